This is an optimization exercise on Yosys and OpenROAD, whose aim is small area, a short achievable clock period and few clock cycles, not a production implementation.
In this exercise RTL edits were held to simulation tests only and were not proved equivalent to the original.
Runs are listed by start time; runs that overlapped did not see each other's results, and the first one shown may already differ from the original design.
Some runs may be left out. An edit can pass the tests and still lose a function that they never use.
No activity file was given, so power comes from the tool's default toggle rates.

--- flow/run.sh ---
#!/bin/bash
# synth_recipe.tcl (not shown) runs the flow's synth.tcl, then flattens the netlist and writes it again
# the make line also repeats each setting of config.mk as NAME=value (left out here)
make -C /OpenROAD-flow-scripts/flow DESIGN_CONFIG=/design/flow/config.mk WORK_HOME=/design/flow/orfs CLKGATE_MAP_FILE= SYNTH_SCRIPT=/design/flow/synth_recipe.tcl finish
--- flow/config.mk ---
export PLATFORM = sky130hd
export DESIGN_NAME = mycpu_top
export DESIGN_NICKNAME = mycpu_top
export VERILOG_FILES = /design/flow/design.v
export SDC_FILE = /design/flow/constraint.sdc
export NUM_CORES = 4
export LEC_CHECK = 0
export CAP_MARGIN = 20
export CORE_MARGIN = 2
export CORE_UTILIZATION = 40
export PLACE_DENSITY = 0.6
export SETUP_SLACK_MARGIN = 0.2
export SLEW_MARGIN = 20
--- flow/constraint.sdc ---
create_clock -name core_clock -period 12.0 [get_ports {clk}]
set_input_delay 2.4000 -clock core_clock [delete_from_list [all_inputs] [get_ports {clk}]]
set_output_delay 2.4000 -clock core_clock [all_outputs]
set_load 0.01 [all_outputs]
--- flow/design.v ---
module reg_file(
    input         clk,
    input  [ 4:0] waddr,
    input  [31:0] wdata,
    input  [ 4:0] raddr1,
    input  [ 4:0] raddr2,
    output [31:0] rdata1,
    output [31:0] rdata2
);
    reg [31:0] r [1:31];
    always @(posedge clk) begin
        if (waddr != 5'd0) r[waddr] <= wdata;
    end
    assign rdata1 = (raddr1 == 5'd0) ? 32'd0 : r[raddr1];
    assign rdata2 = (raddr2 == 5'd0) ? 32'd0 : r[raddr2];
endmodule
module muldiv(
    input         clk,
    input         resetn,
    input         start,         
    input         start_div,
    input         start_sgn,
    input  [31:0] x,             
    input  [31:0] y,             
    input         mthi,          
    input         mtlo,
    input  [31:0] mtval,
    output [31:0] hi,
    output [31:0] lo,
    output        busy_nl        
);
    reg [31:0] H, L, M;
    reg [ 5:0] cnt;
    reg        busy, isdiv, sgn, negq, negr;
    wire mul_last = ~isdiv & (cnt == 6'd31);
    wire div_last =  isdiv & (cnt == 6'd35);
    wire last     = mul_last | div_last;
    assign busy_nl = busy & ~last;
    assign hi = H;
    assign lo = L;
    wire neg_l  = isdiv & ((cnt == 6'd0) | (cnt == 6'd34));
    wire neg_m  = isdiv & (cnt == 6'd1);
    wire neg_h  = isdiv & (cnt == 6'd35);
    wire negph  = neg_l | neg_m | neg_h;
    wire dstep  = isdiv & ~negph;
    wire        msub = sgn & (cnt == 6'd31);
    wire [32:0] mext = {sgn & M[31], M};
    wire [32:0] a_in = negph ? 33'd0 :
                       isdiv ? {H, L[31]} : {sgn & H[31], H};
    wire [32:0] b_in = neg_l ? ~{1'b0, L} :
                       neg_m ? ~{1'b0, M} :
                       neg_h ? ~{1'b0, H} :
                       isdiv ? ~{1'b0, M} :
                       (L[0] ? (msub ? ~mext : mext) : 33'd0);
    wire        c_in = negph | isdiv | (L[0] & msub);
    wire [33:0] sum  = {1'b0, a_in} + {1'b0, b_in} + {33'd0, c_in};
    wire        q    = sum[33];
    always @(posedge clk) begin
        if (~resetn) begin
            busy <= 1'b0;
        end else if (start) begin
            busy <= 1'b1;
        end else if (last) begin
            busy <= 1'b0;
        end
    end
    always @(posedge clk) begin
        if (start) begin
            H     <= 32'd0;
            L     <= start_div ? x : y;
            M     <= start_div ? y : x;
            cnt   <= 6'd0;
            isdiv <= start_div;
            sgn   <= start_sgn;
            negq  <= start_sgn & (x[31] ^ y[31]);
            negr  <= start_sgn & x[31];
        end else if (mthi) begin
            H <= mtval;
        end else if (mtlo) begin
            L <= mtval;
        end else if (busy) begin
            cnt <= cnt + 6'd1;
            if (~isdiv) begin
                H <= sum[32:1];
                L <= {sum[0], L[31:1]};
            end else if (dstep) begin
                H <= q ? sum[31:0] : {H[30:0], L[31]};
                L <= {L[30:0], q};
            end else begin
                if (cnt == 6'd0  && sgn  && L[31]) L <= sum[31:0];
                if (cnt == 6'd1  && sgn  && M[31]) M <= sum[31:0];
                if (cnt == 6'd34 && negq)          L <= sum[31:0];
                if (cnt == 6'd35 && negr)          H <= sum[31:0];
            end
        end
    end
endmodule
module mycpu_top(
    input  resetn,
    input  clk,
    output        inst_sram_en,
    output [ 3:0] inst_sram_wen,
    output [31:0] inst_sram_addr,
    output [31:0] inst_sram_wdata,
    input  [31:0] inst_sram_rdata,
    output        data_sram_en,
    output [ 3:0] data_sram_wen,
    output [31:0] data_sram_addr,
    output [31:0] data_sram_wdata,
    input  [31:0] data_sram_rdata,
    output [31:0] debug_wb_pc,
    output [ 3:0] debug_wb_rf_wen,
    output [ 4:0] debug_wb_rf_wnum,
    output [31:0] debug_wb_rf_wdata
);
    assign inst_sram_en    = 1'b1;
    assign inst_sram_wen   = 4'b0;
    assign inst_sram_wdata = 32'b0;
    assign data_sram_en    = 1'b1;
    reg  [31:0] pc_f1, pc_f2;
    reg         f2v;
    reg         id_v;
    reg  [31:0] id_ir, id_pc;
    reg  [ 4:0] ex_dest;
    reg  [31:0] ex_a, ex_b, ex_st, ex_pc;
    reg  [ 4:0] ex_sa;
    reg         ex_add, ex_sub, ex_slt, ex_sltu, ex_and, ex_or, ex_xor, ex_nor;
    reg         ex_sll, ex_srl, ex_sra, ex_mfhi, ex_mflo;
    reg         ex_ld, ex_st_en, ex_md, ex_div, ex_sgn, ex_mthi, ex_mtlo;
    reg  [ 2:0] ex_w;        
    reg  [ 4:0] m1_dest;
    reg  [31:0] m1_res, m1_pc, m1_wdata;
    reg  [ 3:0] m1_wen;
    reg         m1_ld;
    reg  [ 2:0] m1_w;
    reg  [ 4:0] m2_dest;
    reg  [31:0] m2_res, m2_pc, m2_old;
    reg         m2_ld;
    reg  [ 2:0] m2_w;
    reg  [ 4:0] wb_dest;
    reg  [31:0] wb_val, wb_pc;
    reg  [ 3:0] wb_wen;
    wire [ 5:0] op = id_ir[31:26];
    wire [ 4:0] rs = id_ir[25:21];
    wire [ 4:0] rt = id_ir[20:16];
    wire [ 4:0] rd = id_ir[15:11];
    wire [ 5:0] fn = id_ir[5:0];
    wire [15:0] imm = id_ir[15:0];
    wire is_r      = (op == 6'd0);
    wire is_regimm = (op == 6'd1);
    wire is_j      = (op == 6'd2);
    wire is_jal    = (op == 6'd3);
    wire is_beq    = (op == 6'd4);
    wire is_bne    = (op == 6'd5);
    wire is_blez   = (op == 6'd6);
    wire is_bgtz   = (op == 6'd7);
    wire is_immalu = (op[5:3] == 3'b001);
    wire is_lui    = (op == 6'd15);
    wire is_load   = (op[5:3] == 3'b100);
    wire is_store  = (op[5:3] == 3'b101);
    wire is_lwlr   = is_load & (op[1:0] == 2'b10);
    wire r_jr   = is_r & (fn[5:1] == 5'b00100);
    wire r_jalr = is_r & (fn == 6'b001001);
    wire r_mfhi = is_r & (fn == 6'b010000);
    wire r_mflo = is_r & (fn == 6'b010010);
    wire r_mthi = is_r & (fn == 6'b010001);
    wire r_mtlo = is_r & (fn == 6'b010011);
    wire r_md   = is_r & (fn[5:2] == 4'b0110);
    wire r_shift = is_r & (fn[5:3] == 3'b000);
    wire link    = is_jal | r_jalr | (is_regimm & rt[4]);
    wire is_bj   = is_regimm | is_j | is_jal | is_beq | is_bne | is_blez | is_bgtz | r_jr;
    wire uses_rs = ~(is_j | is_jal | is_lui);
    wire uses_rt = is_r | is_beq | is_bne | is_store | is_lwlr;
    wire [4:0] dest = is_r ? rd :
                      (is_immalu | is_load) ? rt :
                      link ? 5'd31 : 5'd0;
    wire [31:0] rf_a, rf_b;
    wire [31:0] ex_res;
    wire [31:0] m2_val;
    wire rs_nz = (rs != 5'd0);
    wire rt_nz = (rt != 5'd0);
    wire a_ex = rs_nz & (rs == ex_dest);
    wire a_m1 = rs_nz & (rs == m1_dest);
    wire a_m2 = rs_nz & (rs == m2_dest);
    wire a_wb = rs_nz & (rs == wb_dest);
    wire b_ex = rt_nz & (rt == ex_dest);
    wire b_m1 = rt_nz & (rt == m1_dest);
    wire b_m2 = rt_nz & (rt == m2_dest);
    wire b_wb = rt_nz & (rt == wb_dest);
    wire [31:0] va = a_ex ? ex_res : a_m1 ? m1_res : a_m2 ? m2_val : a_wb ? wb_val : rf_a;
    wire [31:0] vb = b_ex ? ex_res : b_m1 ? m1_res : b_m2 ? m2_val : b_wb ? wb_val : rf_b;
    wire ld_haz = (uses_rs & ((a_ex & ex_ld) | (a_m1 & m1_ld))) |
                  (uses_rt & ((b_ex & ex_ld) | (b_m1 & m1_ld)));
    wire md_busy_nl;
    wire md_haz = (r_mfhi | r_mflo | r_mthi | r_mtlo) & (md_busy_nl | ex_md);
    wire br_haz = is_bj & ~f2v;
    wire id_stall = id_v & (ld_haz | md_haz | br_haz);
    wire id_go    = id_v & ~id_stall;
    wire a_zero = (va == 32'd0);
    wire eq     = (va == vb);
    wire taken  = is_j | is_jal | r_jr |
                  (is_beq & eq) | (is_bne & ~eq) |
                  (is_blez & (va[31] | a_zero)) | (is_bgtz & ~(va[31] | a_zero)) |
                  (is_regimm & (va[31] ^ rt[0]));
    wire [31:0] br_tgt = id_pc + 32'd4 + {{14{imm[15]}}, imm, 2'b00};
    wire [31:0] target = r_jr ? va :
                         (is_j | is_jal) ? {4'hb, id_ir[25:0], 2'b00} : br_tgt;
    wire zext = (op == 6'd12) | (op == 6'd13) | (op == 6'd14);
    wire [31:0] immv = is_lui ? {imm, 16'd0} :
                       zext   ? {16'd0, imm} : {{16{imm[15]}}, imm};
    wire [31:0] opa = link ? id_pc : is_lui ? 32'd0 : va;
    wire [31:0] opb = link ? 32'd8 : is_r ? vb : immv;
    wire f_add  = is_load | is_store | link | (op == 6'd8) | (op == 6'd9) |
                  (is_r & (fn[5:1] == 5'b10000));
    wire f_sub  = is_r & (fn[5:1] == 5'b10001);
    wire f_slt  = (op == 6'd10) | (is_r & (fn == 6'b101010));
    wire f_sltu = (op == 6'd11) | (is_r & (fn == 6'b101011));
    wire f_and  = (op == 6'd12) | (is_r & (fn == 6'b100100));
    wire f_or   = (op == 6'd13) | is_lui | (is_r & (fn == 6'b100101));
    wire f_xor  = (op == 6'd14) | (is_r & (fn == 6'b100110));
    wire f_nor  = is_r & (fn == 6'b100111);
    wire f_sll  = r_shift & (fn[1:0] == 2'b00);
    wire f_srl  = r_shift & (fn[1:0] == 2'b10);
    wire f_sra  = r_shift & (fn[1:0] == 2'b11);
    assign inst_sram_addr = pc_f1;
    always @(posedge clk) begin
        pc_f2 <= pc_f1;
        if (~resetn) begin
            pc_f1 <= 32'hbfc00000;
            f2v   <= 1'b0;
            id_v  <= 1'b0;
        end else if (id_stall) begin
            if (f2v) begin
                pc_f1 <= pc_f2;
                f2v   <= 1'b0;
            end else begin
                pc_f1 <= pc_f1 + 32'd4;
                f2v   <= 1'b1;
            end
        end else begin
            id_v <= f2v;
            if (id_v & taken) begin
                pc_f1 <= target;
                f2v   <= 1'b0;
            end else begin
                pc_f1 <= pc_f1 + 32'd4;
                f2v   <= 1'b1;
            end
        end
    end
    always @(posedge clk) begin
        if (~id_stall) begin
            id_ir <= inst_sram_rdata;
            id_pc <= pc_f2;
        end
    end
    always @(posedge clk) begin
        if (~resetn | ~id_go) begin
            ex_dest  <= 5'd0;
            ex_ld    <= 1'b0;
            ex_st_en <= 1'b0;
            ex_md    <= 1'b0;
            ex_mthi  <= 1'b0;
            ex_mtlo  <= 1'b0;
        end else begin
            ex_dest  <= dest;
            ex_ld    <= is_load;
            ex_st_en <= is_store;
            ex_md    <= r_md;
            ex_mthi  <= r_mthi;
            ex_mtlo  <= r_mtlo;
        end
    end
    always @(posedge clk) begin
        if (id_go) begin
            ex_a    <= opa;
            ex_b    <= opb;
            ex_st   <= vb;
            ex_pc   <= id_pc;
            ex_sa   <= fn[2] ? va[4:0] : id_ir[10:6];
            ex_add  <= f_add;
            ex_sub  <= f_sub;
            ex_slt  <= f_slt;
            ex_sltu <= f_sltu;
            ex_and  <= f_and;
            ex_or   <= f_or;
            ex_xor  <= f_xor;
            ex_nor  <= f_nor;
            ex_sll  <= f_sll;
            ex_srl  <= f_srl;
            ex_sra  <= f_sra;
            ex_mfhi <= r_mfhi;
            ex_mflo <= r_mflo;
            ex_div  <= fn[1];
            ex_sgn  <= ~fn[0];
            ex_w    <= op[2:0];
        end
    end
    wire [31:0] hi, lo;
    wire        cmp   = ex_sub | ex_slt | ex_sltu;
    wire [32:0] sum   = {1'b0, ex_a} + {1'b0, ex_b ^ {32{cmp}}} + {32'd0, cmp};
    wire        slt_r = (ex_a[31] & ~ex_b[31]) | (~(ex_a[31] ^ ex_b[31]) & sum[31]);
    wire        sltu_r = ~sum[32];
    wire [31:0] sll_r = ex_b << ex_sa;
    wire [31:0] sr_r  = $signed({ex_sra & ex_b[31], ex_b}) >>> ex_sa;
    assign ex_res = ({32{ex_add | ex_sub}} & sum[31:0]) |
                    ({32{ex_slt}}  & {31'd0, slt_r}) |
                    ({32{ex_sltu}} & {31'd0, sltu_r}) |
                    ({32{ex_and}}  & (ex_a & ex_b)) |
                    ({32{ex_or}}   & (ex_a | ex_b)) |
                    ({32{ex_xor}}  & (ex_a ^ ex_b)) |
                    ({32{ex_nor}}  & ~(ex_a | ex_b)) |
                    ({32{ex_sll}}  & sll_r) |
                    ({32{ex_srl | ex_sra}} & sr_r) |
                    ({32{ex_mfhi}} & hi) |
                    ({32{ex_mflo}} & lo);
    wire [1:0] ea = sum[1:0];
    reg  [3:0] st_wen;
    reg [31:0] st_data;
    always @(*) begin
        case (ex_w)
            3'd0:    st_wen = 4'b0001 << ea;                  
            3'd1:    st_wen = 4'b0011 << ea;                  
            3'd2:    st_wen = 4'b1111 >> (2'd3 - ea);         
            3'd6:    st_wen = 4'b1111 << ea;                  
            default: st_wen = 4'b1111;                        
        endcase
        if (ex_w == 3'd2) st_data = ex_st >> {(2'd3 - ea), 3'b000};
        else              st_data = ex_st << {ea, 3'b000};
    end
    muldiv md(
        .clk      (clk),
        .resetn   (resetn),
        .start    (ex_md),
        .start_div(ex_div),
        .start_sgn(ex_sgn),
        .x        (ex_a),
        .y        (ex_b),
        .mthi     (ex_mthi),
        .mtlo     (ex_mtlo),
        .mtval    (ex_a),
        .hi       (hi),
        .lo       (lo),
        .busy_nl  (md_busy_nl)
    );
    always @(posedge clk) begin
        if (~resetn) begin
            m1_dest <= 5'd0;
            m1_wen  <= 4'd0;
            m1_ld   <= 1'b0;
        end else begin
            m1_dest <= ex_dest;
            m1_wen  <= ex_st_en ? st_wen : 4'd0;
            m1_ld   <= ex_ld;
        end
        m1_res   <= ex_res;
        m1_pc    <= ex_pc;
        m1_wdata <= ex_st_en ? st_data : ex_st;
        m1_w     <= ex_w;
    end
    assign data_sram_addr  = m1_res;
    assign data_sram_wen   = m1_wen;
    assign data_sram_wdata = m1_wdata;
    always @(posedge clk) begin
        if (~resetn) begin
            m2_dest <= 5'd0;
            m2_ld   <= 1'b0;
        end else begin
            m2_dest <= m1_dest;
            m2_ld   <= m1_ld;
        end
        m2_res <= m1_res;
        m2_pc  <= m1_pc;
        m2_old <= m1_wdata;
        m2_w   <= m1_w;
    end
    wire [ 1:0] la = m2_res[1:0];
    wire [31:0] md_ = data_sram_rdata;
    wire [ 7:0] lbyte = la[1] ? (la[0] ? md_[31:24] : md_[23:16]) : (la[0] ? md_[15:8] : md_[7:0]);
    wire [15:0] lhalf = la[1] ? md_[31:16] : md_[15:0];
    reg  [31:0] ld_val;
    reg  [ 3:0] ld_wen;
    always @(*) begin
        ld_wen = 4'b1111;
        case (m2_w)
            3'd0: ld_val = {{24{lbyte[7]}}, lbyte};      
            3'd4: ld_val = {24'd0, lbyte};               
            3'd1: ld_val = {{16{lhalf[15]}}, lhalf};     
            3'd5: ld_val = {16'd0, lhalf};               
            3'd2: begin                                  
                case (la)
                    2'd0: begin ld_val = {md_[7:0],  m2_old[23:0]}; ld_wen = 4'b1000; end
                    2'd1: begin ld_val = {md_[15:0], m2_old[15:0]}; ld_wen = 4'b1100; end
                    2'd2: begin ld_val = {md_[23:0], m2_old[7:0]};  ld_wen = 4'b1110; end
                    default: ld_val = md_;
                endcase
            end
            3'd6: begin                                  
                case (la)
                    2'd1: begin ld_val = {m2_old[31:24], md_[31:8]};  ld_wen = 4'b0111; end
                    2'd2: begin ld_val = {m2_old[31:16], md_[31:16]}; ld_wen = 4'b0011; end
                    2'd3: begin ld_val = {m2_old[31:8],  md_[31:24]}; ld_wen = 4'b0001; end
                    default: ld_val = md_;
                endcase
            end
            default: ld_val = md_;                       
        endcase
    end
    assign m2_val = m2_ld ? ld_val : m2_res;
    always @(posedge clk) begin
        if (~resetn) wb_dest <= 5'd0;
        else         wb_dest <= m2_dest;
        wb_val <= m2_val;
        wb_pc  <= m2_pc;
        wb_wen <= m2_ld ? ld_wen : 4'b1111;
    end
    reg_file rf(
        .clk   (clk),
        .waddr (wb_dest),
        .wdata (wb_val),
        .raddr1(rs),
        .raddr2(rt),
        .rdata1(rf_a),
        .rdata2(rf_b)
    );
    assign debug_wb_pc       = wb_pc;
    assign debug_wb_rf_wen   = wb_wen;
    assign debug_wb_rf_wnum  = wb_dest;
    assign debug_wb_rf_wdata = wb_val;
endmodule
==> results of run 1 <==
[Yosys cell counts (all sizes together) (74+ instances only)]
cell / count / share of area (%)
a21oi: 417 / 2.3
a22oi: 175 / 1.4
dfxtp: 412 / 9.1
edfxtp: 1275 / 42
nand3: 197 / 1.1
o221ai: 74 / 0.71
nand2: 481 / 2.0
mux2i: 387 / 4.3
nor3: 106 / 0.60
nor2: 492 / 2.0
o211ai: 81 / 0.70
clkbuf: 353 / 1.5
buf: 263 / 1.7
mux2: 99 / 1.2
xnor2: 130 / 1.3
ha: 192 / 2.6
mux4: 486 / 12
o21ai: 363 / 2.0
inv: 200 / 0.83
a211oi: 145 / 1.2
[kinds of logic after synthesis]
family,after synthesis,share of synthesized area [%]
AOI/OAI and AO/OA,1848,13.8
and+or+nand+nor,1696,8.78
DFF,1687,51.3
muxes,972,17.6
buffers and inverters,817,3.97
adders and majority gates,196,2.74
xor gates and xnor gates,193,1.86
other,2,0.00828
[through the flow]
step	util, %	cell area [um^2]	worst slack, ns
CTS	45.7	103000	4.07
floorplan	-	90900	3.91
detailed placement	42.9	96600	3.33
global route	45.7	103000	3.65
finish	45.7	103000	3.88
global placement	42.9	96600	3.42
[per-layer routing]
layer	global-route usage, %	vias to the layer above	share of wire (%)
met5	0	-	0.033
met4	20.0	20	7.1
met3	6.93	1040	9.8
met2	51.4	4506	46
met1	40.5	35777	37
li1	-	29162	-
[area by class of cell]
type                    instances  area (um^2)
diodes                         10         25.0
well taps                    2992         3740
clock inverters               122         1450
fillers                     20409       122000
repair buffers                497         4430
multi-input cells            4943        41100
clock buffers                 217         4810
inverters                     201          754
flip-flops and latches       1687        46600
[worst max-delay path, delay by kind of cell (launching register included)]
kind / cells / cell delay, ns
AO/OA/AOI/OAI: 8 / 3.62
AND/OR/NAND/NOR: 7 / 2.37
adder cells (fa/ha/maj): 1 / 0.40
XOR/XNOR: 2 / 0.52
buffers and inverters: 2 / 0.58
flip-flops: 1 / 0.45
[final timing paths]
check / from / to / slack, ns / cells after the start
setup / recovery: ex_sub$_DFFE_PP_ / pc_f1[28]$_SDFF_PN1_ / 3.88 / 20
hold / removal: m1_pc[12]$_DFF_P_ / m2_pc[12]$_DFF_P_ / 0.33 / 0
setup reg to reg: ex_sub$_DFFE_PP_ / pc_f1[28]$_SDFF_PN1_ / 3.88 / 20
hold reg to reg: m1_pc[12]$_DFF_P_ / m2_pc[12]$_DFF_P_ / 0.33 / 0
[power by group through the flow]
stage / combinational [mW] / sequential (mW) / clock (mW)
after floorplan: 1.24 / 6.73 / 0
after global placement: 2.14 / 6.81 / 0
after detailed placement: 2.15 / 6.81 / 0
after CTS: 2.16 / 6.68 / 5.94
after global routing: 2.31 / 6.69 / 6.16
final: 2.23 / 6.69 / 5.88
==> run_results.csv, run 1 <==
group,metric,value,unit
outcome,outcome,"finished clean",
cells_and_area,area_delta_synth_final,13.4,%
floorplanning,core,225000,um^2
cells_and_area,nets,7775,
clock_network,cts_setup_buffers,0,
power_and_ir_drop,leakagePower,35.2,nW
floorplanning,start_util,40.3,%
clock_network,cts_tree,"built",
routing,via_per_inst,6.61,
grt,gr-total-overflow,0,
sta,finalHoldViolations,0,
sta,fmax,123,MHz
power_and_ir_drop,ir_drop,147,uV
cells_and_area,mostFrequentLayoutCell,"edfxtp_1",
power_and_ir_drop,p_sw,4.21,mW
power_and_ir_drop,total_power,14.8,mW
worst_setup_path,cp-start-kind,"flip-flop",
worst_setup_path,cpMostUsedCell,"a211oi_1",
worst_setup_path,critical-path-max-stage-delay,0.87,ns
sta,rsz0062_at_grt,"false",
clock_network,clk_latency,0.90,ns
synthesis,async_flop_share,0,%
sta,period_needed,8.12,ns
sta,setup_viol_count_final,0,
synthesis,yosys_warnings,3,
synthesis,synth_area,90700,um^2
clock_network,hold_buffers,0,
routing,post_drt_wl_per_cell,36.0,um
sta,skew,0.121,ns
floorplanning,fp.dieW,480,um
clock_network,clkSinkCount,1687,
synthesis,synthFlopType,"edfxtp_1",
worst_setup_path,crit_path_end_kind,"flip-flop",
synthesis,synth-seq-area-share,51.3,%
worst_setup_path,critPathArrivalTime,8.82,ns
worst_hold_path,hold_path.class,"reg2reg",
placed_design,port_buffers,238,
clock_network,cts_resized,0,
clock_network,ctsHtreeMaxLevel,4,
sta,drv_slew,0,
clock_network,cts_made_buffers,183,
routing,via_count,70505,
grt,grt_util_all_layers,32.4,%
routing,wirelength,384,mm
sta,worstMarginPinSlew,1.23,ns
routing,drt_pass1_iterations,8,
synthesis,synth.distinct_cells,99,
worst_setup_path,critPathSlowestCell,"nor3b_1",
routing,drc,0,
power_and_ir_drop,p_seq_share,45.2,%
floorplanning,die_y,480,um
cells_and_area,stdcell_count,10669,
sta,slew-limit-headroom,17.7,%
worst_setup_path,path_cells,"nor3_2 > buf_4 > xnor2_1 > inv_1 > fa_1 > nand2b_1 > a211oi_1 > o21ai_1 > a211o_1 > a211oi_1 > nor3_1 > nor3b_1 > o21ai_0 > xor2_1 > a2111oi_0 > and4_1 > nand2_2 > a31oi_1 > and2_1 > o211ai_1",
synthesis,syn-instance-count,7411,
worst_setup_path,crit_type,"reg2reg",
placed_design,post-place-cells,10319,
placed_design,hpwl,259,mm
cells_and_area,regMostFlops,"rf.r",
power_and_ir_drop,pwr-share-clk,39.7,%
floorplanning,ios,277,
placed_design,gp_congestion,1.00,
sta,post-route-period-util,67.7,%
synthesis,postSynthAreaPerCell,12.2,um^2
synthesis,synth_seq_cells,1687,
clock_network,cts-root-buf,"clkbuf_16",
grt,antenna_found_initial,26,
power_and_ir_drop,p_int,10.6,mW
cells_and_area,largest_reg_flops,992,
power_and_ir_drop,cellPowerDensity,144,nW/um^2
flow_run,drv_cap,0,
power_and_ir_drop,swShare,28.4,%
synthesis,synth_edf_count,1275,
grt,grt_pass1_vias,67485,
clock_network,cts.clk_slew.worst_paths,0.06,ns
routing,ant_nets,0,
power_and_ir_drop,pwr-share-comb,15.1,%
cells_and_area,drive_above_1_share,16.5,%
worst_setup_path,critPathRequiredTime,12.70,ns
cells_and_area,layout_common_cells,"1275 x edfxtp_1, 486 x mux4_2, 479 x nand2_1, 452 x nor2_1, 417 x a21oi_1",
floorplanning,dieArea,231000,um^2
floorplanning,rows,174,
routing,drt_iter0_markers,10126,
clock_network,cts_buffer_depth,3,
grt,grt_max_degree,112,
grt,grt_pass1_wl,531,mm
worst_setup_path,path_max_fanout,31,
sta,hold-worst-slack,0.325,ns
sta,setup_tns,0,ns
Testbench counts, summed over its fixed seeds: cycles 32,560.
==> run 2: changes to the inputs <==
--- a/flow/design.v
+++ b/flow/design.v
@@ -31,29 +31,47 @@
 );
     reg [31:0] H, L, M;
-    reg [ 5:0] cnt;
+    reg [33:0] T3;
+    reg [ 4:0] cnt;
     reg        busy, isdiv, sgn, negq, negr;
-    wire mul_last = ~isdiv & (cnt == 6'd31);
-    wire div_last =  isdiv & (cnt == 6'd35);
-    wire last     = mul_last | div_last;
-    assign busy_nl = busy & ~last;
+    wire prep  = (cnt == 5'd0);
+    wire trip  = (cnt == 5'd1);
+    wire fix   = (cnt == 5'd18);
+    wire step  = ~prep & ~trip & ~fix;
+    assign busy_nl = busy & ~fix;
     assign hi = H;
     assign lo = L;
-    wire neg_l  = isdiv & ((cnt == 6'd0) | (cnt == 6'd34));
-    wire neg_m  = isdiv & (cnt == 6'd1);
-    wire neg_h  = isdiv & (cnt == 6'd35);
-    wire negph  = neg_l | neg_m | neg_h;
-    wire dstep  = isdiv & ~negph;
-    wire        msub = sgn & (cnt == 6'd31);
-    wire [32:0] mext = {sgn & M[31], M};
-    wire [32:0] a_in = negph ? 33'd0 :
-                       isdiv ? {H, L[31]} : {sgn & H[31], H};
-    wire [32:0] b_in = neg_l ? ~{1'b0, L} :
-                       neg_m ? ~{1'b0, M} :
-                       neg_h ? ~{1'b0, H} :
-                       isdiv ? ~{1'b0, M} :
-                       (L[0] ? (msub ? ~mext : mext) : 33'd0);
-    wire        c_in = negph | isdiv | (L[0] & msub);
-    wire [33:0] sum  = {1'b0, a_in} + {1'b0, b_in} + {33'd0, c_in};
-    wire        q    = sum[33];
+    wire [33:0] P   = isdiv ? {H, L[31:30]} : {2'b00, H};
+    wire [33:0] M1  = {2'b00, M};
+    wire [33:0] M2  = {1'b0, M, 1'b0};
+    wire        sub = step & isdiv;
+    wire [33:0] p1  = step ? P : 34'd0;
+    wire [33:0] q1  = step ? M1 : {2'b00, L};
+    wire        i1  = sub | ~step;
+    wire [34:0] s1  = {1'b0, p1} + {1'b0, q1 ^ {34{i1}}} + {34'd0, i1};
+    wire        l_zero = (L == 32'd0);
+    wire [33:0] p2  = step ? P : trip ? M1 : 34'd0;
+    wire [33:0] q2  = (step | trip) ? M2 : prep ? M1 : {2'b00, H};
+    wire        i2  = sub | prep | fix;
+    wire        c2  = sub | prep | (fix & (isdiv | l_zero));
+    wire [34:0] s2  = {1'b0, p2} + {1'b0, q2 ^ {34{i2}}} + {34'd0, c2};
+    wire [34:0] s3  = {1'b0, P} + {1'b0, T3 ^ {34{sub}}} + {34'd0, sub};
+    reg  [33:0] sel;
+    reg  [ 1:0] qd;
+    always @(*) begin
+        if (isdiv) begin
+            if (s3[34])      begin sel = s3[33:0]; qd = 2'd3; end
+            else if (s2[34]) begin sel = s2[33:0]; qd = 2'd2; end
+            else if (s1[34]) begin sel = s1[33:0]; qd = 2'd1; end
+            else             begin sel = P;        qd = 2'd0; end
+        end else begin
+            qd = 2'd0;
+            case (L[1:0])
+                2'd0: sel = P;
+                2'd1: sel = s1[33:0];
+                2'd2: sel = s2[33:0];
+                default: sel = s3[33:0];
+            endcase
+        end
+    end
     always @(posedge clk) begin
         if (~resetn) begin
@@ -61,5 +79,5 @@
         end else if (start) begin
             busy <= 1'b1;
-        end else if (last) begin
+        end else if (fix) begin
             busy <= 1'b0;
         end
@@ -70,5 +88,5 @@
             L     <= start_div ? x : y;
             M     <= start_div ? y : x;
-            cnt   <= 6'd0;
+            cnt   <= 5'd0;
             isdiv <= start_div;
             sgn   <= start_sgn;
@@ -80,16 +98,19 @@
             L <= mtval;
         end else if (busy) begin
-            cnt <= cnt + 6'd1;
-            if (~isdiv) begin
-                H <= sum[32:1];
-                L <= {sum[0], L[31:1]};
-            end else if (dstep) begin
-                H <= q ? sum[31:0] : {H[30:0], L[31]};
-                L <= {L[30:0], q};
+            cnt <= cnt + 5'd1;
+            if (prep) begin
+                if (sgn & L[31]) L <= s1[31:0];
+                if (sgn & M[31]) M <= s2[31:0];
+            end else if (trip) begin
+                T3 <= s2[33:0];
+            end else if (fix) begin
+                if (negq)                 L <= s1[31:0];
+                if (isdiv ? negr : negq)  H <= s2[31:0];
+            end else if (isdiv) begin
+                H <= sel[31:0];
+                L <= {L[29:0], qd};
             end else begin
-                if (cnt == 6'd0  && sgn  && L[31]) L <= sum[31:0];
-                if (cnt == 6'd1  && sgn  && M[31]) M <= sum[31:0];
-                if (cnt == 6'd34 && negq)          L <= sum[31:0];
-                if (cnt == 6'd35 && negr)          H <= sum[31:0];
+                H <= sel[33:2];
+                L <= {sel[1:0], L[31:2]};
             end
         end
@@ -121,4 +142,5 @@
     reg         f2v;
     reg         id_v;
+    reg         id_pred;     
     reg  [31:0] id_ir, id_pc;
     reg  [ 4:0] ex_dest;
@@ -224,4 +246,12 @@
     wire f_sra  = r_shift & (fn[1:0] == 2'b11);
     assign inst_sram_addr = pc_f1;
+    wire [31:0] fi     = inst_sram_rdata;
+    wire        f_isj  = (fi[31:27] == 5'b00001);
+    wire        f_isb  = ((fi[31:26] == 6'd1) | (fi[31:28] == 4'b0001)) & fi[15];
+    wire        f_pred = f2v & (f_isj | f_isb);
+    wire [31:0] f_tgt  = f_isj ? {4'hb, fi[25:0], 2'b00} :
+                                 pc_f1 + {{14{fi[15]}}, fi[15:0], 2'b00};
+    wire        redirect = id_v & (id_pred ? ~taken : taken);
+    wire [31:0] red_tgt  = id_pred ? pc_f2 + 32'd4 : target;
     always @(posedge clk) begin
         pc_f2 <= pc_f1;
@@ -230,8 +260,10 @@
             f2v   <= 1'b0;
             id_v  <= 1'b0;
+            id_pred <= 1'b0;
         end else if (id_stall) begin
             if (f2v) begin
                 pc_f1 <= pc_f2;
                 f2v   <= 1'b0;
+                id_pred <= 1'b0;
             end else begin
                 pc_f1 <= pc_f1 + 32'd4;
@@ -240,7 +272,11 @@
         end else begin
             id_v <= f2v;
-            if (id_v & taken) begin
-                pc_f1 <= target;
+            id_pred <= f_pred;
+            if (redirect) begin
+                pc_f1 <= red_tgt;
                 f2v   <= 1'b0;
+            end else if (f_pred) begin
+                pc_f1 <= f_tgt;
+                f2v   <= 1'b1;
             end else begin
                 pc_f1 <= pc_f1 + 32'd4;
@@ -273,5 +309,5 @@
     end
     always @(posedge clk) begin
-        if (id_go) begin
+        begin
             ex_a    <= opa;
             ex_b    <= opb;
==> flow/flow/run.sh (new file) <==
#!/bin/bash
set -euo pipefail
bash standard.sh SETUP_SLACK_MARGIN=7.5 finish > standard_make.log 2>&1
==> flow/standard.sh (new file) <==
#!/bin/bash
# synth_recipe.tcl (not shown) runs the flow's synth.tcl, then flattens the netlist and writes it again
# the make line also repeats each setting of config.mk as NAME=value (left out here)
make -C /OpenROAD-flow-scripts/flow DESIGN_CONFIG=/design/flow/config.mk WORK_HOME=/design/flow/orfs CLKGATE_MAP_FILE= SYNTH_SCRIPT=/design/flow/synth_recipe.tcl "${@:-finish}"
removed: flow/run.sh
==> run_results.csv, run 2 <==
group,metric,value,unit
cells_and_area,multi_input_area,55300,um^2
floorplanning,ios,277,
clock_network,clkSinkCount,1721,
synthesis,synth-seq-area-share,45.6,%
power_and_ir_drop,cellPowerDensity,149,nW/um^2
synthesis,synthFlopType,"edfxtp_1",
clock_network,ctsHtreeMaxLevel,4,
power_and_ir_drop,ir_drop,142,uV
power_and_ir_drop,total_power,18.2,mW
power_and_ir_drop,pwr-share-clk,34.3,%
clock_network,cts.clk_slew.worst_paths,0.07,ns
synthesis,syn-instance-count,8919,
floorplanning,rows,184,
cells_and_area,drive_above_1_share,25.3,%
floorplanning,die_y,506,um
worst_hold_path,hold_path.class,"reg2reg",
grt,gr-total-overflow,0,
clock_network,cts_buffer_depth,3,
power_and_ir_drop,p_int,12.2,mW
grt,grt_pass1_wl,649,mm
sta,period_needed,6.43,ns
cells_and_area,seqCellArea,46200,um^2
power_and_ir_drop,p_sw,6.09,mW
sta,slew-limit-headroom,15.2,%
grt,antenna_found_initial,39,
routing,wirelength,477,mm
worst_setup_path,critPathSlowestCell,"and2_1",
clock_network,cts_tree,"built",
cells_and_area,reg_top3,"rf.r x992, md.T3 x34",
clock_network,clk_latency,0.94,ns
synthesis,synth_most_common_cell,"edfxtp_1",
worst_setup_path,critPathArrivalTime,7.22,ns
sta,finalHoldViolations,0,
sta,worstMarginPinSlew,1.26,ns
sta,setup_tns,0,ns
cells_and_area,fill_cells,22176,
synthesis,synth-simple-area-share,9.94,%
synthesis,synth_area_leaders,"edfxtp_1 34%, mux4_2 12%, dfxtp_1 11%",
clock_network,cts_made_buffers,192,
synthesis,async_flop_share,0,%
synthesis,synthMuxAreaShare,17.1,%
clock_network,cts-root-buf,"clkbuf_16",
cells_and_area,layout_common_cells,"1158 x edfxtp_1, 626 x nand2_1, 530 x nor2_1, 520 x mux4_2, 507 x a21oi_1",
worst_setup_path,crit_type,"reg2reg",
synthesis,synth_edf_count,1158,
synthesis,synth_top_area_share,34.5,%
routing,ant_nets,0,
grt,grt_util_all_layers,35.6,%
routing,drc,0,
cells_and_area,mostFrequentLayoutCell,"edfxtp_1",
flow_run,drv_cap,0,
placed_design,gp_congestion,1.01,
synthesis,yosys.area.top_type,"edfxtp_1",
sta,fmax,156,MHz
cells_and_area,regMostFlops,"rf.r",
grt,grt_pass1_vias,81087,
cells_and_area,largest_reg_flops,992,
routing,via_per_inst,6.69,
synthesis,postSynthAreaPerCell,11.3,um^2
worst_setup_path,critPathRequiredTime,12.80,ns
floorplanning,dieArea,256000,um^2
power_and_ir_drop,swShare,33.4,%
sta,drv_slew,0,
power_and_ir_drop,pwr-share-comb,25.4,%
synthesis,synth_area,101000,um^2
sta,skew,0.131,ns
sta,setup_viol_count_final,0,
worst_setup_path,critical-path-max-stage-delay,0.58,ns
floorplanning,start_util,40.2,%
synthesis,yosys_warnings,3,
synthesis,synth_seq_cells,1721,
power_and_ir_drop,p_seq_share,40.3,%
routing,post_drt_wl_per_cell,37.0,um
synthesis,synth_top_family_by_area,"multiplexers",
grt,grt_max_degree,85,
routing,drt_pass1_iterations,10,
sta,post-route-period-util,53.6,%
synthesis,synthAdderAreaFrac,3.72,%
sta,rsz0062_at_grt,"true",
worst_setup_path,path_cells,"buf_4 > buf_8 > and2_1 > buf_4 > a2111oi_0 > o21ai_1 > nand4_1 > a32oi_1 > a21oi_4 > xor2_1 > o211ai_1 > or4_4 > nor4_4 > nand4_1 > mux2_4 > a31oi_4 > nor2_4 > buf_12 > buf_16 > or3_1 > o311ai_1",
routing,via_count,86270,
routing,drt_iter0_markers,13054,
synthesis,synth-xor-area-share,3.49,%
floorplanning,fp.dieW,506,um
floorplanning,core,251000,um^2
worst_setup_path,crit_path_end_kind,"flip-flop",
synthesis,synth.distinct_cells,122,
worst_setup_path,cp-start-kind,"flip-flop",
cells_and_area,area_delta_synth_final,21.6,%
outcome,outcome,"finished clean",
power_and_ir_drop,leakagePower,45.0,nW
cells_and_area,final_cell_area,123000,um^2
synthesis,ys_top_cells_by_count,"1158 x edfxtp_1, 660 x nand2_1, 596 x nor2_1",
synthesis,synth_compound_gate_area_share,15.9,%
cells_and_area,nets,9743,
placed_design,dpl-instance-area,107000,um^2
worst_setup_path,path_max_fanout,40,
placed_design,hpwl,313,mm
placed_design,port_buffers,238,
[run 2: worst paths after layout]
check,start,end,slack [ns],cells past startpoint
max reg2reg,flip-flop,pc_f1[4]$_SDFF_PN0_,5.57,21
min,ex_pc[10]$_DFF_P_,m1_pc[10]$_DFF_P_,0.31,0
min reg2reg,ex_pc[10]$_DFF_P_,m1_pc[10]$_DFF_P_,0.31,0
max,flip-flop,pc_f1[4]$_SDFF_PN0_,5.57,21
[run 2: worst max-delay path: cells and delay by family, from the launching register on]
family,cells,cell delay (ns)
flops,1,0.31
xor+xnor,1,0.17
simple gates,7,2.47
compound gates,7,1.45
buf+inv,5,1.42
mux,1,0.45
[run 2: metrics by stage]
stage | hold WS, ns | std cells | worst slack (ns) | util, %
after global routing | 0.308 | 12893 | 5.65 | 48.9
after detailed placement | 0.312 | 12121 | 3.18 | 42.8
after CTS | 0.292 | 12707 | 5.63 | 47.5
after global placement | 0.312 | 12118 | 3.27 | 42.8
after floorplan | 0.310 | 8955 | 5.78 | -
final | 0.309 | 12903 | 5.57 | 48.9
[run 2: area by class of cell]
class                           count  share of cell area [%]
Antenna cell                       13                  0.0265
Clock buffer                      237                    4.18
Clock inverter                    118                    1.23
Inverter                          211                   0.665
Multi-Input combinational cell   6325                    45.1
Sequential cell                  1721                    37.6
Tap cell                         3348                    3.41
Timing Repair Buffer              930                    7.78
[run 2: power groups by stage]
| stage | combinational [mW] | sequential [mW] | clock (mW) |
|---|---|---|---|
| 3_5_place_dp | 3.82 | 7.44 | 0 |
| 2_1_floorplan | 2.14 | 7.29 | 0 |
| 4_1_cts | 4.22 | 7.33 | 6.30 |
| 3_3_place_gp | 3.79 | 7.45 | 0 |
| 6_report | 4.64 | 7.35 | 6.25 |
| 5_1_grt | 4.81 | 7.34 | 6.50 |
[run 2: routing by layer]
layer / vias up / GRT usage, % / share of wire [%]
met5: - / 0 / 0.065
met2: 5999 / 54.9 / 44
met1: 43376 / 45.2 / 37
li1: 35361 / - / -
met4: 28 / 20.9 / 7.4
met3: 1506 / 9.04 / 11
[run 2: logic make-up after synthesis]
| group | Yosys count |
|---|---|
| AOI/OAI and AO/OA | 2390 |
| xor gates and xnor gates | 402 |
| adders and majority gates | 296 |
| buffers and inverters | 916 |
| DFF | 1721 |
| muxes | 1055 |
| other | 2 |
| and+or+nand+nor | 2137 |
[run 2: what timing repair did]
action / CTS / global route
gates cloned: 28 / 10
setup endpoints to repair: 369 / 215
hold endpoints to repair: 0 / 0
hold buffers: 0 / 0
resized for setup: 731 / 412
pin swaps: 205 / 222
buffers inserted: 203 / 172
Testbench counts for the RTL of run 2, summed over its fixed seeds: cycles 29,532.
==> run 3: changes to the inputs <==
--- a/flow/design.v
+++ b/flow/design.v
@@ -31,47 +31,29 @@
 );
     reg [31:0] H, L, M;
-    reg [33:0] T3;
-    reg [ 4:0] cnt;
+    reg [ 5:0] cnt;
     reg        busy, isdiv, sgn, negq, negr;
-    wire prep  = (cnt == 5'd0);
-    wire trip  = (cnt == 5'd1);
-    wire fix   = (cnt == 5'd18);
-    wire step  = ~prep & ~trip & ~fix;
-    assign busy_nl = busy & ~fix;
+    wire mul_last = ~isdiv & (cnt == 6'd31);
+    wire div_last =  isdiv & (cnt == 6'd35);
+    wire last     = mul_last | div_last;
+    assign busy_nl = busy & ~last;
     assign hi = H;
     assign lo = L;
-    wire [33:0] P   = isdiv ? {H, L[31:30]} : {2'b00, H};
-    wire [33:0] M1  = {2'b00, M};
-    wire [33:0] M2  = {1'b0, M, 1'b0};
-    wire        sub = step & isdiv;
-    wire [33:0] p1  = step ? P : 34'd0;
-    wire [33:0] q1  = step ? M1 : {2'b00, L};
-    wire        i1  = sub | ~step;
-    wire [34:0] s1  = {1'b0, p1} + {1'b0, q1 ^ {34{i1}}} + {34'd0, i1};
-    wire        l_zero = (L == 32'd0);
-    wire [33:0] p2  = step ? P : trip ? M1 : 34'd0;
-    wire [33:0] q2  = (step | trip) ? M2 : prep ? M1 : {2'b00, H};
-    wire        i2  = sub | prep | fix;
-    wire        c2  = sub | prep | (fix & (isdiv | l_zero));
-    wire [34:0] s2  = {1'b0, p2} + {1'b0, q2 ^ {34{i2}}} + {34'd0, c2};
-    wire [34:0] s3  = {1'b0, P} + {1'b0, T3 ^ {34{sub}}} + {34'd0, sub};
-    reg  [33:0] sel;
-    reg  [ 1:0] qd;
-    always @(*) begin
-        if (isdiv) begin
-            if (s3[34])      begin sel = s3[33:0]; qd = 2'd3; end
-            else if (s2[34]) begin sel = s2[33:0]; qd = 2'd2; end
-            else if (s1[34]) begin sel = s1[33:0]; qd = 2'd1; end
-            else             begin sel = P;        qd = 2'd0; end
-        end else begin
-            qd = 2'd0;
-            case (L[1:0])
-                2'd0: sel = P;
-                2'd1: sel = s1[33:0];
-                2'd2: sel = s2[33:0];
-                default: sel = s3[33:0];
-            endcase
-        end
-    end
+    wire neg_l  = isdiv & ((cnt == 6'd0) | (cnt == 6'd34));
+    wire neg_m  = isdiv & (cnt == 6'd1);
+    wire neg_h  = isdiv & (cnt == 6'd35);
+    wire negph  = neg_l | neg_m | neg_h;
+    wire dstep  = isdiv & ~negph;
+    wire        msub = sgn & (cnt == 6'd31);
+    wire [32:0] mext = {sgn & M[31], M};
+    wire [32:0] a_in = negph ? 33'd0 :
+                       isdiv ? {H, L[31]} : {sgn & H[31], H};
+    wire [32:0] b_in = neg_l ? ~{1'b0, L} :
+                       neg_m ? ~{1'b0, M} :
+                       neg_h ? ~{1'b0, H} :
+                       isdiv ? ~{1'b0, M} :
+                       (L[0] ? (msub ? ~mext : mext) : 33'd0);
+    wire        c_in = negph | isdiv | (L[0] & msub);
+    wire [33:0] sum  = {1'b0, a_in} + {1'b0, b_in} + {33'd0, c_in};
+    wire        q    = sum[33];
     always @(posedge clk) begin
         if (~resetn) begin
@@ -79,5 +61,5 @@
         end else if (start) begin
             busy <= 1'b1;
-        end else if (fix) begin
+        end else if (last) begin
             busy <= 1'b0;
         end
@@ -88,5 +70,5 @@
             L     <= start_div ? x : y;
             M     <= start_div ? y : x;
-            cnt   <= 5'd0;
+            cnt   <= 6'd0;
             isdiv <= start_div;
             sgn   <= start_sgn;
@@ -98,19 +80,16 @@
             L <= mtval;
         end else if (busy) begin
-            cnt <= cnt + 5'd1;
-            if (prep) begin
-                if (sgn & L[31]) L <= s1[31:0];
-                if (sgn & M[31]) M <= s2[31:0];
-            end else if (trip) begin
-                T3 <= s2[33:0];
-            end else if (fix) begin
-                if (negq)                 L <= s1[31:0];
-                if (isdiv ? negr : negq)  H <= s2[31:0];
-            end else if (isdiv) begin
-                H <= sel[31:0];
-                L <= {L[29:0], qd};
+            cnt <= cnt + 6'd1;
+            if (~isdiv) begin
+                H <= sum[32:1];
+                L <= {sum[0], L[31:1]};
+            end else if (dstep) begin
+                H <= q ? sum[31:0] : {H[30:0], L[31]};
+                L <= {L[30:0], q};
             end else begin
-                H <= sel[33:2];
-                L <= {sel[1:0], L[31:2]};
+                if (cnt == 6'd0  && sgn  && L[31]) L <= sum[31:0];
+                if (cnt == 6'd1  && sgn  && M[31]) M <= sum[31:0];
+                if (cnt == 6'd34 && negq)          L <= sum[31:0];
+                if (cnt == 6'd35 && negr)          H <= sum[31:0];
             end
         end
==> run_results.csv, run 3 <==
group,metric,value,unit
outcome,outcome,"finished clean",
routing,drt_iter0_markers,10512,
worst_setup_path,critical-path-max-stage-delay,0.73,ns
worst_setup_path,crit_cells,20,
power_and_ir_drop,ir_drop,140,uV
synthesis,synth_area,93900,um^2
worst_setup_path,critPathArrivalTime,7.11,ns
synthesis,yosys_warnings,3,
cells_and_area,layout_common_cells,"1124 x edfxtp_1, 515 x nand2_1, 507 x dfxtp_1, 500 x mux4_2, 444 x nor2_1",
routing,via_per_inst,6.65,
clock_network,cts.clk_slew.worst_paths,0.07,ns
cells_and_area,largest_reg_flops,992,
sta,post-route-period-util,52.9,%
grt,grt_max_degree,89,
worst_setup_path,path_cells,"buf_4 > nand2b_1 > nor2_1 > a211oi_1 > a31oi_1 > a211oi_1 > a211o_1 > a32o_1 > a221oi_1 > nor3_1 > nand4_1 > buf_4 > buf_4 > o21bai_2 > a41o_4 > mux2i_4 > buf_6 > buf_16 > o311a_1 > a311oi_2",
placed_design,dpl-instance-area,99700,um^2
synthesis,ys_top_cells_by_count,"1124 x edfxtp_1, 564 x dfxtp_1, 543 x nand2_1",
power_and_ir_drop,swShare,32.5,%
placed_design,hpwl,291,mm
cells_and_area,stdcell_count,11616,
clock_network,ctsHtreeMaxLevel,4,
placed_design,gp_congestion,1.05,
worst_setup_path,critPathSlowestCell,"a31oi_1",
synthesis,synthFlopType,"edfxtp_1",
sta,hold-worst-slack,0.320,ns
grt,gr-total-overflow,0,
floorplanning,rows,177,
clock_network,cts_made_buffers,183,
power_and_ir_drop,p_seq_share,41.5,%
routing,drt_pass1_iterations,8,
worst_setup_path,crit_path_end_kind,"flip-flop",
power_and_ir_drop,total_power,17.2,mW
floorplanning,dieArea,239000,um^2
cells_and_area,regMostFlops,"rf.r",
clock_network,cts-root-buf,"clkbuf_16",
synthesis,async_flop_share,0,%
floorplanning,core,233000,um^2
sta,rsz0062_at_grt,"true",
floorplanning,ios,277,
synthesis,synth-seq-area-share,47.9,%
grt,grt_pass1_wl,596,mm
worst_setup_path,cpMostUsedCell,"buf_4",
worst_setup_path,path_max_fanout,22,
power_and_ir_drop,pwr-share-clk,34.7,%
grt,grt_pass1_vias,74360,
power_and_ir_drop,pwr-share-comb,23.8,%
cells_and_area,final_cell_area,113000,um^2
clock_network,cts_tree,"built",
worst_setup_path,cp-start-kind,"flip-flop",
sta,skew,0.114,ns
routing,wirelength,437,mm
routing,ant_nets,0,
power_and_ir_drop,p_int,11.6,mW
grt,grt_util_all_layers,35.5,%
routing,drc,0,
cells_and_area,multi_input_area,48000,um^2
synthesis,synth_area_leaders,"edfxtp_1 36%, dfxtp_1 12%, mux4_2 12%",
synthesis,synth_most_common_cell,"edfxtp_1",
placed_design,post-place-cells,10979,
cells_and_area,seqCellArea,45200,um^2
synthesis,synth.distinct_cells,129,
floorplanning,die_y,489,um
synthesis,postSynthAreaPerCell,11.8,um^2
worst_setup_path,r2r_slack,5.65,ns
clock_network,clkSinkCount,1688,
worst_setup_path,worstReg2RegEnd,"pc_f1[18]$_SDFF_PN0_",
worst_setup_path,r2r_cells,20,
power_and_ir_drop,leakagePower,40.5,nW
routing,via_count,77203,
worst_setup_path,critPathRequiredTime,12.76,ns
synthesis,synth_top_area_share,35.9,%
synthesis,synth_seq_cells,1688,
cells_and_area,mostFrequentLayoutCell,"edfxtp_1",
sta,finalHoldViolations,0,
sta,fmax,157,MHz
power_and_ir_drop,cellPowerDensity,153,nW/um^2
worst_setup_path,cp-endpoint,"pc_f1[18]$_SDFF_PN0_",
sta,slew-limit-headroom,23.8,%
flow_run,drv_cap,0,
placed_design,port_buffers,238,
sta,setup_viol_count_final,0,
cells_and_area,fill_cells,20501,
sta,setup_tns,0,ns
synthesis,syn-instance-count,7938,
grt,antenna_found_initial,19,
synthesis,yosys.area.top_type,"edfxtp_1",
worst_setup_path,cp.buffers_inverters,5,
clock_network,clk_latency,0.90,ns
sta,worstMarginPinSlew,1.14,ns
cells_and_area,drive_above_1_share,24.2,%
synthesis,synth_edf_count,1124,
cells_and_area,nets,8612,
floorplanning,fp.dieW,489,um
worst_setup_path,crit_family,"compound AO/OA/AOI/OAI gates",
worst_setup_path,crit_type,"reg2reg",
cells_and_area,area_delta_synth_final,20.0,%
power_and_ir_drop,p_sw,5.60,mW
sta,period_needed,6.35,ns
clock_network,cts_buffer_depth,3,
sta,drv_slew,0,
worst_hold_path,hold_path.class,"reg2reg",
floorplanning,start_util,40.3,%
routing,post_drt_wl_per_cell,37.6,um
==> run 3: cell types whose count changed in the layout (fill, tap and decap cells not counted), moves of 45 or more <==
cell,change
mux2_2,-50
ha_1,-67
xnor2_1,-95
nand2_1,-111
mux2i_1,-45
nand3_1,+49
nor2_1,-86
buf_4,-125
a21oi_1,-140
a21o_1,-58
==> run 3: worst register-to-register path, cell delays in order (launching register included) <==
cell	delay, ns
dfxtp_4	0.63
buf_4	0.54
nand2b_1	0.57
nor2_1	0.47
a211oi_1	0.15
a31oi_1	0.73
a211oi_1	0.12
a211o_1	0.32
a32o_1	0.26
a221oi_1	0.50
nor3_1	0.13
nand4_1	0.12
buf_4	0.16
buf_4	0.13
o21bai_2	0.07
a41o_4	0.30
mux2i_4	0.22
buf_6	0.14
buf_16	0.13
o311a_1	0.30
a311oi_2	0.26
==> run 3: power groups by stage <==
stage | Sequential [mW] | Clock (mW) | Combinational (mW)
global route | 7.15 | 6.25 | 4.23
detailed placement | 7.24 | 0 | 3.43
CTS | 7.12 | 6.02 | 3.80
global placement | 7.24 | 0 | 3.42
finish | 7.15 | 5.98 | 4.10
floorplan | 7.10 | 0 | 1.88
==> run 3: repair_timing <==
item | CTS | global route
setup endpoints to repair | 302 | 180
gates cloned | 28 | 7
pin swaps | 137 | 117
setup buffers | 187 | 65
hold buffers | 0 | 0
resized for setup | 670 | 316
==> run 3: area by class of cell <==
| type | instances | area share (%) |
|---|---|---|
| antenna | 6 | 0.0133 |
| clock buffer | 241 | 4.47 |
| clock inverter | 102 | 1.17 |
| inverter | 212 | 0.716 |
| multi-input combinational | 5441 | 42.6 |
| sequential | 1688 | 40.1 |
| tap | 3132 | 3.48 |
| timing repair buffer | 794 | 7.49 |
==> run 3: kinds of logic after synthesis <==
group,share of synthesized area (%)
flip-flops,47.9
AO/OA/AOI/OAI,14.9
adder cells (fa/ha/maj),3.05
other,0.00799
XOR/XNOR,2.27
AND/OR/NAND/NOR,9.89
buffers and inverters,4.67
multiplexers,17.3
==> run 3: how the worst min path moves through the flow <==
| stage | startpoint | end | slack, ns | cells after the start |
|---|---|---|---|---|
| detailed placement | ex_pc[5]$_DFF_P_ | m1_pc[5]$_DFF_P_ | 0.31 | 0 |
| CTS | ex_pc[11]$_DFF_P_ | m1_pc[11]$_DFF_P_ | 0.32 | 0 |
| global placement | m1_w[1]$_DFF_P_ | m2_w[1]$_DFF_P_ | 0.31 | 0 |
| finish | ex_pc[11]$_DFF_P_ | m1_pc[11]$_DFF_P_ | 0.32 | 0 |
| floorplan | ex_pc[0]$_DFF_P_ | m1_pc[0]$_DFF_P_ | 0.31 | 0 |
| global route | m1_pc[29]$_DFF_P_ | m2_pc[29]$_DFF_P_ | 0.32 | 0 |
==> run 3: through the flow <==
| step | utilization [%] | worst slack [ns] |
|---|---|---|
| detailed placement | 42.8 | 2.93 |
| CTS | 47.6 | 5.73 |
| global route | 48.4 | 5.65 |
| global placement | 42.8 | 3.05 |
| floorplan | - | 5.67 |
| finish | 48.4 | 5.65 |
==> run 3: layer usage <==
| metal | wire, um | GRT usage [%] | vias to the layer above |
|---|---|---|---|
| li1 | - | - | 31748 |
| met1 | 153000 | 41.9 | 38692 |
| met5 | 75 | 0 | - |
| met3 | 44500 | 8.92 | 1468 |
| met4 | 39400 | 26.4 | 12 |
| met2 | 199000 | 56.0 | 5283 |
Testbench counts for the RTL of run 3, summed over its fixed seeds: cycles 31,784.
==> run 4: changes to the inputs <==
--- a/flow/design.v
+++ b/flow/design.v
@@ -33,16 +33,22 @@
     reg [ 5:0] cnt;
     reg        busy, isdiv, sgn, negq, negr;
-    wire mul_last = ~isdiv & (cnt == 6'd31);
-    wire div_last =  isdiv & (cnt == 6'd35);
-    wire last     = mul_last | div_last;
+    reg  last, neg_l, neg_m, neg_h, negph, dstep, msub;
+    wire [5:0] cnt_n   = start ? 6'd0 : cnt + 6'd1;
+    wire       isdiv_n = start ? start_div : isdiv;
+    wire       sgn_n   = start ? start_sgn : sgn;
+    always @(posedge clk) begin
+        if (start | busy) begin
+            last  <= isdiv_n ? (cnt_n == 6'd35) : (cnt_n == 6'd31);
+            neg_l <= isdiv_n & ((cnt_n == 6'd0) | (cnt_n == 6'd34));
+            neg_m <= isdiv_n & (cnt_n == 6'd1);
+            neg_h <= isdiv_n & (cnt_n == 6'd35);
+            negph <= isdiv_n & ((cnt_n == 6'd0) | (cnt_n == 6'd1) | (cnt_n == 6'd34) | (cnt_n == 6'd35));
+            dstep <= isdiv_n & ~((cnt_n == 6'd0) | (cnt_n == 6'd1) | (cnt_n == 6'd34) | (cnt_n == 6'd35));
+            msub  <= sgn_n & (cnt_n == 6'd31);
+        end
+    end
     assign busy_nl = busy & ~last;
     assign hi = H;
     assign lo = L;
-    wire neg_l  = isdiv & ((cnt == 6'd0) | (cnt == 6'd34));
-    wire neg_m  = isdiv & (cnt == 6'd1);
-    wire neg_h  = isdiv & (cnt == 6'd35);
-    wire negph  = neg_l | neg_m | neg_h;
-    wire dstep  = isdiv & ~negph;
-    wire        msub = sgn & (cnt == 6'd31);
     wire [32:0] mext = {sgn & M[31], M};
     wire [32:0] a_in = negph ? 33'd0 :
@@ -123,4 +129,5 @@
     reg         id_pred;     
     reg  [31:0] id_ir, id_pc;
+    reg  [31:0] id_ra, id_rb;    
     reg  [ 4:0] ex_dest;
     reg  [31:0] ex_a, ex_b, ex_st, ex_pc;
@@ -129,4 +136,7 @@
     reg         ex_sll, ex_srl, ex_sra, ex_mfhi, ex_mflo;
     reg         ex_ld, ex_st_en, ex_md, ex_div, ex_sgn, ex_mthi, ex_mtlo;
+    reg         ex_cin;      
+    reg         ex_addsub;   
+    reg         ex_slow;     
     reg  [ 2:0] ex_w;        
     reg  [ 4:0] m1_dest;
@@ -179,4 +189,5 @@
     wire [31:0] ex_res;
     wire [31:0] m2_val;
+    reg  [31:0] ld_val;
     wire rs_nz = (rs != 5'd0);
     wire rt_nz = (rt != 5'd0);
@@ -189,8 +200,20 @@
     wire b_m2 = rt_nz & (rt == m2_dest);
     wire b_wb = rt_nz & (rt == wb_dest);
-    wire [31:0] va = a_ex ? ex_res : a_m1 ? m1_res : a_m2 ? m2_val : a_wb ? wb_val : rf_a;
-    wire [31:0] vb = b_ex ? ex_res : b_m1 ? m1_res : b_m2 ? m2_val : b_wb ? wb_val : rf_b;
+    wire [31:0] ra = a_m1 ? m1_res : a_m2 ? m2_res : a_wb ? wb_val : id_ra;
+    wire [31:0] rb = b_m1 ? m1_res : b_m2 ? m2_res : b_wb ? wb_val : id_rb;
+    wire [31:0] ex_fres;
+    wire [31:0] va = a_ex ? ex_res : ra;
+    wire [31:0] vb = b_ex ? ex_res : rb;
+    wire [31:0] ba = a_ex ? ex_fres : ra;
+    wire a_m2ld = a_m2 & m2_ld & ~a_ex & ~a_m1;
+    wire b_m2ld = b_m2 & m2_ld & ~b_ex & ~b_m1;
+    wire [31:0] fa = a_m2ld ? ld_val : va;
+    wire [31:0] fb = b_m2ld ? ld_val : vb;
+    wire is_beqne = is_beq | is_bne;
     wire ld_haz = (uses_rs & ((a_ex & ex_ld) | (a_m1 & m1_ld))) |
-                  (uses_rt & ((b_ex & ex_ld) | (b_m1 & m1_ld)));
+                  (uses_rt & ((b_ex & ex_ld) | (b_m1 & m1_ld))) |
+                  (is_bj & ((uses_rs & a_m2ld) | (uses_rt & b_m2ld))) |
+                  (is_bj & uses_rs & a_ex & ex_slow & ~(is_beqne & ex_addsub)) |
+                  (is_beqne & b_ex & ex_slow & ~ex_addsub);
     wire md_busy_nl;
     wire md_haz = (r_mfhi | r_mflo | r_mthi | r_mtlo) & (md_busy_nl | ex_md);
@@ -198,18 +221,23 @@
     wire id_stall = id_v & (ld_haz | md_haz | br_haz);
     wire id_go    = id_v & ~id_stall;
-    wire a_zero = (va == 32'd0);
-    wire eq     = (va == vb);
+    wire [31:0] cmp_c = a_ex ? rb : ra;
+    wire [32:0] cmp_k = {(ex_a & ex_b) | ((ex_a | ex_b) & ~cmp_c), ex_cin};
+    wire        sum_eq = ((ex_a ^ ex_b ^ cmp_c) == cmp_k[31:0]);
+    wire        ex_eq  = ex_addsub ? sum_eq : (ex_fres == cmp_c);
+    wire eq     = (a_ex & b_ex) ? 1'b1 : (a_ex | b_ex) ? ex_eq : (ra == rb);
+    wire a_zero = (ba == 32'd0);
     wire taken  = is_j | is_jal | r_jr |
                   (is_beq & eq) | (is_bne & ~eq) |
-                  (is_blez & (va[31] | a_zero)) | (is_bgtz & ~(va[31] | a_zero)) |
-                  (is_regimm & (va[31] ^ rt[0]));
-    wire [31:0] br_tgt = id_pc + 32'd4 + {{14{imm[15]}}, imm, 2'b00};
-    wire [31:0] target = r_jr ? va :
+                  (is_blez & (ba[31] | a_zero)) | (is_bgtz & ~(ba[31] | a_zero)) |
+                  (is_regimm & (ba[31] ^ rt[0]));
+    wire [29:0] br_off = id_pred ? 30'd1 : {{14{imm[15]}}, imm};
+    wire [31:0] br_tgt = {id_pc[31:2] + br_off + 30'd1, id_pc[1:0]};
+    wire [31:0] target = r_jr ? ba :
                          (is_j | is_jal) ? {4'hb, id_ir[25:0], 2'b00} : br_tgt;
     wire zext = (op == 6'd12) | (op == 6'd13) | (op == 6'd14);
     wire [31:0] immv = is_lui ? {imm, 16'd0} :
                        zext   ? {16'd0, imm} : {{16{imm[15]}}, imm};
-    wire [31:0] opa = link ? id_pc : is_lui ? 32'd0 : va;
-    wire [31:0] opb = link ? 32'd8 : is_r ? vb : immv;
+    wire [31:0] opa = link ? id_pc : is_lui ? 32'd0 : fa;
+    wire [31:0] opb = link ? 32'd8 : is_r ? fb : immv;
     wire f_add  = is_load | is_store | link | (op == 6'd8) | (op == 6'd9) |
                   (is_r & (fn[5:1] == 5'b10000));
@@ -222,4 +250,5 @@
     wire f_nor  = is_r & (fn == 6'b100111);
     wire f_sll  = r_shift & (fn[1:0] == 2'b00);
+    wire f_cmp  = f_sub | f_slt | f_sltu;
     wire f_srl  = r_shift & (fn[1:0] == 2'b10);
     wire f_sra  = r_shift & (fn[1:0] == 2'b11);
@@ -229,8 +258,10 @@
     wire        f_isb  = ((fi[31:26] == 6'd1) | (fi[31:28] == 4'b0001)) & fi[15];
     wire        f_pred = f2v & (f_isj | f_isb);
-    wire [31:0] f_tgt  = f_isj ? {4'hb, fi[25:0], 2'b00} :
-                                 pc_f1 + {{14{fi[15]}}, fi[15:0], 2'b00};
+    wire [16:0] f_lo    = {1'b0, pc_f1[17:2]} + {1'b0, fi[15:0]};
+    wire [13:0] f_hi_m1 = pc_f1[31:18] - 14'd1;
+    wire [31:0] f_btgt  = {f_lo[16] ? pc_f1[31:18] : f_hi_m1, f_lo[15:0], pc_f1[1:0]};
+    wire [31:0] f_tgt   = f_isj ? {4'hb, fi[25:0], 2'b00} : f_btgt;
     wire        redirect = id_v & (id_pred ? ~taken : taken);
-    wire [31:0] red_tgt  = id_pred ? pc_f2 + 32'd4 : target;
+    wire [31:0] red_tgt  = target;
     always @(posedge clk) begin
         pc_f2 <= pc_f1;
@@ -264,8 +295,15 @@
         end
     end
+    wire [4:0] f_rs = fi[25:21];
+    wire [4:0] f_rt = fi[20:16];
     always @(posedge clk) begin
         if (~id_stall) begin
             id_ir <= inst_sram_rdata;
             id_pc <= pc_f2;
+            id_ra <= (wb_dest != 5'd0 && wb_dest == f_rs) ? wb_val : rf_a;
+            id_rb <= (wb_dest != 5'd0 && wb_dest == f_rt) ? wb_val : rf_b;
+        end else begin
+            if (a_wb) id_ra <= wb_val;
+            if (b_wb) id_rb <= wb_val;
         end
     end
@@ -290,8 +328,11 @@
         begin
             ex_a    <= opa;
-            ex_b    <= opb;
-            ex_st   <= vb;
+            ex_b    <= opb ^ {32{f_cmp}};
+            ex_cin  <= f_cmp;
+            ex_addsub <= f_add | f_sub;
+            ex_slow <= f_add | f_sub | f_slt | f_sltu | r_shift;
+            ex_st   <= fb;
             ex_pc   <= id_pc;
-            ex_sa   <= fn[2] ? va[4:0] : id_ir[10:6];
+            ex_sa   <= fn[2] ? fa[4:0] : id_ir[10:6];
             ex_add  <= f_add;
             ex_sub  <= f_sub;
@@ -313,21 +354,30 @@
     end
     wire [31:0] hi, lo;
-    wire        cmp   = ex_sub | ex_slt | ex_sltu;
-    wire [32:0] sum   = {1'b0, ex_a} + {1'b0, ex_b ^ {32{cmp}}} + {32'd0, cmp};
-    wire        slt_r = (ex_a[31] & ~ex_b[31]) | (~(ex_a[31] ^ ex_b[31]) & sum[31]);
+    wire [32:0] sum   = {1'b0, ex_a} + {1'b0, ex_b} + {32'd0, ex_cin};
+    wire        slt_r = (ex_a[31] & ex_b[31]) | ((ex_a[31] ^ ex_b[31]) & sum[31]);
     wire        sltu_r = ~sum[32];
-    wire [31:0] sll_r = ex_b << ex_sa;
-    wire [31:0] sr_r  = $signed({ex_sra & ex_b[31], ex_b}) >>> ex_sa;
-    assign ex_res = ({32{ex_add | ex_sub}} & sum[31:0]) |
+    reg  [31:0] sh_in, sh_rev;
+    wire [31:0] sh_out = $signed({ex_sra & ex_b[31], sh_in}) >>> ex_sa;
+    integer k;
+    always @(*) begin
+        for (k = 0; k < 32; k = k + 1) begin
+            sh_in[k]  = ex_sll ? ex_b[31-k] : ex_b[k];
+            sh_rev[k] = sh_out[31-k];
+        end
+    end
+    wire [31:0] sll_r = sh_rev;
+    wire [31:0] sr_r  = sh_out;
+    assign ex_fres = ({32{ex_and}}  & (ex_a & ex_b)) |
+                     ({32{ex_or}}   & (ex_a | ex_b)) |
+                     ({32{ex_xor}}  & (ex_a ^ ex_b)) |
+                     ({32{ex_nor}}  & ~(ex_a | ex_b)) |
+                     ({32{ex_mfhi}} & hi) |
+                     ({32{ex_mflo}} & lo);
+    assign ex_res = ex_fres |
+                    ({32{ex_add | ex_sub}} & sum[31:0]) |
                     ({32{ex_slt}}  & {31'd0, slt_r}) |
                     ({32{ex_sltu}} & {31'd0, sltu_r}) |
-                    ({32{ex_and}}  & (ex_a & ex_b)) |
-                    ({32{ex_or}}   & (ex_a | ex_b)) |
-                    ({32{ex_xor}}  & (ex_a ^ ex_b)) |
-                    ({32{ex_nor}}  & ~(ex_a | ex_b)) |
                     ({32{ex_sll}}  & sll_r) |
-                    ({32{ex_srl | ex_sra}} & sr_r) |
-                    ({32{ex_mfhi}} & hi) |
-                    ({32{ex_mflo}} & lo);
+                    ({32{ex_srl | ex_sra}} & sr_r);
     wire [1:0] ea = sum[1:0];
     reg  [3:0] st_wen;
@@ -394,5 +444,4 @@
     wire [ 7:0] lbyte = la[1] ? (la[0] ? md_[31:24] : md_[23:16]) : (la[0] ? md_[15:8] : md_[7:0]);
     wire [15:0] lhalf = la[1] ? md_[31:16] : md_[15:0];
-    reg  [31:0] ld_val;
     reg  [ 3:0] ld_wen;
     always @(*) begin
@@ -434,6 +483,6 @@
         .waddr (wb_dest),
         .wdata (wb_val),
-        .raddr1(rs),
-        .raddr2(rt),
+        .raddr1(f_rs),
+        .raddr2(f_rt),
         .rdata1(rf_a),
         .rdata2(rf_b)
==> run_results.csv, run 4 <==
group,metric,value,unit
cells_and_area,largest_reg_flops,992,
placed_design,gp_congestion,1.04,
synthesis,synthFlopType,"edfxtp_1",
worst_hold_path,hold_start,"ex_pc[0]$_DFF_P_",
sta,period_needed,5.72,ns
worst_setup_path,critPathArrivalTime,6.49,ns
cells_and_area,drive_above_1_share,25.0,%
worst_setup_path,critPathSlowestCell,"mux2i_2",
flow_run,drv_cap,0,
routing,drt_pass1_iterations,8,
routing,drt_iter0_markers,9820,
power_and_ir_drop,ir_drop,120,uV
worst_hold_path,hold_path.class,"reg2reg",
cells_and_area,final_cell_area,114000,um^2
sta,drv_slew,0,
sta,setup_tns,0,ns
sta,setup_viol_count_final,0,
clock_network,cts_tree,"built",
worst_setup_path,crit_family,"compound AO/OA/AOI/OAI gates",
routing,via_per_inst,6.48,
power_and_ir_drop,cellPowerDensity,149,nW/um^2
grt,grt_pass1_wl,570,mm
placed_design,dpl-instance-area,100000,um^2
worst_setup_path,r2r_slack,6.28,ns
routing,ant_nets,0,
sta,rsz0062_at_grt,"true",
grt,antenna_found_initial,24,
synthesis,syn-instance-count,7916,
placed_design,pre_cts_ws,4.70,ns
sta,finalHoldViolations,0,
worst_setup_path,crit_path_end_kind,"flip-flop",
synthesis,synth_area,94000,um^2
synthesis,async_flop_share,0,%
clock_network,cts_buffer_depth,3,
synthesis,postSynthAreaPerCell,11.9,um^2
synthesis,synth.distinct_cells,97,
synthesis,synth_area_leaders,"edfxtp_1 36%, dfxtp_1 13%, mux4_2 12%",
worst_hold_path,holdPathEnd,"m1_pc[0]$_DFF_P_",
floorplanning,dieArea,239000,um^2
grt,grt_pass1_vias,73133,
synthesis,yosys_warnings,3,
sta,worst_slack,6.28,ns
worst_setup_path,critical-path-max-stage-delay,0.59,ns
worst_setup_path,cp.buffers_inverters,7,
synthesis,synth_top_area_share,36.1,%
grt,gr-total-overflow,0,
worst_setup_path,cp-start-kind,"flip-flop",
worst_setup_path,path_max_fanout,7,
floorplanning,ios,277,
clock_network,cts.clk_slew.worst_paths,0.07,ns
clock_network,ctsHtreeMaxLevel,4,
synthesis,yosys.area.top_type,"edfxtp_1",
synthesis,synth-seq-area-share,49.3,%
synthesis,synth_edf_count,1129,
floorplanning,start_util,40.3,%
synthesis,ys_top_cells_by_count,"1129 x edfxtp_1, 632 x nor2_1, 623 x dfxtp_1",
clock_network,cts-root-buf,"clkbuf_16",
cells_and_area,mostFrequentLayoutCell,"edfxtp_1",
power_and_ir_drop,leakagePower,40.9,nW
sta,skew,0.0876,ns
placed_design,hpwl,272,mm
grt,grt_max_degree,101,
sta,post-route-period-util,47.7,%
clock_network,cts_made_buffers,189,
routing,wirelength,413,mm
synthesis,synth_most_common_cell,"edfxtp_1",
worst_hold_path,hold_depth,0,
floorplanning,fp.dieW,489,um
worst_setup_path,worstReg2RegEnd,"pc_f1[19]$_SDFFE_PN0P_",
cells_and_area,layout_common_cells,"1129 x edfxtp_1, 561 x nor2_1, 550 x dfxtp_1, 510 x mux4_2, 457 x mux2i_1",
cells_and_area,nets,8589,
routing,drc,0,
grt,grt_util_all_layers,33.7,%
floorplanning,rows,177,
clock_network,clkSinkCount,1752,
placed_design,port_buffers,238,
cells_and_area,utilization,49.1,%
clock_network,clk_latency,0.89,ns
routing,post_drt_wl_per_cell,35.4,um
sta,worstMarginPinSlew,1.25,ns
floorplanning,core,233000,um^2
synthesis,synth_seq_cells,1752,
sta,slew-limit-headroom,16.1,%
outcome,outcome,"finished clean",
cells_and_area,area_delta_synth_final,21.8,%
worst_setup_path,r2r_cells,25,
worst_setup_path,r2r-start,"id_ir[22]$_DFFE_PN_",
cells_and_area,regMostFlops,"rf.r",
floorplanning,die_y,489,um
sta,hold-worst-slack,0.321,ns
routing,via_count,75398,
sta,fmax,175,MHz
worst_setup_path,critPathRequiredTime,12.77,ns
worst_setup_path,crit_type,"reg2reg",
-- run 4: cell types whose count changed in the layout (fill, tap and decap cells not counted), sizes merged, moves of 73 or more --
cell and delta:
mux2i +146, nor2 +128, o21ai +107, nand3 -105, a221oi +77, ha -73
-- run 4: worst max path at each step --
| stage | cells after the start | slack (ns) | end | start |
|---|---|---|---|---|
| after global placement | 19 | 4.71 | pc_f1[23]$_SDFFE_PN1P_ | id_ir[16]$_DFFE_PN_ |
| after detailed placement | 19 | 4.70 | pc_f1[23]$_SDFFE_PN1P_ | id_ir[21]$_DFFE_PN_ |
| after CTS | 23 | 6.51 | pc_f1[26]$_SDFFE_PN1P_ | id_ir[17]$_DFFE_PN_ |
| after floorplan | 18 | 6.74 | pc_f1[30]$_SDFFE_PN0P_ | inst_sram_rdata[0] |
| final | 25 | 6.28 | pc_f1[19]$_SDFFE_PN0P_ | id_ir[22]$_DFFE_PN_ |
| after global routing | 24 | 6.22 | pc_f1[19]$_SDFFE_PN0P_ | id_ir[25]$_DFFE_PN_ |
-- run 4: repair_timing --
item	in CTS	in global routing
buffers inserted	211	80
endpoints found under the setup margin	414	269
resized for setup	765	295
hold buffers	0	0
endpoints found under the hold margin	0	0
pin swaps	197	130
gates cloned	43	2
-- run 4: cells by family (layout without fill, tap and decap cells) --
family	Yosys count	count (layout)	share of synthesized area, %
other cells	2	51	0.00799
flops	1752	1752	49.3
compound gates	2022	2022	14.4
xor+xnor	301	301	2.90
simple gates	1713	1720	8.33
mux	1088	1088	18.5
buf+inv	852	1387	3.72
fa+ha+maj	186	186	2.78
-- run 4: power breakdown --
part / internal, mW / switching (mW) / total (mW)
Combinational: 1.40 / 2.38 / 3.78
Clock: 3.42 / 2.60 / 6.01
Sequential: 6.87 / 0.404 / 7.28
-- run 4: layer usage --
layer	up-vias	part of all wire, %	global-route usage (%)
met5	-	0.0090	0
met4	6	9.1	24.7
met3	1241	8.1	5.97
met2	4505	46	53.9
met1	38144	36	41.1
li1	31502	-	-
-- run 4: through the flow --
stage | total power [mW] | std cells
4_1_cts | 16.9 | 11542
5_1_grt | 17.5 | 11631
6_report | 17.1 | 11639
2_1_floorplan | 9.05 | 7952
3_3_place_gp | 10.6 | 10938
3_5_place_dp | 10.6 | 10940
-- run 4: final cells by class --
type | instances | area, um^2
fill | 20383 | 119000
clock inverter | 98 | 1150
antenna | 13 | 32.5
timing repair buffer | 829 | 9040
sequential | 1752 | 46500
inverter | 210 | 808
multi-input combinational | 5355 | 47800
tap | 3132 | 3920
clock buffer | 250 | 5200
Testbench counts for the RTL of run 4, summed over its fixed seeds: cycles 31,838.
==> run 5: changes to the inputs <==
--- a/flow/config.mk
+++ b/flow/config.mk
@@ -8,6 +8,5 @@
 export CAP_MARGIN = 20
 export CORE_MARGIN = 2
-export CORE_UTILIZATION = 40
-export PLACE_DENSITY = 0.6
-export SETUP_SLACK_MARGIN = 0.2
+export CORE_UTILIZATION = 65
+export PLACE_DENSITY = 0.75
 export SLEW_MARGIN = 20
==> run_results.csv, run 5 <==
group,metric,value,unit
synthesis,yosys_warnings,3,
synthesis,synth.distinct_cells,97,
clock_network,clkSinkCount,1752,
synthesis,synthFlopType,"edfxtp_1",
clock_network,cts-root-buf,"clkbuf_16",
floorplanning,fp.dieW,384,um
synthesis,synth_most_common_cell,"edfxtp_1",
synthesis,syn-instance-count,7916,
grt,gr-total-overflow,19,
synthesis,synth-simple-area-share,8.33,%
outcome,lastStage,"global routing (5_1_grt)",
synthesis,synth_area_leaders,"edfxtp_1 36%, dfxtp_1 13%, mux4_2 12%",
floorplanning,rows,139,
synthesis,async_flop_share,0,%
synthesis,synth_top_family_by_area,"multiplexers",
synthesis,synth-seq-area-share,49.3,%
grt,grt_max_degree,81,
grt,grt_util_all_layers,74.1,%
floorplanning,ios,277,
synthesis,synth_top_area_share,36.1,%
placed_design,port_buffers,238,
synthesis,synth_compound_gate_area_share,14.4,%
placed_design,hpwl,267,mm
synthesis,synth_edf_count,1129,
synthesis,ys_top_cells_by_count,"1129 x edfxtp_1, 632 x nor2_1, 623 x dfxtp_1",
outcome,outcome,"stopped before the end",
clock_network,cts_buffer_depth,3,
synthesis,synth_area,94000,um^2
synthesis,synthMuxAreaShare,18.5,%
clock_network,ctsHtreeMaxLevel,4,
synthesis,yosys.area.top_type,"edfxtp_1",
synthesis,synthAdderAreaFrac,2.78,%
clock_network,cts_made_buffers,177,
floorplanning,die_y,384,um
floorplanning,start_util,65.4,%
placed_design,gp_congestion,1.10,
outcome,error,"[ERROR GRT-0232] Routing congestion too high. Check the congestion heatmap in the GUI.",
synthesis,synth-xor-area-share,2.90,%
synthesis,postSynthAreaPerCell,11.9,um^2
synthesis,synth_seq_cells,1752,
[run 5: per-stage QoR]
stage / power, mW / instances / setup slack (ns) / cell area (um^2)
floorplan: 9.05 / 7952 / 6.74 / 94900
global placement: 10.5 / 9690 / 5.35 / 98600
detailed placement: 10.6 / 9690 / 5.23 / 98600
CTS: 16.8 / 10254 / 6.45 / 110000
[run 5: how the worst min path moves through the flow]
stage	end	slack [ns]
after CTS	m1_pc[31]$_DFF_P_	0.28
after detailed placement	m1_pc[17]$_DFF_P_	0.31
after floorplan	m1_pc[0]$_DFF_P_	0.31
after global placement	m2_pc[16]$_DFF_P_	0.31
[run 5: per-layer routing]
layer	GRT overflow	GRT usage, %
met2	10	90.5
met5	0	26.5
met1	1	75.8
met3	0	57.3
met4	8	72.9
[run 5: power groups by stage]
stage          logic [mW]  registers, mW  clock network (mW)
2_1_floorplan        1.73           7.31                   0
3_3_place_gp         3.11           7.38                   0
3_5_place_dp         3.17           7.38                   0
4_1_cts              3.48           7.27                6.03
[run 5: what timing repair did]
action	in CTS
pin swaps	182
cloned	40
hold buffers	0
setup buffers	193
resized for setup	710
setup endpoints to repair	386
[run 5: kinds of logic after synthesis]
logic type               count (synthesis)
flip-flops                            1752
adder cells (fa/ha/maj)                186
AND/OR/NAND/NOR                       1713
buffers and inverters                  852
AO/OA/AOI/OAI                         2022
other                                    2
XOR/XNOR                               301
multiplexers                          1088
==> run 6: changes to the inputs <==
--- a/flow/design.v
+++ b/flow/design.v
@@ -190,14 +190,6 @@
     wire [31:0] m2_val;
     reg  [31:0] ld_val;
-    wire rs_nz = (rs != 5'd0);
-    wire rt_nz = (rt != 5'd0);
-    wire a_ex = rs_nz & (rs == ex_dest);
-    wire a_m1 = rs_nz & (rs == m1_dest);
-    wire a_m2 = rs_nz & (rs == m2_dest);
-    wire a_wb = rs_nz & (rs == wb_dest);
-    wire b_ex = rt_nz & (rt == ex_dest);
-    wire b_m1 = rt_nz & (rt == m1_dest);
-    wire b_m2 = rt_nz & (rt == m2_dest);
-    wire b_wb = rt_nz & (rt == wb_dest);
+    reg  a_ex, a_m1, a_m2, a_wb;
+    reg  b_ex, b_m1, b_m2, b_wb;
     wire [31:0] ra = a_m1 ? m1_res : a_m2 ? m2_res : a_wb ? wb_val : id_ra;
     wire [31:0] rb = b_m1 ? m1_res : b_m2 ? m2_res : b_wb ? wb_val : id_rb;
@@ -308,4 +300,28 @@
         end
     end
+    wire       f_rs_nz = (f_rs != 5'd0);
+    wire       f_rt_nz = (f_rt != 5'd0);
+    wire [4:0] ex_dest_n = id_go ? dest : 5'd0;
+    always @(posedge clk) begin
+        if (~id_stall) begin
+            a_ex <= f_rs_nz & (f_rs == ex_dest_n);
+            a_m1 <= f_rs_nz & (f_rs == ex_dest);
+            a_m2 <= f_rs_nz & (f_rs == m1_dest);
+            a_wb <= f_rs_nz & (f_rs == m2_dest);
+            b_ex <= f_rt_nz & (f_rt == ex_dest_n);
+            b_m1 <= f_rt_nz & (f_rt == ex_dest);
+            b_m2 <= f_rt_nz & (f_rt == m1_dest);
+            b_wb <= f_rt_nz & (f_rt == m2_dest);
+        end else begin
+            a_ex <= 1'b0;
+            a_m1 <= a_ex;
+            a_m2 <= a_m1;
+            a_wb <= a_m2;
+            b_ex <= 1'b0;
+            b_m1 <= b_ex;
+            b_m2 <= b_m1;
+            b_wb <= b_m2;
+        end
+    end
     always @(posedge clk) begin
         if (~resetn | ~id_go) begin
--- a/flow/config.mk
+++ b/flow/config.mk
@@ -8,5 +8,6 @@
 export CAP_MARGIN = 20
 export CORE_MARGIN = 2
-export CORE_UTILIZATION = 65
-export PLACE_DENSITY = 0.75
+export CORE_UTILIZATION = 40
+export PLACE_DENSITY = 0.6
+export SETUP_SLACK_MARGIN = 0.2
 export SLEW_MARGIN = 20
==> run_results.csv, run 6 <==
group,metric,value,unit
cells_and_area,fill_cells,20740,
synthesis,synth_seq_cells,1760,
worst_setup_path,path_max_fanout,8,
cells_and_area,drive_above_1_share,24.5,%
synthesis,synth_most_common_cell,"edfxtp_1",
clock_network,cts.clk_slew.worst_paths,0.07,ns
synthesis,async_flop_share,0,%
floorplanning,core,235000,um^2
sta,period_needed,5.10,ns
placed_design,hpwl,285,mm
worst_setup_path,r2r-start,"ex_a[28]$_DFF_P_",
floorplanning,dieArea,241000,um^2
sta,setup_viol_count_final,0,
worst_setup_path,critPathArrivalTime,5.91,ns
worst_setup_path,cp-start-kind,"flip-flop",
grt,gr-usage-met1,44.2,%
worst_setup_path,cpMostUsedCell,"inv_1",
routing,drt_pass1_iterations,6,
sta,setup_tns,0,ns
sta,drv_slew,0,
cells_and_area,largest_reg_flops,992,
routing,post_drt_wl_per_cell,37.4,um
grt,antenna_found_initial,32,
worst_setup_path,critPathSlowestCell,"dfxtp_2",
grt,grt_pass1_wl,596,mm
clock_network,ctsHtreeMaxLevel,4,
sta,finalHoldViolations,0,
grt,gr-usage-met3,7.12,%
placed_design,port_buffers,238,
cells_and_area,multi_input_area,47900,um^2
worst_setup_path,r2r_cells,16,
outcome,outcome,"finished clean",
power_and_ir_drop,ir_drop,130,uV
grt,grt_pass1_vias,73781,
clock_network,hold_buffers,0,
cells_and_area,layout_common_cells,"1129 x edfxtp_1, 553 x nor2_1, 534 x dfxtp_1, 484 x mux4_2, 472 x mux2i_1",
routing,drt_iter0_markers,10542,
grt,grt_max_degree,108,
floorplanning,start_util,40.2,%
synthesis,synth_area,94700,um^2
power_and_ir_drop,leakagePower,41.4,nW
worst_hold_path,hold_start,"ex_pc[18]$_DFF_P_",
sta,slew-limit-headroom,11.4,%
clock_network,cts_buffer_depth,3,
floorplanning,fp.dieW,491,um
synthesis,synth.distinct_cells,100,
sta,fmax,196,MHz
power_and_ir_drop,cellPowerDensity,156,nW/um^2
worst_setup_path,crit_path_end_kind,"flip-flop",
power_and_ir_drop,total_power,17.9,mW
worst_setup_path,crit_type,"reg2reg",
worst_setup_path,path_cells,"inv_1 > ha_1 > a22oi_1 > nand3_1 > inv_1 > xnor2_1 > and4_1 > nand4_1 > o311ai_2 > o311ai_4 > buf_6 > o211a_1 > or2_4 > buf_12 > or4_4 > a311oi_2",
cells_and_area,mostFrequentLayoutCell,"edfxtp_1",
cells_and_area,area_delta_synth_final,21.1,%
synthesis,syn-instance-count,8034,
sta,rsz0062_at_grt,"true",
floorplanning,ios,277,
routing,ant_nets,0,
cells_and_area,regMostFlops,"rf.r",
routing,via_per_inst,6.63,
grt,grt_use_met2,54.1,%
synthesis,synth_top_area_share,35.8,%
synthesis,synthFlopType,"edfxtp_1",
synthesis,postSynthAreaPerCell,11.8,um^2
sta,skew,0.0602,ns
clock_network,cts-root-buf,"clkbuf_16",
routing,drc,0,
worst_setup_path,worstReg2RegEnd,"pc_f1[30]$_SDFFE_PN0P_",
grt,gr-total-overflow,0,
flow_run,drv_cap,0,
floorplanning,rows,178,
synthesis,yosys.area.top_type,"edfxtp_1",
worst_hold_path,hold_path.class,"reg2reg",
grt,top_usage_layer,"met2",
sta,worstMarginPinSlew,1.33,ns
sta,post-route-period-util,42.5,%
worst_setup_path,critical-path-max-stage-delay,0.52,ns
cells_and_area,seqCellArea,46700,um^2
floorplanning,die_y,491,um
routing,via_count,77836,
worst_hold_path,hold_depth,0,
worst_setup_path,critPathRequiredTime,12.81,ns
clock_network,cts_tree,"built",
synthesis,synth-seq-area-share,49.1,%
routing,wirelength,439,mm
sta,worst_slack,6.90,ns
cells_and_area,nets,8669,
placed_design,pre_cts_ws,5.12,ns
placed_design,gp_congestion,1.03,
synthesis,synth_area_leaders,"edfxtp_1 36%, dfxtp_1 13%, mux4_2 12%",
worst_hold_path,holdPathEnd,"m1_pc[18]$_DFF_P_",
synthesis,synth_edf_count,1129,
clock_network,clkSinkCount,1760,
synthesis,yosys_warnings,3,
worst_setup_path,r2r_slack,6.90,ns
clock_network,cts_made_buffers,193,
grt,grt_util_all_layers,35.0,%
clock_network,clk_latency,0.92,ns
synthesis,ys_top_cells_by_count,"1129 x edfxtp_1, 631 x dfxtp_1, 605 x nor2_1",
-- run 6: layer usage --
metal | routed length [um] | up-vias
met5 | 160 | -
met4 | 36900 | 22
met3 | 42700 | 1336
met2 | 196000 | 5152
met1 | 163000 | 39544
li1 | - | 31782
-- run 6: worst max-delay path: cells and delay by family (launching register included) --
| family | cells | cell delay (ns) |
|---|---|---|
| buf+inv | 4 | 0.86 |
| fa+ha+maj | 1 | 0.45 |
| flops | 1 | 0.52 |
| xor+xnor | 1 | 0.17 |
| simple gates | 5 | 1.81 |
| compound gates | 5 | 1.15 |
-- run 6: cells by family after synthesis --
kind of cell / after synthesis / share of synthesized area (%)
XOR/XNOR: 350 / 3.24
flip-flops: 1760 / 49.1
buffers and inverters: 850 / 3.66
other: 2 / 0.00793
adder cells (fa/ha/maj): 186 / 2.76
multiplexers: 1122 / 18.5
AO/OA/AOI/OAI: 2052 / 14.4
AND/OR/NAND/NOR: 1712 / 8.35
-- run 6: layout make-up --
type,instances,share of cell area (%)
sequential,1760,40.7
multi-input combinational,5468,41.8
clock inverter,116,1.11
antenna,12,0.0262
clock buffer,248,4.69
timing repair buffer,780,7.49
tap,3150,3.44
inverter,213,0.737
timing repair inverter,1,0.00436
-- run 6: timing repair --
item	4_1_cts	5_1_grt
endpoints found under the setup margin	432	193
resized for setup	626	306
cloned	38	14
pin swaps	107	167
buffers inserted	153	99
endpoints found under the hold margin	0	0
-- run 6: report_power, final --
group          total [mW]  switching [mW]  internal (mW)
Sequential           7.51           0.551           6.96
Clock                6.24            2.73           3.51
Combinational        4.19            2.61           1.58
-- run 6: through the flow --
| step | instance area, um^2 | cells | utilization (%) | hold WS [ns] |
|---|---|---|---|---|
| finish | 115000 | 11748 | 48.7 | 0.317 |
| detailed placement | 101000 | 11068 | 42.9 | 0.312 |
| CTS | 112000 | 11623 | 47.7 | 0.325 |
| global placement | 101000 | 11067 | 42.9 | 0.311 |
| floorplan | 95100 | 8070 | - | 0.310 |
| global route | 115000 | 11737 | 48.7 | 0.325 |
-- run 6: worst max path at each step --
stage                             startpoint                     end
after floorplan           inst_sram_rdata[0]  pc_f1[20]$_SDFFE_PN0P_
after global placement          b_m1$_DFF_P_  pc_f1[30]$_SDFFE_PN0P_
after detailed placement        a_m1$_DFF_P_  pc_f1[30]$_SDFFE_PN0P_
after CTS                       b_wb$_DFF_P_  pc_f1[30]$_SDFFE_PN0P_
after global routing        ex_a[29]$_DFF_P_  pc_f1[30]$_SDFFE_PN0P_
final                       ex_a[28]$_DFF_P_  pc_f1[30]$_SDFFE_PN0P_
Testbench counts for the RTL of run 6, summed over its fixed seeds: cycles 31,838.
==> run 7: changes to the inputs <==
--- a/flow/design.v
+++ b/flow/design.v
@@ -28,16 +28,33 @@
     output [31:0] hi,
     output [31:0] lo,
-    output        busy_nl        
+    output        busy_nl,       
+    output        mtb_full       
 );
+    reg [31:0] mtb;
+    reg        mtb_hi, mtb_lo;
+    assign mtb_full = mtb_hi | mtb_lo;
     reg [31:0] H, L, M;
     reg [ 5:0] cnt;
     reg        busy, isdiv, sgn, negq, negr;
     reg  last, neg_l, neg_m, neg_h, negph, dstep, msub;
-    wire [5:0] cnt_n   = start ? 6'd0 : cnt + 6'd1;
+    wire       negq_s  = start_sgn & (x[31] ^ y[31]);
+    wire       negr_s  = start_sgn & x[31];
+    wire [5:0] cnt_s   = ~start_div ? 6'd0 :
+                         (start_sgn & x[31]) ? 6'd0 :
+                         (start_sgn & y[31]) ? 6'd1 : 6'd2;
+    wire [5:0] cnt_b   = ~isdiv ? cnt + 6'd1 :
+                         (cnt == 6'd0)  ? ((sgn & M[31]) ? 6'd1 : 6'd2) :
+                         (cnt == 6'd33) ? (negq ? 6'd34 : 6'd35) :
+                         cnt + 6'd1;
+    wire [5:0] cnt_n   = start ? cnt_s : cnt_b;
     wire       isdiv_n = start ? start_div : isdiv;
     wire       sgn_n   = start ? start_sgn : sgn;
+    wire       negq_n  = start ? negq_s : negq;
+    wire       negr_n  = start ? negr_s : negr;
     always @(posedge clk) begin
         if (start | busy) begin
-            last  <= isdiv_n ? (cnt_n == 6'd35) : (cnt_n == 6'd31);
+            last  <= isdiv_n ? ((cnt_n == 6'd35) | ((cnt_n == 6'd34) & ~negr_n) |
+                                ((cnt_n == 6'd33) & ~negq_n & ~negr_n))
+                             : (cnt_n == 6'd31);
             neg_l <= isdiv_n & ((cnt_n == 6'd0) | (cnt_n == 6'd34));
             neg_m <= isdiv_n & (cnt_n == 6'd1);
@@ -71,4 +88,15 @@
         end
     end
+    wire mt_hold = (mthi | mtlo) & busy & ~last;
+    always @(posedge clk) begin
+        if (~resetn | start | (busy & last)) begin
+            mtb_hi <= 1'b0;
+            mtb_lo <= 1'b0;
+        end else if (mt_hold) begin
+            mtb_hi <= mthi;
+            mtb_lo <= mtlo;
+        end
+        if (mt_hold) mtb <= mtval;
+    end
     always @(posedge clk) begin
         if (start) begin
@@ -76,15 +104,11 @@
             L     <= start_div ? x : y;
             M     <= start_div ? y : x;
-            cnt   <= 6'd0;
+            cnt   <= cnt_n;
             isdiv <= start_div;
             sgn   <= start_sgn;
-            negq  <= start_sgn & (x[31] ^ y[31]);
-            negr  <= start_sgn & x[31];
-        end else if (mthi) begin
-            H <= mtval;
-        end else if (mtlo) begin
-            L <= mtval;
+            negq  <= negq_s;
+            negr  <= negr_s;
         end else if (busy) begin
-            cnt <= cnt + 6'd1;
+            cnt <= cnt_n;
             if (~isdiv) begin
                 H <= sum[32:1];
@@ -99,4 +123,13 @@
                 if (cnt == 6'd35 && negr)          H <= sum[31:0];
             end
+            if (last) begin
+                if (mthi)        H <= mtval;
+                else if (mtb_hi) H <= mtb;
+                if (mtlo)        L <= mtval;
+                else if (mtb_lo) L <= mtb;
+            end
+        end else begin
+            if (mthi) H <= mtval;
+            if (mtlo) L <= mtval;
         end
     end
@@ -124,5 +157,8 @@
     assign inst_sram_wdata = 32'b0;
     assign data_sram_en    = 1'b1;
-    reg  [31:0] pc_f1, pc_f2;
+    wire [31:0] pc_f1;
+    reg  [31:0] pc_f2;
+    reg  [31:0] pc_r, pc_s;      
+    reg         pc_sel;          
     reg         f2v;
     reg         id_v;
@@ -209,5 +245,7 @@
                   (is_beqne & b_ex & ex_slow & ~ex_addsub);
     wire md_busy_nl;
-    wire md_haz = (r_mfhi | r_mflo | r_mthi | r_mtlo) & (md_busy_nl | ex_md);
+    wire md_mtb_full;
+    wire md_haz = ((r_mfhi | r_mflo) & (md_busy_nl | ex_md)) |
+                  ((r_mthi | r_mtlo) & (md_busy_nl | ex_md) & (md_mtb_full | ex_mthi | ex_mtlo));
     wire br_haz = is_bj & ~f2v;
     wire id_stall = id_v & (ld_haz | md_haz | br_haz);
@@ -219,8 +257,4 @@
     wire eq     = (a_ex & b_ex) ? 1'b1 : (a_ex | b_ex) ? ex_eq : (ra == rb);
     wire a_zero = (ba == 32'd0);
-    wire taken  = is_j | is_jal | r_jr |
-                  (is_beq & eq) | (is_bne & ~eq) |
-                  (is_blez & (ba[31] | a_zero)) | (is_bgtz & ~(ba[31] | a_zero)) |
-                  (is_regimm & (ba[31] ^ rt[0]));
     wire [29:0] br_off = id_pred ? 30'd1 : {{14{imm[15]}}, imm};
     wire [31:0] br_tgt = {id_pc[31:2] + br_off + 30'd1, id_pc[1:0]};
@@ -230,6 +264,12 @@
     wire [31:0] immv = is_lui ? {imm, 16'd0} :
                        zext   ? {16'd0, imm} : {{16{imm[15]}}, imm};
-    wire [31:0] opa = link ? id_pc : is_lui ? 32'd0 : fa;
-    wire [31:0] opb = link ? 32'd8 : is_r ? fb : immv;
+    wire [31:0] ra_l = a_m2ld ? ld_val : ra;
+    wire [31:0] rb_l = b_m2ld ? ld_val : rb;
+    wire        opa_ex = a_ex & ~link & ~is_lui;
+    wire        opb_ex = b_ex & ~link & is_r;
+    wire [31:0] opa_o = link ? id_pc : is_lui ? 32'd0 : ra_l;
+    wire [31:0] opb_o = (link ? 32'd8 : is_r ? rb_l : immv) ^ {32{f_cmp}};
+    wire [31:0] opa = opa_ex ? ex_res : opa_o;
+    wire [31:0] opb = opb_ex ? (ex_res ^ {32{f_cmp}}) : opb_o;
     wire f_add  = is_load | is_store | link | (op == 6'd8) | (op == 6'd9) |
                   (is_r & (fn[5:1] == 5'b10000));
@@ -254,34 +294,30 @@
     wire [31:0] f_btgt  = {f_lo[16] ? pc_f1[31:18] : f_hi_m1, f_lo[15:0], pc_f1[1:0]};
     wire [31:0] f_tgt   = f_isj ? {4'hb, fi[25:0], 2'b00} : f_btgt;
-    wire        redirect = id_v & (id_pred ? ~taken : taken);
+    wire        t_other  = is_j | is_jal | r_jr |
+                           (is_blez & (ba[31] | a_zero)) | (is_bgtz & ~(ba[31] | a_zero)) |
+                           (is_regimm & (ba[31] ^ rt[0]));
+    wire        redirect = id_go & (is_beqne ? (eq ^ is_bne ^ id_pred) : (t_other ^ id_pred));
     wire [31:0] red_tgt  = target;
+    wire [31:0] pc_inc = pc_f1 + 32'd4;
+    wire [31:0] pc_seq = id_stall ? (f2v ? pc_f2 : pc_inc) : (f_pred ? f_tgt : pc_inc);
+    assign pc_f1 = pc_sel ? pc_r : pc_s;
     always @(posedge clk) begin
         pc_f2 <= pc_f1;
+        pc_r  <= red_tgt;
         if (~resetn) begin
-            pc_f1 <= 32'hbfc00000;
+            pc_s   <= 32'hbfc00000;
+            pc_sel <= 1'b0;
             f2v   <= 1'b0;
             id_v  <= 1'b0;
             id_pred <= 1'b0;
-        end else if (id_stall) begin
-            if (f2v) begin
-                pc_f1 <= pc_f2;
-                f2v   <= 1'b0;
-                id_pred <= 1'b0;
-            end else begin
-                pc_f1 <= pc_f1 + 32'd4;
-                f2v   <= 1'b1;
-            end
         end else begin
-            id_v <= f2v;
-            id_pred <= f_pred;
-            if (redirect) begin
-                pc_f1 <= red_tgt;
-                f2v   <= 1'b0;
-            end else if (f_pred) begin
-                pc_f1 <= f_tgt;
-                f2v   <= 1'b1;
-            end else begin
-                pc_f1 <= pc_f1 + 32'd4;
-                f2v   <= 1'b1;
+            pc_s   <= pc_seq;
+            pc_sel <= redirect;
+            f2v   <= ~redirect & ~(id_stall & f2v);
+            if (~id_stall) begin
+                id_v    <= f2v;
+                id_pred <= f_pred;
+            end else if (f2v) begin
+                id_pred <= 1'b0;
             end
         end
@@ -344,9 +380,9 @@
         begin
             ex_a    <= opa;
-            ex_b    <= opb ^ {32{f_cmp}};
+            ex_b    <= opb;
             ex_cin  <= f_cmp;
             ex_addsub <= f_add | f_sub;
             ex_slow <= f_add | f_sub | f_slt | f_sltu | r_shift;
-            ex_st   <= fb;
+            ex_st   <= b_ex ? ex_res : rb_l;
             ex_pc   <= id_pc;
             ex_sa   <= fn[2] ? fa[4:0] : id_ir[10:6];
@@ -423,5 +459,6 @@
         .hi       (hi),
         .lo       (lo),
-        .busy_nl  (md_busy_nl)
+        .busy_nl  (md_busy_nl),
+        .mtb_full (md_mtb_full)
     );
     always @(posedge clk) begin
==> flow/flow/run.sh (replaced) <==
#!/bin/bash
set -euo pipefail
bash standard.sh SETUP_SLACK_MARGIN=7.6 finish > standard_make.log 2>&1
--- a/flow/config.mk
+++ b/flow/config.mk
@@ -9,5 +9,7 @@
 export CORE_MARGIN = 2
 export CORE_UTILIZATION = 40
+export CTS_CLUSTER_DIAMETER = 100
+export CTS_CLUSTER_SIZE = 30
 export PLACE_DENSITY = 0.6
-export SETUP_SLACK_MARGIN = 0.2
 export SLEW_MARGIN = 20
+export TNS_END_PERCENT = 10
==> run_results.csv, run 7 <==
group,metric,value,unit
synthesis,ys_top_cells_by_count,"1165 x edfxtp_1, 662 x dfxtp_1, 658 x nor2_1",
routing,drt_pass1_iterations,10,
sta,fmax,209,MHz
routing,via_count,82156,
floorplanning,core,248000,um^2
routing,drt_iter0_markers,12398,
clock_network,cts-root-buf,"clkbuf_16",
synthesis,yosys.area.top_type,"edfxtp_1",
sta,drv_slew,0,
floorplanning,rows,183,
sta,post-route-period-util,40.0,%
power_and_ir_drop,ir_drop,115,uV
clock_network,clkSinkCount,1827,
floorplanning,start_util,40.1,%
routing,ant_nets,0,
routing,post_drt_wl_per_cell,35.4,um
power_and_ir_drop,p_seq_share,48.9,%
worst_setup_path,crit_path_end_kind,"flip-flop",
cells_and_area,drive_above_1_share,18.4,%
worst_setup_path,r2r_cells,11,
grt,antenna_found_initial,38,
synthesis,synth_top_area_share,35.1,%
flow_run,drv_cap,0,
worst_setup_path,worstReg2RegEnd,"ex_b[14]$_DFF_P_",
synthesis,synth_area_leaders,"edfxtp_1 35%, dfxtp_1 13%, mux4_2 9.6%",
grt,gr-total-overflow,0,
routing,drc,0,
worst_setup_path,critPathSlowestCell,"o22ai_1",
sta,setup_tns,0,ns
placed_design,gp_congestion,1.07,
worst_hold_path,holdPathEnd,"m2_pc[0]$_DFF_P_",
worst_setup_path,cp-start-kind,"input port",
worst_setup_path,critical-path-max-stage-delay,0.76,ns
placed_design,pre_cts_ws,5.69,ns
synthesis,synth_area,99600,um^2
worst_setup_path,critPathRequiredTime,12.66,ns
power_and_ir_drop,pwr-share-clk,25.0,%
worst_setup_path,r2r-start,"ex_sll$_DFF_P_",
worst_setup_path,path_max_fanout,6,
clock_network,ctsHtreeMaxLevel,3,
cells_and_area,regMostFlops,"rf.r",
sta,finalHoldViolations,0,
synthesis,postSynthAreaPerCell,11.3,um^2
grt,grt_max_degree,173,
sta,period_needed,4.80,ns
sta,worst_slack,7.20,ns
sta,worstMarginPinSlew,1.26,ns
synthesis,async_flop_share,0,%
floorplanning,ios,277,
synthesis,synth_edf_count,1165,
floorplanning,die_y,503,um
synthesis,synth_most_common_cell,"edfxtp_1",
grt,grt_pass1_wl,600,mm
power_and_ir_drop,pwr-share-comb,26.0,%
power_and_ir_drop,p_int,10.2,mW
power_and_ir_drop,p_sw,5.44,mW
synthesis,synthFlopType,"edfxtp_1",
synthesis,yosys_warnings,3,
cells_and_area,largest_reg_flops,992,
sta,setup_viol_count_final,0,
worst_setup_path,critPathArrivalTime,5.46,ns
clock_network,cts_made_buffers,88,
clock_network,cts_tree,"built",
worst_hold_path,hold_start,"m1_pc[0]$_DFF_P_",
clock_network,cts.clk_slew.worst_paths,0.12,ns
sta,rsz0062_at_grt,"true",
synthesis,synth_seq_cells,1827,
worst_setup_path,path_cells,"clkdlybuf4s50_1 > mux2_2 > o21ai_0 > a21oi_1 > o22ai_1 > nand2_1 > o21ai_0 > a21oi_1 > a221oi_2 > xnor2_1",
worst_setup_path,crit_type,"in2reg",
grt,grt_util_all_layers,33.2,%
cells_and_area,layout_common_cells,"1165 x edfxtp_1, 609 x dfxtp_1, 606 x nor2_1, 601 x nand2_1, 546 x mux2i_1",
grt,grt_pass1_vias,76625,
outcome,outcome,"finished clean",
power_and_ir_drop,leakagePower,39.8,nW
worst_hold_path,hold_depth,0,
synthesis,synth.distinct_cells,108,
placed_design,hpwl,290,mm
cells_and_area,area_delta_synth_final,13.7,%
sta,slew-limit-headroom,15.3,%
synthesis,syn-instance-count,8783,
cells_and_area,nets,9134,
cells_and_area,mostFrequentLayoutCell,"edfxtp_1",
floorplanning,dieArea,253000,um^2
worst_setup_path,r2r_slack,7.28,ns
power_and_ir_drop,cellPowerDensity,138,nW/um^2
clock_network,cts_buffer_depth,3,
cells_and_area,fill_cells,22659,
floorplanning,fp.dieW,503,um
sta,skew,0.0517,ns
clock_network,clk_latency,0.83,ns
worst_hold_path,hold_path.class,"reg2reg",
routing,via_per_inst,6.68,
routing,wirelength,435,mm
power_and_ir_drop,swShare,34.8,%
placed_design,port_buffers,238,
synthesis,synth-seq-area-share,48.4,%
[run 7: worst max-delay path by stage]
stage | from | endpoint | cells past startpoint
floorplan | inst_sram_rdata[0] | pc_s[19]$_SDFF_PN0_ | 13
global placement | data_sram_rdata[7] | ex_b[10]$_DFF_P_ | 8
detailed placement | data_sram_rdata[7] | ex_b[10]$_DFF_P_ | 8
CTS | ex_a[23]$_DFF_P_ | ex_b[0]$_DFF_P_ | 18
global route | inst_sram_rdata[21] | id_ra[4]$_DFF_P_ | 8
finish | data_sram_rdata[3] | ex_b[3]$_DFF_P_ | 10
[run 7: layer usage]
| metal | up-vias | global-route usage (%) | part of all wire (%) |
|---|---|---|---|
| met2 | 5816 | 50.1 | 43 |
| li1 | 33902 | - | - |
| met5 | - | 0 | 0.042 |
| met4 | 26 | 18.6 | 6.9 |
| met3 | 1160 | 7.53 | 11 |
| met1 | 41252 | 44.1 | 38 |
[run 7: layout make-up]
type	count	area, um^2	area share (%)
clock inverter	46	684	0.604
inverter	279	1060	0.939
antenna	17	42.5	0.0376
timing repair buffer	670	6500	5.74
multi-input combinational	6016	50000	44.2
sequential	1827	48400	42.7
tap	3330	4170	3.68
clock buffer	115	2410	2.13
[run 7: timing repair]
item / 4_1_cts / 5_1_grt
cloned: 13 / 3
setup endpoints to repair: 425 / 383
buffers inserted: 105 / 58
pin swaps: 66 / 60
hold buffers: 0 / 0
resized for setup: 446 / 205
[run 7: kinds of logic after synthesis]
| kind of cell | share of synthesized area (%) |
|---|---|
| AO/OA/AOI/OAI | 15.8 |
| AND/OR/NAND/NOR | 9.31 |
| flip-flops | 48.4 |
| multiplexers | 17.1 |
| buffers and inverters | 4.02 |
| XOR/XNOR | 2.73 |
| adder cells (fa/ha/maj) | 2.62 |
| other | 0.00754 |
[run 7: metrics by stage]
stage                     total power, mW  cell area, um^2  std cells  utilization [%]  hold WS [ns]
after CTS                            15.4           112000      12222             45.1         0.333
after global routing                 16.0           113000      12289             45.6         0.334
after floorplan                      9.69            99900       8819                -         0.310
after detailed placement             11.5           106000      11943             42.7         0.312
after global placement               11.4           106000      11939             42.6         0.313
final                                15.6           113000      12300             45.6         0.334
[run 7: worst max-delay path: cells and delay by family]
family,cells,cell delay [ns]
compound gates,6,1.81
xor+xnor,1,0.30
simple gates,1,0.10
mux,1,0.32
buf+inv,1,0.52
[run 7: power by group through the flow]
stage / Combinational (mW) / Clock (mW) / Sequential, mW
2_1_floorplan: 2.00 / 0 / 7.70
3_3_place_gp: 3.68 / 0 / 7.75
3_5_place_dp: 3.70 / 0 / 7.75
4_1_cts: 3.85 / 3.95 / 7.62
5_1_grt: 4.23 / 4.14 / 7.66
6_report: 4.08 / 3.92 / 7.65
Testbench counts for the RTL of run 7, summed over its fixed seeds: cycles 30,300.

-- afterwards: timing with drivers on the ports --
The results above use ideal ports. As a check the final layouts listed here were re-extracted and re-timed, cells and wires unchanged.
Step 1 (the two cells are an assumption about what drives the block):
set clk [get_ports {clk}]
set_driving_cell -lib_cell sky130_fd_sc_hd__clkbuf_16 $clk
set_driving_cell -lib_cell sky130_fd_sc_hd__buf_2 [delete_from_list [all_inputs] $clk]
Step 2 moves the port delays by t, midway between the first and last clock arrival at a register: inputs arrive t later, outputs are due t later. That takes back most of the time a late clock gives input paths.
Slacks: ideal ports / drivers / drivers and shift; pairs: ideal ports / drivers.
run	t, ns	setup slack, ns	worst setup path after step 2	worst register clock-pin slew, ns	worst slew at a driven data input, ns
run 1	0.930	3.881 / 3.881 / 3.131	input to register	0.07 / 0.07	0.20
run 2	0.970	5.572 / 5.572 / 4.711	input to register	0.07 / 0.07	0.22
run 3	0.943	5.648 / 5.648 / 4.793	input to register	0.08 / 0.08	0.12
run 4	0.944	6.282 / 6.282 / 5.879	input to register	0.07 / 0.07	0.10
run 6	0.975	6.899 / 6.899 / 6.300	input to register	0.07 / 0.07	0.30
run 7	0.901	7.205 / 7.188 / 6.373	input to register	0.12 / 0.12	0.10
After both steps every run listed still meets setup and hold. The setup slack of run 2, which loses most, moves by 0.000 ns with the drivers and by -0.861 ns with both steps.
